From an optimization exercise on the open Yosys and OpenROAD flow, aimed at small area and a short achievable clock period; shortcuts taken in it are not production practice.
At most, simulation tests tie the RTL to the original design; equivalence was not proved.
Runs are listed by start time; runs that overlapped did not see each other's results, and the first one shown may already differ from the original design.
Not every run is shown, and edits may drop behaviour that the tests do not exercise.
Only the layout flow was run in run 3; the RTL was not checked for function there.
Power figures rest on the tool's default switching activity, not on a simulated workload.

==> flow/design.v <==
module calc_tile_n #(
    parameter int GLB_BYTES = 64*1024,   
    parameter int BYTES_I   = 1,           
    parameter int BYTES_W   = 1,           
    parameter int BYTES_P   = 2            
)(
    input logic [1:0] layer_type,  
    input logic [7:0] out_C,  
    input  logic [1:0]  kH,           
    input  logic [1:0]  kW,       
    input  logic [7:0]  tile_D,       
    input  logic [7:0]  tile_K,      
    input  logic [7:0]  tile_D_f,     
    input  logic [7:0]  tile_K_f,    
    input   logic [7:0] M1,  
    input   logic [7:0] M2,  
    input   logic [7:0] M3,  
    output logic [31:0]  tile_n  
);
logic [31:0] n_max;
logic [31:0] tmp1, tmp2, tmp3, tmp4;
assign tmp1 = kH * kW * tile_D_f * tile_K_f * BYTES_W;  
assign tmp2 = tile_K * BYTES_P;  
assign tmp3 = M2 * M3 * tile_K * BYTES_P;
assign tmp4 = M1 * tile_D * BYTES_I + M3 * tile_K * BYTES_P;
assign n_max = (GLB_BYTES - tmp1 - tmp2 + tmp3) / tmp4;  
always_comb begin
    if (layer_type == 2'd0)
        tile_n = {n_max[31:2], 2'b0};
    else
        tile_n = n_max;  
end
endmodule
module Layer_Decoder #(
    parameter int GLB_BYTES  = 64*1024,  
    parameter int BYTES_I    = 1,  
    parameter int BYTES_W    = 1,  
    parameter int BYTES_P    = 2   
) (
    input  logic         clk,
    input  logic         rst_n,
    input logic uLD_en_i,  
    input  logic [5:0]   layer_id_i,
    input  logic [1:0]   layer_type_i,      
    input  logic [7:0]   in_R_i, in_C_i,    
    input  logic [10:0]   in_D_i, out_K_i,   
    input  logic [1:0]   stride_i,          
    input  logic [1:0]   pad_T_i, pad_B_i, pad_L_i, pad_R_i,
    input  logic [31:0]  base_ifmap_i,
    input  logic [31:0]  base_weight_i,
    input  logic [31:0]  base_bias_i,
    input  logic [31:0]  base_ofmap_i,
    input  logic [3:0]   flags_i,          
    input  logic [7:0]   quant_scale_i,    
    output logic [5:0]   layer_id_o,
    output logic [1:0]   layer_type_o,
    output logic [7:0]   padded_R_o, padded_C_o,
    output logic [10:0]   in_D_o, out_K_o,
    output logic [1:0]   stride_o,
    output logic [1:0]   pad_T_o, pad_B_o, pad_L_o, pad_R_o,
    output logic [1:0]   kH_o, kW_o,  
    output logic [31:0]  base_ifmap_o,
    output logic [31:0]  base_weight_o,
    output logic [31:0]  base_bias_o,
    output logic [31:0]  base_ofmap_o,
    output logic [3:0]   flags_o,
    output logic [5:0]   quant_scale_o,
    output logic [31:0]  tile_n_o,  
    output logic [7:0]   tile_D_o,
    output logic [7:0]   tile_K_o,
    output logic [7:0]   tile_D_f_o,  
    output logic [7:0]   tile_K_f_o,  
    output logic [7:0]   in_R_o,
    output logic [7:0]   in_C_o,
    output logic [7:0]   out_R_o,
    output logic [7:0]   out_C_o 
);
logic [7:0] padded_R, padded_C;
logic [1:0] kH, kW;
logic [7:0] out_R, out_C;
logic [7:0] tile_D, tile_K;
logic [7:0] tile_D_f, tile_K_f;
logic [31:0] tile_n;  
always_comb begin
    unique case (layer_type_i)
        2'd0: begin kH = 2'd1; kW = 2'd1; end  
        2'd1: begin kH = 2'd3; kW = 2'd3; end  
        2'd2: begin kH = 2'd1; kW = 2'd1; end  
        default: begin kH = 2'd3; kW = 2'd3; end
    endcase
end
always_comb begin
    unique case (layer_type_i)
        2'd0: begin tile_D = 11'd32; tile_K = 11'd32; end   
        2'd1: begin tile_D = 11'd10;  tile_K = 11'd10; end  
        2'd2: begin tile_D = 11'd10; tile_K = 11'd10; end   
        default: begin tile_D = 11'd32; tile_K = 11'd32; end
    endcase
end
always_comb begin
    unique case (layer_type_i)
        2'd0: begin tile_D_f = 11'd32; tile_K_f = 11'd32; end   
        2'd1: begin tile_D_f = 11'd1;  tile_K_f = 11'd10; end   
        2'd2: begin tile_D_f = 11'd10; tile_K_f = 11'd10; end   
        default: begin tile_D_f = 11'd32; tile_K_f = 11'd32; end
    endcase
end
logic [7:0] M1, M2, M3;
always_comb begin
    unique case (layer_type_i)
        2'd0: begin M1 = 8'd1; M2 = 8'd0; M3 = 8'd1; end  
        2'd1: begin M1 = in_C_i; M2 = 8'd2; M3 = out_C; end  
        2'd2: begin M1 = 8'd1; M2 = 8'd0; M3 = 8'd1; end  
        default: begin M1 = 8'd1; M2 = 8'd0; M3 = 8'd1; end  
    endcase
end
assign padded_R = in_R_i + pad_T_i + pad_B_i;  
assign padded_C = in_C_i + pad_L_i + pad_R_i;  
assign out_R = ((padded_R - kH + stride_i - 1)/stride_i ) + 1;
assign out_C =  ((padded_C - kW + stride_i - 1)/stride_i) + 1;
calc_tile_n #(
    .GLB_BYTES(GLB_BYTES),
    .BYTES_I(BYTES_I),
    .BYTES_W(BYTES_W),
    .BYTES_P(BYTES_P)
) calc_n_max_u (
    .layer_type(layer_type_i),
    .out_C(out_C),
    .kH(kH),
    .kW(kW),   
    .tile_D(tile_D), 
    .tile_K(tile_K),
    .tile_D_f(tile_D_f),
    .tile_K_f(tile_K_f),
    .M1(M1),  
    .M2(M2),  
    .M3(M3),  
    .tile_n(tile_n)
);
always_ff @(posedge clk or negedge rst_n) begin
    if (!rst_n) begin
        layer_id_o      <= 6'd0;
        layer_type_o    <= 2'd0;
        padded_R_o      <= 8'd0; 
        padded_C_o      <= 8'd0;
        kH_o           <= 2'd0;
        kW_o           <= 2'd0;
        in_D_o          <= 11'd0; 
        out_K_o         <= 11'd0;
        stride_o        <= 2'd0;
        pad_T_o         <= 2'd0; 
        pad_B_o         <= 2'd0;
        pad_L_o         <= 2'd0; 
        pad_R_o         <= 2'd0;
        base_ifmap_o    <= 32'd0;
        base_weight_o   <= 32'd0;
        base_bias_o     <= 32'd0;
        base_ofmap_o    <= 32'd0;
        flags_o         <= 4'd0;
        quant_scale_o   <= 6'd0;
        tile_n_o         <= 32'd0;
        tile_D_o        <= 8'd0;
        tile_K_o        <= 8'd0;
        tile_D_f_o      <= 8'd0;
        tile_K_f_o      <= 8'd0;
        in_R_o          <= 8'd0;
        in_C_o          <= 8'd0;
        out_R_o         <= 8'd0;
        out_C_o         <= 8'd0;
    end 
    else if(uLD_en_i) begin
        layer_id_o      <= layer_id_i;
        layer_type_o    <= layer_type_i;
        padded_R_o      <= padded_R;   
        padded_C_o      <= padded_C;   
        kH_o           <= kH;
        kW_o           <= kW;
        in_D_o          <= in_D_i;   
        out_K_o         <= out_K_i;
        stride_o        <= stride_i;
        pad_T_o         <= pad_T_i;  
        pad_B_o         <= pad_B_i;
        pad_L_o         <= pad_L_i;  
        pad_R_o         <= pad_R_i;
        base_ifmap_o    <= base_ifmap_i;
        base_weight_o   <= base_weight_i;
        base_bias_o     <= base_bias_i;
        base_ofmap_o    <= base_ofmap_i;
        flags_o         <= flags_i;
        quant_scale_o   <= quant_scale_i;
        tile_n_o         <= tile_n;
        tile_D_o        <= tile_D;
        tile_K_o        <= tile_K;
        tile_D_f_o        <= tile_D_f;
        tile_K_f_o        <= tile_K_f;
        in_R_o          <= in_R_i;
        in_C_o          <= in_C_i;
        out_R_o         <= out_R;
        out_C_o         <= out_C;
    end
end
endmodule
==> flow/run.sh <==
#!/bin/bash
# synth_recipe.tcl (not shown) runs the flow's synth.tcl, then flattens the netlist and writes it again
# the make line also repeats each setting of config.mk as NAME=value (left out here)
make -C /OpenROAD-flow-scripts/flow DESIGN_CONFIG=/design/flow/config.mk WORK_HOME=/design/flow/orfs CLKGATE_MAP_FILE= SYNTH_SCRIPT=/design/flow/synth_recipe.tcl finish
==> flow/config.mk <==
export PLATFORM = sky130hd
export DESIGN_NAME = Layer_Decoder
export DESIGN_NICKNAME = Layer_Decoder
export VERILOG_FILES = /design/flow/design.v
export SDC_FILE = /design/flow/constraint.sdc
export NUM_CORES = 4
export LEC_CHECK = 0
export CAP_MARGIN = 20
export CORE_MARGIN = 2
export CORE_UTILIZATION = 40
export SLEW_MARGIN = 20
==> flow/constraint.sdc <==
create_clock -name core_clock -period 200.0 [get_ports {clk}]
set_input_delay 40.0000 -clock core_clock [delete_from_list [all_inputs] [get_ports {clk}]]
set_output_delay 40.0000 -clock core_clock [all_outputs]
set_load 0.01 [all_outputs]
==> results of run 1 <==
synth_stat cells, types with 35 or more instances:
| cell | number | area, um^2 |
|---|---|---|
| a211oi_1 | 71 | 533 |
| a21boi_0 | 40 | 300 |
| a21o_1 | 110 | 826 |
| a21oi_1 | 737 | 3690 |
| a31oi_1 | 108 | 676 |
| and2_1 | 134 | 838 |
| and3_1 | 123 | 769 |
| and4_1 | 53 | 464 |
| buf_2 | 44 | 220 |
| buf_4 | 41 | 308 |
| clkbuf_1 | 168 | 631 |
| dfrtp_1 | 264 | 6610 |
| fa_1 | 47 | 941 |
| ha_1 | 640 | 8010 |
| inv_1 | 491 | 1840 |
| mux2_2 | 338 | 3810 |
| mux2i_1 | 102 | 1020 |
| nand2_1 | 651 | 2440 |
| nand2b_1 | 99 | 619 |
| nand3_1 | 289 | 1450 |
| nand3b_1 | 39 | 293 |
| nand4_1 | 135 | 845 |
| nor2_1 | 921 | 3460 |
| nor2b_1 | 117 | 732 |
| nor3_1 | 366 | 1830 |
| nor4_1 | 107 | 669 |
| o2111ai_1 | 35 | 307 |
| o211ai_1 | 82 | 616 |
| o21a_1 | 244 | 1830 |
| o21ai_0 | 396 | 1980 |
| o21ai_1 | 64 | 320 |
| o21bai_1 | 53 | 398 |
| o31a_1 | 46 | 403 |
| o31ai_1 | 73 | 548 |
| or2_2 | 130 | 813 |
| or3_1 | 114 | 713 |
| or4_1 | 62 | 465 |
| xnor2_1 | 407 | 3560 |
| xor2_1 | 290 | 2540 |
final cells by class:
| class | instances | area (um^2) |
|---|---|---|
| clock buffer | 39 | 845 |
| tap | 2189 | 2740 |
| clock inverter | 14 | 200 |
| multi-input combinational | 8098 | 61000 |
| inverter | 499 | 1880 |
| fill | 16400 | 81200 |
| timing repair buffer | 1256 | 10700 |
| sequential | 264 | 6610 |
state kept, by name (all words and copies together) (netlist names), 11 cells and up:
register       cells
base_ifmap_o      32
out_K_o           11
base_bias_o       32
base_ofmap_o      32
in_D_o            11
tile_n_o          32
base_weight_o     32
kinds of logic after synthesis:
kind of cell | Yosys count | synth area share
adders and majority gates | 702 | 0.136
AOI/OAI and AO/OA | 2625 | 0.268
DFF | 264 | 0.0991
and+or+nand+nor | 3578 | 0.281
other | 2 | 0.000113
buffers and inverters | 785 | 0.0473
muxes | 444 | 0.0732
xor gates and xnor gates | 708 | 0.0948
layout by cell type (no fill, tap or decap), types with 93 or more instances in the layout:
master	netlist	final
nor2b_1	117	104
clkdlybuf4s50_1	0	458
nor4_1	107	104
mux2_2	338	337
nand2_1	651	621
nor3_1	366	341
or2_2	130	116
and2_1	134	122
dfrtp_1	264	264
ha_1	640	594
a21o_1	110	110
nand2b_1	99	97
inv_1	491	477
and3_1	123	115
nor2_1	921	829
a21oi_1	737	523
or3_1	114	109
nand4_1	135	135
nand3_1	289	271
buf_4	41	771
a31oi_1	108	103
a21oi_2	9	197
o21ai_0	396	345
xnor2_1	407	392
o21a_1	244	231
xor2_1	290	285
mux2i_1	102	93
per-stage QoR:
| step | setup WS (ns) | instances | hold WS, ns | setup TNS, ns |
|---|---|---|---|---|
| 2_1_floorplan | 0.0125 | 9147 | 0.518 | 0 |
| 3_3_place_gp | -1.08 | 12100 | 0.468 | -1.08 |
| 3_5_place_dp | -2.33 | 12100 | 0.469 | -2.33 |
| 4_1_cts | 0.0393 | 12100 | 0.485 | 0 |
| 5_1_grt | -1.72 | 12400 | 0.512 | -1.72 |
| 6_report | 8.74 | 12400 | 0.480 | 0 |
repair_timing:
action,4_1_cts,5_1_grt
gates resized for setup,29,423
hold buffers,0,0
pin swaps,7,462
endpoints found under the setup margin,1,4
buffers inserted,11,235
per-layer routing:
| layer | GRT usage | share of wire |
|---|---|---|
| met1 | 0.384 | 0.47 |
| met2 | 0.430 | 0.46 |
| met3 | 0.0264 | 0.056 |
| met4 | 0.0451 | 0.018 |
| met5 | 0 | 0 |
==> results.txt, run 1 <==
Placed Area roughly 0.079 mm^2; DRC 0; Bufs and invs on worst path ~210; register area share after synthesis 0.0991; DR WL/cell slightly below 20 um; Worst Setup SP pad_R_i[1]; diode count 0; CP max FO 26; critical path type in -> reg; Hold Crit Endpoint tile_n_o[1]; Sink Count between 200 and 300; R2R setup slack 199.06 ns; CTS tree done; pin count of the biggest net entering global routing 90; initial DRC count 5348; Most common cell on crit path a21oi_2; CP arrival 191.75 ns; crit end category flop; Ports 493; Initial Util 0.404; post-route cell area about 0.084 mm^2; Final Hold Viols 0; Avg Vias per Cell 5.98; vias in the first global route 68300; Syn Std Cell Area roughly 0.067 mm^2; max-capacitance violation count 0; Layout area overhead 25.9%; crit path launch type primary input; final max-slew violation count 0; Cell variety after synth 154; Worst R2R End out_C_o[1]; I/O Buffers around 470; DR pass1 iterations 8; Tcrit/Tclk final 0.956; nets@finish 11000; total global routing track utilization 0.266; Clock H-tree levels 1; Worst EP required ~200 ns; status no timing/DRC/antenna violations; relative slew slack 0.259; worst hold path stage count 2; Cells after Synth about 9000; clock transition at the registers of the reported paths around 0.060 ns; Synth async-reset ratio 1.00; DP HPWL between 150000 and 200000 um; Avg Inst Size Synth 7.32 um^2; Slew @ Worst Pin approximately 1.1 ns; clk latency of the worst-skew pair about 0.65 ns; Reg2Reg Depth 1; critical path's largest stage delay ~0.68 ns; fin crit period about 190 ns; Die Height 412 um; layout cell share with drive strength beyond 1 0.212; Worst Setup EP tile_n_o[0]; Root Driver clkbuf_16; Routed Antenna Nets 0; vias after detailed routing around 74000; Slowest-stage cell, CP or4_4; Primary FF master, synth dfrtp_1; core area about 0.17 mm^2; reg2reg start out_C_o[1]; fmax approximately 5.2 MHz; Stages on worst setup path roughly 1100; first-pass GRT wire length about 370000 um; Post-synth EDFFs 0; overflow left after global routing 0; HP Class reg -> reg; final setup fails 0; Layout Skew 0 ns; die area about 0.17 mm^2; gpl congestion a little over 0.9; TritonCTS buffer count 30; Die X 412 um; fin util 0.508; WL final about 240000 um; row count around 150; HP Start tile_n_o[1]; FF+latch count, synth between 200 and 300; maximum root-to-sink buffer count 3; Ys Warns 2; RSZ-0062 raised after global routing yes; antenna violations before repair 7; cell family with most CP delay compound AO/OA/AOI/OAI gates
Power of run 1 is not shown: the default activity estimate is doubtful for this run.
==> run 2: changes to the inputs <==
==> flow/design.v (replaced) <==
module calc_tile_n (
    input  logic [7:0]  in_C,
    input  logic [7:0]  out_C,
    output logic [12:0] tile_n
);
logic [12:0] num;
logic [9:0]  den;
assign num = 13'd6542 + {3'd0, out_C, 2'b00};
assign den = {2'd0, in_C} + {1'b0, out_C, 1'b0};
function automatic logic [13:0] borrows(input logic [12:0] a, input logic [12:0] b);
    logic [12:0] g, t, g2, t2;
    integer j, s;
    g = ~a & b;           
    t = ~a | b;           
    for (s = 1; s < 13; s = s * 2) begin
        g2 = g; t2 = t;
        for (j = 0; j < 13; j = j + 1)
            if (j >= s) begin
                g2[j] = g[j] | (t[j] & g[j-s]);
                t2[j] = t[j] & t[j-s];
            end
        g = g2; t = t2;
    end
    borrows = {g, 1'b0};
endfunction
logic [12:0] dd;
logic [12:0] rem [0:13];
assign dd      = {3'd0, den};
assign rem[13] = num;
genvar i;
generate
    for (i = 12; i >= 0; i--) begin : g_div
        logic [12:0] a, diff;
        logic [13:0] bo;
        assign a  = rem[i+1] >> i;
        assign bo = borrows(a, dd);
        assign tile_n[i] = ~bo[13];
        assign diff = a ^ ({13{tile_n[i]}} & (dd ^ bo[12:0]));
        assign rem[i] = (diff << i) | (rem[i+1] & ((13'd1 << i) - 1));
    end
endgenerate
endmodule
module Layer_Decoder (
    input  logic         clk,
    input  logic         rst_n,
    input logic uLD_en_i,  
    input  logic [5:0]   layer_id_i,
    input  logic [1:0]   layer_type_i,      
    input  logic [7:0]   in_R_i, in_C_i,    
    input  logic [10:0]   in_D_i, out_K_i,   
    input  logic [1:0]   stride_i,          
    input  logic [1:0]   pad_T_i, pad_B_i, pad_L_i, pad_R_i,
    input  logic [31:0]  base_ifmap_i,
    input  logic [31:0]  base_weight_i,
    input  logic [31:0]  base_bias_i,
    input  logic [31:0]  base_ofmap_i,
    input  logic [3:0]   flags_i,          
    input  logic [7:0]   quant_scale_i,    
    output logic [5:0]   layer_id_o,
    output logic [1:0]   layer_type_o,
    output logic [7:0]   padded_R_o, padded_C_o,
    output logic [10:0]   in_D_o, out_K_o,
    output logic [1:0]   stride_o,
    output logic [1:0]   pad_T_o, pad_B_o, pad_L_o, pad_R_o,
    output logic [1:0]   kH_o, kW_o,  
    output logic [31:0]  base_ifmap_o,
    output logic [31:0]  base_weight_o,
    output logic [31:0]  base_bias_o,
    output logic [31:0]  base_ofmap_o,
    output logic [3:0]   flags_o,
    output logic [5:0]   quant_scale_o,
    output logic [31:0]  tile_n_o,
    output logic [7:0]   tile_D_o,
    output logic [7:0]   tile_K_o,
    output logic [7:0]   tile_D_f_o,
    output logic [7:0]   tile_K_f_o,
    output logic [7:0]   in_R_o,
    output logic [7:0]   in_C_o,
    output logic [7:0]   out_R_o,
    output logic [7:0]   out_C_o
);
function automatic logic [7:0] out_size(input logic [7:0] padded,
                                        input logic       k3,
                                        input logic [1:0] stride);
    logic [8:0] z;
    logic [8:0] z3;
    z  = {1'b0, padded} + (k3 ? 9'd0 : 9'd2);
    z3 = z + 9'd2;
    case (stride)
        2'd2:    out_size = z[8:1];
        2'd3:    out_size = (z == 9'd0) ? 8'd86 : 8'(z3 / 9'd3);
        default: out_size = 8'(z - 9'd2);
    endcase
endfunction
logic       k3_i;
logic [7:0] padded_R_i, padded_C_i;
logic [7:0] out_R_d, out_C_d;
assign k3_i       = layer_type_i[0];              
assign padded_R_i = in_R_i + pad_T_i + pad_B_i;
assign padded_C_i = in_C_i + pad_L_i + pad_R_i;
assign out_R_d    = out_size(padded_R_i, k3_i, stride_i);
assign out_C_d    = out_size(padded_C_i, k3_i, stride_i);
always_ff @(posedge clk or negedge rst_n) begin
    if (!rst_n) begin
        layer_id_o      <= 6'd0;
        layer_type_o    <= 2'd0;
        in_D_o          <= 11'd0;
        out_K_o         <= 11'd0;
        stride_o        <= 2'd0;
        pad_T_o         <= 2'd0;
        pad_B_o         <= 2'd0;
        pad_L_o         <= 2'd0;
        pad_R_o         <= 2'd0;
        base_ifmap_o    <= 32'd0;
        base_weight_o   <= 32'd0;
        base_bias_o     <= 32'd0;
        base_ofmap_o    <= 32'd0;
        flags_o         <= 4'd0;
        quant_scale_o   <= 6'd0;
        in_R_o          <= 8'd0;
        in_C_o          <= 8'd0;
        out_R_o         <= 8'd0;
        out_C_o         <= 8'd0;
    end
    else if (uLD_en_i) begin
        layer_id_o      <= layer_id_i;
        layer_type_o    <= layer_type_i;
        in_D_o          <= in_D_i;
        out_K_o         <= out_K_i;
        stride_o        <= stride_i;
        pad_T_o         <= pad_T_i;
        pad_B_o         <= pad_B_i;
        pad_L_o         <= pad_L_i;
        pad_R_o         <= pad_R_i;
        base_ifmap_o    <= base_ifmap_i;
        base_weight_o   <= base_weight_i;
        base_bias_o     <= base_bias_i;
        base_ofmap_o    <= base_ofmap_i;
        flags_o         <= flags_i;
        quant_scale_o   <= quant_scale_i[5:0];
        in_R_o          <= in_R_i;
        in_C_o          <= in_C_i;
        out_R_o         <= out_R_d;
        out_C_o         <= out_C_d;
    end
end
logic        loaded;                  
logic        pw, dw, std, lin;
logic [12:0] n_dw;
assign loaded = |stride_o;
assign pw  = loaded & (layer_type_o == 2'd0);
assign dw  = (layer_type_o == 2'd1);
assign std = (layer_type_o == 2'd2);
assign lin = (layer_type_o == 2'd3);
assign padded_R_o = in_R_o + pad_T_o + pad_B_o;
assign padded_C_o = in_C_o + pad_L_o + pad_R_o;
assign kH_o = {layer_type_o[0], loaded};
assign kW_o = kH_o;
assign tile_D_o   = {2'b00, pw | lin, 1'b0, dw | std, 1'b0, dw | std, 1'b0};
assign tile_K_o   = tile_D_o;
assign tile_K_f_o = tile_D_o;
assign tile_D_f_o = {2'b00, pw | lin, 1'b0, std, 1'b0, std, dw};
calc_tile_n calc_n_max_u (
    .in_C   (in_C_o),
    .out_C  (out_C_o),
    .tile_n (n_dw)
);
always_comb begin
    tile_n_o = 32'd0;
    if (dw)  tile_n_o[12:0] = n_dw;
    if (pw)  tile_n_o[12:0] = 13'd668;
    if (std) tile_n_o[12:0] = 13'd2180;
    if (lin) tile_n_o[12:0] = 13'd586;
end
endmodule
--- a/flow/config.mk
+++ b/flow/config.mk
@@ -7,2 +7,3 @@
 export LEC_CHECK = 0
+export ABC_AREA = 1
 export CAP_MARGIN = 20
==> results.txt, run 2 <==
# resized after CTS 0 (-100%); post-synthesis simple-gate area fraction 0.431 (+0.150); Synth area leaders dfrtp_1 (31%), nand2_1 (25%), nand3_1 (6.4%); Synth top area share 0.314 (+0.194); clk latency of the worst-skew pair 0.53 ns (-0.12 ns); Die X 208 um (-49%); fmax 18.5 MHz (+250%); Worst R2R End in_C_o[0]; vias in the first global route 17200 (-75%); Syn Std Cell Area 0.0167 mm^2 (-75%); Root Driver clkbuf_16; Worst EP required 160.00 ns (-40.49 ns); Post-synth top cells nand2_1 (1098), inv_1 (262), nand3_1 (214), dfrtp_1 (210), nor2_1 (164); Avg Vias per Cell 5.01 (-16%); Slowest-stage cell, CP inv_1; RSZ-0062 raised after global routing no; layout cell share with drive strength beyond 1 0.0619 (-0.150); Reg2Reg Depth 2 (+1); final max-slew violation count 0 (unchanged); DP HPWL 47400 um (-76%); Layout Skew 0 ns (unchanged); count leader, synth nand2_1; clock transition at the registers of the reported paths 0.06 ns (about the same); gpl congestion 0.928 (+0.61%); Avg Inst Size Synth 6.41 um^2 (-12%); Sink Count 210 (-20%); critical path type reg -> out; Slew @ Worst Pin 1.12 ns (+0.0319 ns); reg2reg start in_C_o[0]; Cells after Synth 2606 (-71%); combinational family with the most area after synthesis simple AND/OR/NAND/NOR gates; Tcrit/Tclk final 0.270 (-0.686); Hold Crit Endpoint base_ifmap_o[5]; row count 74 (-50%); cell family with most CP delay simple AND/OR/NAND/NOR gates; total global routing track utilization 0.278 (+0.0121); setup TNS 0 ns (unchanged); register area share after synthesis 0.314 (+0.215); pre-CTS setup slack 146.66 ns (+148.99 ns); Layout area overhead 33.3%; final setup fails 0 (unchanged); crit path launch type flop; CP max FO 17 (-35%); Cell variety after synth 61 (-60%); maximum root-to-sink buffer count 3 (unchanged); DR pass1 iterations 5 (-3); fin crit period 54.01 ns (-137.24 ns); CP arrival 14.01 ns (-177.74 ns); CTS tree done; worst hold path stage count 2 (unchanged); crit end category primary output; vias after detailed routing 17800 (-76%); first-pass GRT wire length 96100 um (-74%); fill count 4052 (-75%); Ports 493 (unchanged); die area 0.0434 mm^2 (-74%); Post-Synth Adder-Cell Area 0.0440 (-0.0925); Hold-fix buffers, CTS 0 (unchanged); Initial Util 0.408 (+0.00387); Primary FF master, synth dfrtp_1; critical path's largest stage delay 0.75 ns (+0.07 ns); antenna violations before repair 3 (-4); R2R setup slack 198.28 ns (-0.78 ns); compound-cell area share of the yosys netlist 0.0624 (-0.206); Bufs and invs on worst path 12 (-94%); Synth async-reset ratio 1.00 (unchanged); mux cell area share after synthesis 0.000674 (-0.0725); DRC 0 (unchanged); TritonCTS buffer count 26 (-13%); DR WL/cell 17.2 um (-12%); overflow left after global routing 0 (unchanged); commonest non-fill, non-tap cell in the layout nand2_1; Ys Warns 3 (+1); Clock H-tree levels 1 (unchanged); Die Height 208 um (-49%); xor and xnor area share after synthesis 0.0367 (-0.0581); Placed Area 0.0214 mm^2 (-73%); post-CTS setup buffer count 0 (-11); worst setup margin 145.99 ns (+137.24 ns); HP Class reg -> reg; relative slew slack 0.256 (-0.00257); max-capacitance violation count 0 (unchanged); initial DRC count 1247 (-77%); post-route cell area 0.0223 mm^2 (-73%); I/O Buffers 452 (-4.0%); nets@finish 3255 (-71%); post-synth top area cell dfrtp_1; Final Hold Viols 0 (unchanged); core area 0.0410 mm^2 (-75%); HP Start base_ifmap_o[5]; FF+latch count, synth 210 (-20%); commonest cells after routing, fill and taps aside nand2_1 (1098), clkdlybuf4s50_1 (450), inv_1 (261), nand3_1 (214), dfrtp_1 (209); WL final 61300 um (-75%); status no timing/DRC/antenna violations; Worst Setup SP out_C_o[2]; Most common cell on crit path nand2_1; Post-synth EDFFs 0 (unchanged); pin count of the biggest net entering global routing 129 (+43%); Routed Antenna Nets 0 (unchanged)
-- run 2: cell types whose count changed after synthesis, moves of 243 or more --
cell and change:
a21oi_1 -688, ha_1 -602, mux2_2 -337, nand2_1 +447, nor2_1 -757, nor3_1 -351
o21a_1 -243, o21ai_0 -326, xnor2_1 -394
-- run 2: final cells by class --
type	instances	area, um^2	share of cell area
antenna	2	5.00	0.000225
clock buffer	35	734	0.0330
clock inverter	9	135	0.00606
inverter	293	1110	0.0497
multi-input combinational	2009	9750	0.438
sequential	210	5260	0.236
tap	532	666	0.0299
timing repair buffer	465	4630	0.208
-- run 2: cells by family after synthesis --
logic type,count (synthesis)
muxes,1
AOI/OAI and AO/OA,179
xor gates and xnor gates,70
adders and majority gates,51
buffers and inverters,424
and+or+nand+nor,1670
other,1
DFF,210
-- run 2: worst max-delay path by stage --
| stage | cells after the start | slack [ns] | endpoint |
|---|---|---|---|
| finish | 87 | 145.99 | tile_n_o[0] |
| floorplan | 89 | 151.12 | tile_n_o[0] |
| global placement | 89 | 146.89 | tile_n_o[0] |
| CTS | 89 | 146.08 | tile_n_o[0] |
| detailed placement | 89 | 146.66 | tile_n_o[0] |
| global route | 87 | 144.45 | tile_n_o[0] |
-- run 2: stage by stage --
step                utilization  hold WS, ns  cells
global route              0.543        0.485   3554
finish                    0.543        0.466   3555
floorplan                     -        0.509   2643
global placement          0.522        0.453   3509
detailed placement        0.522        0.457   3509
CTS                       0.543        0.472   3553
-- run 2: metal layers --
layer / vias up / share of wire / track usage
li1: 8904 / - / -
met1: 8310 / 0.42 / 0.341
met2: 507 / 0.50 / 0.495
met3: 87 / 0.064 / 0.0568
met4: 2 / 0.022 / 0.0722
met5: - / 0.00024 / 0
-- run 2: worst min-delay path, stage by stage (launching register included) --
cell and delay [ns]:
dfrtp_1 0.34, nand2_1 0.05, nand2_1 0.04
Power of run 2 is not shown: default switching activity piles up to over one toggle a cycle in this logic, so the estimate is an artifact.
==> run 3: changes to the inputs <==
--- a/flow/design.v
+++ b/flow/design.v
@@ -9,10 +9,10 @@
 assign den = {2'd0, in_C} + {1'b0, out_C, 1'b0};
-function automatic logic [13:0] borrows(input logic [12:0] a, input logic [12:0] b);
-    logic [12:0] g, t, g2, t2;
+function automatic logic [11:0] borrows(input logic [10:0] a, input logic [10:0] b);
+    logic [10:0] g, t, g2, t2;
     integer j, s;
-    g = ~a & b;           
-    t = ~a | b;           
-    for (s = 1; s < 13; s = s * 2) begin
+    g = ~a & b;
+    t = ~a | b;
+    for (s = 1; s < 11; s = s * 2) begin
         g2 = g; t2 = t;
-        for (j = 0; j < 13; j = j + 1)
+        for (j = 0; j < 11; j = j + 1)
             if (j >= s) begin
@@ -25,6 +25,4 @@
 endfunction
-logic [12:0] dd;
-logic [12:0] rem [0:13];
-assign dd      = {3'd0, den};
-assign rem[13] = num;
+logic [12:0] r [0:13];
+assign r[13] = num;
 genvar i;
@@ -32,9 +30,22 @@
     for (i = 12; i >= 0; i--) begin : g_div
-        logic [12:0] a, diff;
-        logic [13:0] bo;
-        assign a  = rem[i+1] >> i;
-        assign bo = borrows(a, dd);
-        assign tile_n[i] = ~bo[13];
-        assign diff = a ^ ({13{tile_n[i]}} & (dd ^ bo[12:0]));
-        assign rem[i] = (diff << i) | (rem[i+1] & ((13'd1 << i) - 1));
+        localparam int W  = 13 - i;               
+        localparam int WC = (W < 11) ? W : 11;    
+        logic [10:0] a, b, nb;
+        logic [11:0] bo;
+        logic        hi_zero;
+        assign a  = 11'(r[i+1] >> i);             
+        assign b  = {1'b0, den} & ((11'd1 << WC) - 11'd1);
+        if (WC < 10) begin : g_hz
+            assign hi_zero = ~|den[9:WC];
+        end else begin : g_nhz
+            assign hi_zero = 1'b1;
+        end
+        assign bo = borrows(a & ((11'd1 << WC) - 11'd1), b);
+        assign tile_n[i] = hi_zero & ~bo[WC];
+        assign nb = (a ^ ({11{tile_n[i]}} & (b ^ bo[10:0]))) & ((11'd1 << WC) - 11'd1);
+        if (i > 0) begin : g_lo
+            assign r[i] = {13'(nb) << i} | (r[i+1] & ((13'd1 << i) - 13'd1));
+        end else begin : g_last
+            assign r[i] = 13'(nb);
+        end
     end
@@ -95,8 +106,6 @@
 logic       k3_i;
-logic [7:0] padded_R_i, padded_C_i;
-logic [7:0] out_R_d, out_C_d;
+logic [7:0] padded_C_i;
+logic [7:0] out_C_d;
 assign k3_i       = layer_type_i[0];              
-assign padded_R_i = in_R_i + pad_T_i + pad_B_i;
 assign padded_C_i = in_C_i + pad_L_i + pad_R_i;
-assign out_R_d    = out_size(padded_R_i, k3_i, stride_i);
 assign out_C_d    = out_size(padded_C_i, k3_i, stride_i);
@@ -121,3 +130,2 @@
         in_C_o          <= 8'd0;
-        out_R_o         <= 8'd0;
         out_C_o         <= 8'd0;
@@ -142,3 +150,2 @@
         in_C_o          <= in_C_i;
-        out_R_o         <= out_R_d;
         out_C_o         <= out_C_d;
@@ -156,2 +163,3 @@
 assign padded_C_o = in_C_o + pad_L_o + pad_R_o;
+assign out_R_o = out_size(padded_R_o, layer_type_o[0], stride_o);
 assign kH_o = {layer_type_o[0], loaded};
==> flow/flow/run.sh (new file) <==
#!/bin/bash
# The standard layout (standard.sh, ORFS synthesis to final), with one
# change: the buffer that global placement puts on every input and output port
# is sky130_fd_sc_hd__buf_1 instead of the cell buffer_ports picks by default.
# make's full output goes to standard.log here; ORFS keeps each step's log
# under orfs/logs.
set -euo pipefail
cd "$(dirname "$0")/.."
bash standard.sh "BUFFER_PORTS_ARGS=-buffer_cell sky130_fd_sc_hd__buf_1" finish > standard.log 2>&1
==> flow/standard.sh (new file) <==
#!/bin/bash
# synth_recipe.tcl (not shown) runs the flow's synth.tcl, then flattens the netlist and writes it again
# the make line also repeats each setting of config.mk as NAME=value (left out here)
make -C /OpenROAD-flow-scripts/flow DESIGN_CONFIG=/design/flow/config.mk WORK_HOME=/design/flow/orfs CLKGATE_MAP_FILE= SYNTH_SCRIPT=/design/flow/synth_recipe.tcl "${@:-finish}"
--- a/flow/config.mk
+++ b/flow/config.mk
@@ -10,3 +10,3 @@
 export CORE_MARGIN = 2
-export CORE_UTILIZATION = 40
+export CORE_UTILIZATION = 60
 export SLEW_MARGIN = 20
removed: flow/run.sh
==> results.txt, run 3 <==
final max-slew violation count 0 (unchanged); max-capacitance violation count 0 (unchanged); pin count of the biggest net entering global routing 109 (-16%); post-CTS setup buffer count 0 (unchanged); commonest cells after routing, fill and taps aside nand2_1 (1062), buf_1 (450), inv_1 (268), dfrtp_1 (201), nand3_1 (193); setup TNS 0 ns (unchanged); DR WL/cell 16.2 um (-6.2%); reg2reg start in_C_o[0]; Post-Synth Adder-Cell Area 0.0374 (-0.00666); Most common cell on crit path nand2_1; count leader, synth nand2_1; core area 0.0286 mm^2 (-30%); Cell variety after synth 71 (+16%); DRC 0 (unchanged); Synth top area share 0.290 (-0.0241); maximum root-to-sink buffer count 3 (unchanged); fmax 19.2 MHz (+3.8%); CTS tree done; register area share after synthesis 0.290 (-0.0241); Worst EP required 160.00 ns (about the same); critical path's largest stage delay 0.55 ns (-0.20 ns); fin util 0.688 (+0.145); Syn Std Cell Area 0.0174 mm^2 (+4.2%); FF+latch count, synth 202 (-3.8%); Layout Skew 0 ns (unchanged); Ys Warns 3 (unchanged); crit end category primary output; Primary FF master, synth dfrtp_1; Synth area leaders dfrtp_1 (29%), nand2_1 (23%), inv_1 (5.8%); Slowest-stage cell, CP dfrtp_1; total global routing track utilization 0.352 (+0.0743); RSZ-0062 raised after global routing no; gpl congestion 0.936 (+0.86%); row count 62 (-16%); commonest non-fill, non-tap cell in the layout nand2_1; Post-synth EDFFs 0 (unchanged); status no timing/DRC/antenna violations; die area 0.0304 mm^2 (-30%); first-pass GRT wire length 87400 um (-9.1%); diode count 0 (-2); Hold-fix buffers, CTS 0 (unchanged); compound-cell area share of the yosys netlist 0.0606 (-0.00172); TritonCTS buffer count 23 (-12%); post-synth top area cell dfrtp_1; vias in the first global route 16900 (-1.7%); Avg Vias per Cell 5.32 (+6.2%); hold slack 0.468 ns (+0.00265 ns); Stages on worst setup path 82 (-5.7%); # resized after CTS 0 (unchanged); Slew @ Worst Pin 1.02 ns (-0.0997 ns); mux cell area share after synthesis 0 (-0.000674); Routed Antenna Nets 0 (unchanged); post-synthesis simple-gate area fraction 0.458 (+0.0272); Post-synth top cells nand2_1 (1062), inv_1 (268), dfrtp_1 (202), nand3_1 (193), nor2_1 (130); CP arrival 12.04 ns (-1.97 ns); critical path type reg -> out; clk latency of the worst-skew pair 0.51 ns (-0.02 ns); R2R setup slack 198.39 ns (+0.11 ns); worst hold path stage count 2 (unchanged); Die Height 174 um (-16%); Reg2Reg Depth 2 (unchanged); final setup fails 0 (unchanged); relative slew slack 0.323 (+0.0665); Avg Inst Size Synth 6.70 um^2 (+4.5%); Worst R2R End in_C_o[0]; fin crit period 52.04 ns (-1.97 ns); Layout area overhead 13.1%; Tcrit/Tclk final 0.260 (-0.00986); HP Start base_ofmap_o[19]; overflow left after global routing 0 (unchanged); DR pass1 iterations 6 (+1); CP max FO 20 (+3); Synth async-reset ratio 1.00 (unchanged); Initial Util 0.608 (+0.201); cell family with most CP delay simple AND/OR/NAND/NOR gates; Cells after Synth 2598 (-0.31%); vias after detailed routing 18100 (+1.4%); antenna violations before repair 0 (-3); xor and xnor area share after synthesis 0.0251 (-0.0116); Sink Count 202 (-3.8%); Final Hold Viols 0 (unchanged); Hold Crit Endpoint base_ofmap_o[19]; layout cell share with drive strength beyond 1 0.111 (+0.0491); clock transition at the registers of the reported paths 0.07 ns (about the same); Root Driver clkbuf_16; combinational family with the most area after synthesis simple AND/OR/NAND/NOR gates; Die X 174 um (-16%); initial DRC count 1322 (+6.0%); HP Class reg -> reg; Bufs and invs on worst path 9 (-3); WL final 54900 um (-10%); Ports 493 (unchanged); DP HPWL 42500 um (-10%); crit path launch type flop; I/O Buffers 452 (unchanged); Clock H-tree levels 1 (unchanged); nets@finish 3237 (-0.55%)
-- run 3: changes by cell type after synthesis, moves of 17 or more --
cell,before,now
nand3_1,214,193
nand2_4,5,23
nand3_2,23,65
nand4_1,67,49
nand2_1,1098,1062
nor2_1,164,130
nand2_2,42,82
clkbuf_8,0,17
xor2_1,57,39
-- run 3: per-stage QoR --
step	instance area [um^2]	std cells	setup slack, ns
finish	19700	3393	147.96
floorplan	17600	2635	151.44
global route	19700	3393	146.94
detailed placement	18800	3351	148.69
CTS	19700	3393	148.11
global placement	18800	3351	148.90
-- run 3: layout make-up --
| class | count | area (um^2) |
|---|---|---|
| Inverter | 311 | 1250 |
| Clock buffer | 25 | 593 |
| Sequential cell | 202 | 5060 |
| Tap cell | 384 | 480 |
| Multi-Input combinational cell | 1993 | 10300 |
| Fill cell | 2601 | 8920 |
| Timing Repair Buffer | 461 | 1770 |
| Clock inverter | 17 | 285 |
-- run 3: how the worst max path moves through the flow --
| stage | start | to | slack [ns] |
|---|---|---|---|
| 6_report | out_C_o[0] | tile_n_o[0] | 147.96 |
| 4_1_cts | out_C_o[0] | tile_n_o[0] | 148.11 |
| 3_5_place_dp | out_C_o[0] | tile_n_o[0] | 148.69 |
| 5_1_grt | out_C_o[0] | tile_n_o[0] | 146.94 |
| 2_1_floorplan | out_C_o[0] | tile_n_o[0] | 151.44 |
| 3_3_place_gp | out_C_o[0] | tile_n_o[0] | 148.90 |
-- run 3: kinds of logic after synthesis --
group / Yosys count
buf+inv: 440
other cells: 1
compound gates: 175
simple gates: 1685
flops: 202
fa+ha+maj: 46
xor+xnor: 49
-- run 3: tightest hold or removal path, stage by stage (launching register included) --
cell and delay (ns):
dfrtp_1 0.34, nand2_1 0.05, nand2_1 0.05
-- run 3: metal layers --
metal	GRT usage	vias to the layer above	wire (um)
li1	-	8853	-
met1	0.488	8399	23800
met2	0.569	689	25200
met3	0.0545	112	4070
met4	0.109	0	1780
met5	0	-	0
Power of run 3 is left out for the same reason.
==> run 4: changes to the inputs <==
--- a/flow/design.v
+++ b/flow/design.v
@@ -1,31 +1,24 @@
-module calc_tile_n (
-    input  logic [7:0]  in_C,
-    input  logic [7:0]  out_C,
-    output logic [12:0] tile_n
-);
-logic [12:0] num;
-logic [9:0]  den;
-assign num = 13'd6542 + {3'd0, out_C, 2'b00};
-assign den = {2'd0, in_C} + {1'b0, out_C, 1'b0};
+module calc_tile_n #(
+    parameter int HI = 12,
+    parameter int LO = 0
+) (
+    input  logic [12:0]  rem_i,    
+    input  logic [9:0]   den,
+    output logic [HI:LO] quo,
+    output logic [12:0]  rem_o     
+);
 function automatic logic [11:0] borrows(input logic [10:0] a, input logic [10:0] b);
-    logic [10:0] g, t, g2, t2;
-    integer j, s;
-    g = ~a & b;
-    t = ~a | b;
-    for (s = 1; s < 11; s = s * 2) begin
-        g2 = g; t2 = t;
-        for (j = 0; j < 11; j = j + 1)
-            if (j >= s) begin
-                g2[j] = g[j] | (t[j] & g[j-s]);
-                t2[j] = t[j] & t[j-s];
-            end
-        g = g2; t = t2;
-    end
-    borrows = {g, 1'b0};
-endfunction
-logic [12:0] r [0:13];
-assign r[13] = num;
+    logic [11:0] bo;
+    integer j;
+    bo[0] = 1'b0;
+    for (j = 0; j < 11; j = j + 1)
+        bo[j+1] = (~a[j] & b[j]) | ((~a[j] | b[j]) & bo[j]);
+    borrows = bo;
+endfunction
+logic [12:0] r [LO:HI+1];
+assign r[HI+1] = rem_i;
+assign rem_o   = r[LO];
 genvar i;
 generate
-    for (i = 12; i >= 0; i--) begin : g_div
+    for (i = HI; i >= LO; i--) begin : g_row
         localparam int W  = 13 - i;               
@@ -35,3 +28,3 @@
         logic        hi_zero;
-        assign a  = 11'(r[i+1] >> i);             
+        assign a  = 11'(r[i+1] >> i) & ((11'd1 << WC) - 11'd1);
         assign b  = {1'b0, den} & ((11'd1 << WC) - 11'd1);
@@ -42,7 +35,7 @@
         end
-        assign bo = borrows(a & ((11'd1 << WC) - 11'd1), b);
-        assign tile_n[i] = hi_zero & ~bo[WC];
-        assign nb = (a ^ ({11{tile_n[i]}} & (b ^ bo[10:0]))) & ((11'd1 << WC) - 11'd1);
+        assign bo     = borrows(a, b);
+        assign quo[i] = hi_zero & ~bo[WC];
+        assign nb     = (a ^ ({11{quo[i]}} & (b ^ bo[10:0]))) & ((11'd1 << WC) - 11'd1);
         if (i > 0) begin : g_lo
-            assign r[i] = {13'(nb) << i} | (r[i+1] & ((13'd1 << i) - 13'd1));
+            assign r[i] = (13'(nb) << i) | (r[i+1] & ((13'd1 << i) - 13'd1));
         end else begin : g_last
@@ -92,2 +85,18 @@
 );
+function automatic logic [7:0] div3(input logic [8:0] x);
+    logic [1:0] r;
+    logic [8:0] q;
+    r = 2'd0;
+    for (int i = 8; i >= 0; i--) begin
+        q[i] = (r == 2'd2) | ((r == 2'd1) & x[i]);
+        case ({r, x[i]})
+            3'b001:  r = 2'd1;
+            3'b010:  r = 2'd2;
+            3'b100:  r = 2'd1;
+            3'b101:  r = 2'd2;
+            default: r = 2'd0;
+        endcase
+    end
+    div3 = q[7:0];    
+endfunction
 function automatic logic [7:0] out_size(input logic [7:0] padded,
@@ -96,8 +105,6 @@
     logic [8:0] z;
-    logic [8:0] z3;
-    z  = {1'b0, padded} + (k3 ? 9'd0 : 9'd2);
-    z3 = z + 9'd2;
+    z = {1'b0, padded} + (k3 ? 9'd0 : 9'd2);
     case (stride)
         2'd2:    out_size = z[8:1];
-        2'd3:    out_size = (z == 9'd0) ? 8'd86 : 8'(z3 / 9'd3);
+        2'd3:    out_size = (z == 9'd0) ? 8'd86 : div3(z + 9'd2);
         default: out_size = 8'(z - 9'd2);
@@ -111,2 +118,28 @@
 assign out_C_d    = out_size(padded_C_i, k3_i, stride_i);
+localparam int SPLIT = 8;
+function automatic logic [12:0] tile_n_const(input logic [1:0] t);
+    case (t)
+        2'd0: tile_n_const = 13'd668;
+        2'd2:  tile_n_const = 13'd2180;
+        2'd3:    tile_n_const = 13'd586;
+        default:    tile_n_const = 13'd0;
+    endcase
+endfunction
+logic [9:0]        den_d;
+logic [12:0]       num_d, rem_d;
+logic [12:SPLIT]   quo_hi, tile_n_hi_d;
+assign num_d = 13'd6542 + {3'd0, out_C_d, 2'b00};
+assign den_d = {2'd0, in_C_i} + {1'b0, out_C_d, 1'b0};
+calc_tile_n #(.HI(12), .LO(SPLIT)) calc_n_hi_u (
+    .rem_i (num_d),
+    .den   (den_d),
+    .quo   (quo_hi),
+    .rem_o (rem_d)
+);
+logic [12:0]       const_d;
+assign const_d     = tile_n_const(layer_type_i);
+assign tile_n_hi_d = (layer_type_i == 2'd1) ? quo_hi : const_d[12:SPLIT];
+logic [12:SPLIT]   tile_n_hi;
+logic [9:0]        den_q;
+logic [12:0]       rem_q;
 always_ff @(posedge clk or negedge rst_n) begin
@@ -131,2 +164,5 @@
         out_C_o         <= 8'd0;
+        tile_n_hi       <= '0;
+        den_q           <= 10'd0;
+        rem_q           <= 13'd0;
     end
@@ -151,2 +187,5 @@
         out_C_o         <= out_C_d;
+        tile_n_hi       <= tile_n_hi_d;
+        den_q           <= den_d;
+        rem_q           <= rem_d;
     end
@@ -155,3 +194,2 @@
 logic        pw, dw, std, lin;
-logic [12:0] n_dw;
 assign loaded = |stride_o;
@@ -170,13 +208,19 @@
 assign tile_D_f_o = {2'b00, pw | lin, 1'b0, std, 1'b0, std, dw};
-calc_tile_n calc_n_max_u (
-    .in_C   (in_C_o),
-    .out_C  (out_C_o),
-    .tile_n (n_dw)
-);
+logic [SPLIT-1:0] quo_lo;
+logic [12:0]      rem_unused;
+calc_tile_n #(.HI(SPLIT-1), .LO(0)) calc_n_lo_u (
+    .rem_i (rem_q),
+    .den   (den_q),
+    .quo   (quo_lo),
+    .rem_o (rem_unused)
+);
+logic [12:0]      const_q;
+assign const_q = tile_n_const(layer_type_o);
 always_comb begin
     tile_n_o = 32'd0;
-    if (dw)  tile_n_o[12:0] = n_dw;
-    if (pw)  tile_n_o[12:0] = 13'd668;
-    if (std) tile_n_o[12:0] = 13'd2180;
-    if (lin) tile_n_o[12:0] = 13'd586;
+    tile_n_o[12:SPLIT] = tile_n_hi;
+    if (dw)
+        tile_n_o[SPLIT-1:0] = quo_lo;
+    else if (loaded)
+        tile_n_o[SPLIT-1:0] = const_q[SPLIT-1:0];
 end
==> results.txt, run 4 <==
HP Class reg -> reg; Tcrit/Tclk final 0.254 (-0.00591); final setup fails 0 (unchanged); fmax 19.7 MHz (+2.3%); critical path's largest stage delay 0.74 ns (+0.19 ns); RSZ-0062 raised after global routing no; die area 0.0261 mm^2 (-14%); HP Start base_ofmap_o[9]; count leader, synth nand2_1; Worst R2R End den_q[3]; Die X 162 um (-7.4%); WL final 45100 um (-18%); gpl congestion 0.927 (-0.93%); crit path launch type flop; Avg Inst Size Synth 7.12 um^2 (+6.2%); Synth async-reset ratio 1.00 (unchanged); Slew @ Worst Pin 0.967 ns (-0.0490 ns); antenna violations before repair 0 (unchanged); Slowest-stage cell, CP dfrtp_1; Die Height 162 um (-7.4%); Hold Crit Endpoint base_ofmap_o[9]; post-synthesis simple-gate area fraction 0.355 (-0.103); R2R setup slack 198.52 ns (+0.13 ns); commonest non-fill, non-tap cell in the layout nand2_1; TritonCTS buffer count 26 (+13%); # resized after CTS 0 (unchanged); CP max FO 16 (-20%); worst setup margin 149.14 ns (+1.18 ns); reg2reg start den_q[3]; Routed Antenna Nets 0 (unchanged); Cell variety after synth 56 (-21%); overflow left after global routing 0 (unchanged); relative slew slack 0.356 (+0.0326); Layout area overhead 16.5%; hold slack 0.468 ns (-0.0000620 ns); vias in the first global route 13900 (-18%); I/O Buffers 452 (unchanged); core area 0.0243 mm^2 (-15%); Worst EP required 160.00 ns (about the same); DR pass1 iterations 5 (-1); Final Hold Viols 0 (unchanged); status no timing/DRC/antenna violations; clk latency of the worst-skew pair 0.53 ns (+0.02 ns); post-CTS setup buffer count 0 (unchanged); compound-cell area share of the yosys netlist 0.0594 (-0.00123); first-pass GRT wire length 72600 um (-17%); Reg2Reg Depth 2 (unchanged); Most common cell on crit path nand3_2; row count 57 (-8.1%); Post-synth top cells nand2_1 (905), dfrtp_1 (228), inv_1 (210), nand3_1 (113), o21ai_0 (92); Sink Count 228 (+13%); nets@finish 2725 (-16%); Initial Util 0.612 (+0.00388); layout cell share with drive strength beyond 1 0.0587 (-0.0523); clock transition at the registers of the reported paths 0.06 ns (about the same); mux cell area share after synthesis 0 (unchanged); diode count 0 (unchanged); critical path type reg -> out; total global routing track utilization 0.344 (-0.00829); Hold-fix buffers, CTS 0 (unchanged); Primary FF master, synth dfrtp_1; DP HPWL 34800 um (-18%); Synth top area share 0.383 (+0.0929); DRC 0 (unchanged); worst hold path stage count 2 (unchanged); CP arrival 10.86 ns (-1.18 ns); vias after detailed routing 14700 (-19%); pin count of the biggest net entering global routing 133 (+22%); Root Driver clkbuf_16; Synth area leaders dfrtp_1 (38%), nand2_1 (23%), inv_1 (5.3%); CTS tree done; xor and xnor area share after synthesis 0.0584 (+0.0333); Ports 493 (unchanged); maximum root-to-sink buffer count 3 (unchanged); post-synth top area cell dfrtp_1; Layout Skew 0 ns (unchanged); max-capacitance violation count 0 (unchanged); Avg Vias per Cell 5.20 (-2.3%); DR WL/cell 15.9 um (-1.5%); Clock H-tree levels 1 (unchanged); fin util 0.713 (+0.0251); combinational family with the most area after synthesis simple AND/OR/NAND/NOR gates; setup TNS 0 ns (unchanged); Post-synth EDFFs 0 (unchanged); crit end category primary output; final max-slew violation count 0 (unchanged); commonest cells after routing, fill and taps aside nand2_1 (905), buf_1 (450), dfrtp_1 (228), inv_1 (210), nand3_1 (113); Cells after Synth 2091 (-20%); Syn Std Cell Area 0.0149 mm^2 (-14%); register area share after synthesis 0.383 (+0.0929); Post-Synth Adder-Cell Area 0.0385 (+0.00113); fin crit period 50.86 ns (-1.18 ns); initial DRC count 1168 (-12%); Ys Warns 5 (+2); FF+latch count, synth 228 (+13%); pre-CTS setup slack 149.25 ns (+0.563 ns)
[run 4: cell types whose count changed after synthesis, sizes merged, moves of 26 or more]
cell,previous run,this run
nand2,1169,925
xor2,40,71
nand4,65,17
inv,298,220
dfrtp,202,228
nor2,150,92
nand3,267,157
a21oi,55,21
[run 4: cell type report]
type	instances	area, um^2
Multi-Input combinational cell	1550	7760
Tap cell	324	405
Fill cell	2138	6970
Timing Repair Buffer	459	1760
Inverter	222	843
Sequential cell	228	5710
Clock inverter	8	121
Clock buffer	37	763
[run 4: kinds of logic (layout without fill, tap and decap cells)]
logic type / count (synthesis) / count (layout)
AND/OR/NAND/NOR: 1224 / 1224
buffers and inverters: 350 / 726
flip-flops: 228 / 228
AO/OA/AOI/OAI: 153 / 153
XOR/XNOR: 95 / 95
adder cells (fa/ha/maj): 40 / 40
other: 1 / 38
[run 4: worst max-delay path, delay by kind of cell, from the launching register on]
kind / cells / cell delay (ns)
buffers and inverters: 6 / 0.99
xor gates and xnor gates: 4 / 0.87
DFF: 1 / 0.74
AOI/OAI and AO/OA: 2 / 0.20
and+or+nand+nor: 69 / 7.45
[run 4: per-layer routing]
metal	wire [um]	GRT usage
met1	19400	0.479
met2	20600	0.540
met3	3620	0.0747
met4	1470	0.108
met5	0	0
[run 4: worst max-delay path by stage]
stage,from,to,slack [ns],cells past startpoint
floorplan,in_C_i[1],rem_q[10],151.14,68
global placement,in_C_i[1],rem_q[8],149.59,68
detailed placement,in_C_i[1],rem_q[10],149.25,69
CTS,den_q[2],tile_n_o[0],149.28,81
global route,den_q[2],tile_n_o[0],147.96,81
finish,den_q[2],tile_n_o[0],149.14,81
[run 4: per-stage QoR]
| step | std cells | cell area [um^2] |
|---|---|---|
| after global routing | 2828 | 17400 |
| after CTS | 2828 | 17400 |
| after global placement | 2783 | 16500 |
| after detailed placement | 2783 | 16500 |
| final | 2828 | 17400 |
| after floorplan | 2128 | 15000 |
Power of run 4 is left out for the same reason.
==> run 5: changes to the inputs <==
--- a/flow/config.mk
+++ b/flow/config.mk
@@ -10,3 +10,4 @@
 export CORE_MARGIN = 2
-export CORE_UTILIZATION = 60
+export CORE_UTILIZATION = 70
+export CTS_BUF_LIST = sky130_fd_sc_hd__clkbuf_4 sky130_fd_sc_hd__clkbuf_8
 export SLEW_MARGIN = 20
==> results.txt, run 5 <==
TritonCTS buffer count 38 (+46%); final setup fails 0 (unchanged); Most common cell on crit path nand3_2; vias in the first global route 13900 (-0.59%); Slowest-stage cell, CP dfrtp_1; count leader, synth nand2_1; wire length on met3 4690 um (+30%); first-pass GRT wire length 70500 um (-2.9%); Avg Inst Size Synth 7.12 um^2 (unchanged); Sink Count 228 (unchanged); Cell variety after synth 56 (unchanged); Routed Antenna Nets 0 (unchanged); clock transition at the registers of the reported paths 0.06 ns (about the same); core area 0.0210 mm^2 (-14%); RSZ-0062 raised after global routing no; final max-slew violation count 0 (unchanged); worst hold path stage count 2 (unchanged); max-capacitance violation count 0 (unchanged); Worst EP required 160.00 ns (about the same); WL final 45700 um (+1.3%); commonest cells after routing, fill and taps aside nand2_1 (905), buf_1 (450), dfrtp_1 (228), inv_1 (210), nand3_1 (113); maximum root-to-sink buffer count 3 (unchanged); crit end category primary output; Die Height 150 um (-7.2%); Reg2Reg Depth 2 (unchanged); Synth top area share 0.383 (unchanged); critical path's largest stage delay 0.79 ns (+0.05 ns); die area 0.0225 mm^2 (-14%); Primary FF master, synth dfrtp_1; crit path launch type flop; fin crit period 51.09 ns (+0.232 ns); met2 WL 20000 um (-2.6%); Clock H-tree levels 2 (+1); FF+latch count, synth 228 (unchanged); DRC 0 (unchanged); Syn Std Cell Area 0.0149 mm^2 (unchanged); Layout Skew 0 ns (unchanged); DP HPWL 34800 um (about the same); overflow left after global routing 0 (unchanged); DR pass1 iterations 5 (unchanged); total global routing track utilization 0.400 (+0.0563); commonest non-fill, non-tap cell in the layout nand2_1; CP arrival 11.09 ns (+0.23 ns); Tcrit/Tclk final 0.255 (+0.00116); initial DRC count 1333 (+14%); Hold-fix buffers, CTS 0 (unchanged); antenna violations before repair 5 (+5); setup TNS 0 ns (unchanged); clk latency of the worst-skew pair 0.54 ns (about the same); Root Driver clkbuf_8; Ys Warns 5 (unchanged); Synth async-reset ratio 1.00 (unchanged); post-CTS setup buffer count 0 (unchanged); Ports 493 (unchanged); gpl congestion 0.932 (+0.58%); relative slew slack 0.348 (-0.00785); Synth area leaders dfrtp_1 (38%), nand2_1 (23%), inv_1 (5.3%); HP Class reg -> reg; post-synth top area cell dfrtp_1; layout cell share with drive strength beyond 1 0.0681 (+0.00944); # resized after CTS 0 (unchanged); CP max FO 16 (unchanged); DR WL/cell 16.3 um (+2.2%); Top Layer Used met5; Die X 150 um (-7.2%); Slew @ Worst Pin 0.978 ns (+0.0118 ns); Cells after Synth 2091 (unchanged); critical path type reg -> out; vias after detailed routing 15100 (+2.5%); status no timing/DRC/antenna violations; nets@finish 2736 (+0.40%); fmax 19.6 MHz (-0.46%); Post-synth top cells nand2_1 (905), dfrtp_1 (228), inv_1 (210), nand3_1 (113), o21ai_0 (92); Post-synth EDFFs 0 (unchanged); Layout area overhead 15.2%; Avg Vias per Cell 5.38 (+3.5%); I/O Buffers 452 (unchanged); Initial Util 0.711 (+0.0983); pin count of the biggest net entering global routing 124 (-6.8%); row count 53 (-7.0%); Final Hold Viols 0 (unchanged); CTS tree done; register area share after synthesis 0.383 (unchanged); M1 wire length 18300 um (-5.7%)
## run 5: cells by family after synthesis
| kind of cell | share of synthesized area |
|---|---|
| xor gates and xnor gates | 0.0584 |
| AOI/OAI and AO/OA | 0.0594 |
| adders and majority gates | 0.0385 |
| other | 0.000252 |
| buffers and inverters | 0.105 |
| and+or+nand+nor | 0.355 |
| DFF | 0.383 |
## run 5: per-layer routing
layer  vias up  GRT usage
met3       160      0.114
met2       712      0.591
met5         -          0
met1      6992      0.538
met4         2      0.209
li1       7204          -
## run 5: cell type report
type                    instances  area, um^2
well taps                     275         344
diodes                          3        7.51
repair buffers                458        1750
flip-flops and latches        228        5710
multi-input cells            1550        7760
clock inverters                10        63.8
clock buffers                  56         683
fillers                      1518        3800
inverters                     222         843
## run 5: worst max-delay path: cells and delay by family (launching register included)
kind | cells | cell delay (ns)
DFF | 1 | 0.79
xor gates and xnor gates | 3 | 0.69
buffers and inverters | 5 | 0.91
AOI/OAI and AO/OA | 2 | 0.19
and+or+nand+nor | 71 | 7.90
## run 5: worst paths after layout
check / start / endpoint / slack, ns
setup / recovery: den_q[2] / tile_n_o[0] / 148.91
hold / removal: base_ifmap_o[25] / base_ifmap_o[25] / 0.47
setup reg to reg: den_q[3] / den_q[3] / 198.48
hold reg to reg: base_ifmap_o[25] / base_ifmap_o[25] / 0.47
max in group asynchronous: rst_n / in_R_o[7] / 158.54
min in group asynchronous: rst_n / base_bias_o[29] / 39.30
## run 5: per-stage QoR
stage               hold slack (ns)  cell area (um^2)  worst slack (ns)   util  instances
floorplan                     0.464             15000            151.14      -       2128
global placement              0.452             16400            149.57  0.783       2733
detailed placement            0.456             16400            149.12  0.783       2733
CTS                           0.471             17100            149.14  0.818       2799
global route                  0.490             17200            147.94  0.819       2802
finish                        0.467             17200            148.91  0.819       2802
Power of run 5 is left out for the same reason.
==> run 6: changes to the inputs <==
--- a/flow/design.v
+++ b/flow/design.v
@@ -85,2 +85,19 @@
 );
+function automatic logic [10:0] add11(input logic [10:0] x, input logic [10:0] y);
+    logic [10:0] g, t, g2, t2, c;
+    integer j, s;
+    g = x & y;
+    t = x | y;
+    for (s = 1; s < 11; s = s * 2) begin
+        g2 = g; t2 = t;
+        for (j = 0; j < 11; j = j + 1)
+            if (j >= s) begin
+                g2[j] = g[j] | (t[j] & g[j-s]);
+                t2[j] = t[j] & t[j-s];
+            end
+        g = g2; t = t2;
+    end
+    c = {g[9:0], 1'b0};
+    add11 = x ^ (y ^ c);
+endfunction
 function automatic logic [7:0] div3(input logic [8:0] x);
@@ -116,3 +133,3 @@
 assign k3_i       = layer_type_i[0];              
-assign padded_C_i = in_C_i + pad_L_i + pad_R_i;
+assign padded_C_i = 8'(add11({3'b000, in_C_i}, {8'd0, 3'({1'b0, pad_L_i} + {1'b0, pad_R_i})}));
 assign out_C_d    = out_size(padded_C_i, k3_i, stride_i);
@@ -130,4 +147,4 @@
 logic [12:SPLIT]   quo_hi, tile_n_hi_d;
-assign num_d = 13'd6542 + {3'd0, out_C_d, 2'b00};
-assign den_d = {2'd0, in_C_i} + {1'b0, out_C_d, 1'b0};
+assign num_d = {add11({3'd0, out_C_d}, 11'd1635), 2'b10};
+assign den_d = 10'(add11({3'd0, in_C_i}, {2'b00, out_C_d, 1'b0}));
 calc_tile_n #(.HI(12), .LO(SPLIT)) calc_n_hi_u (
@@ -165,4 +182,2 @@
         tile_n_hi       <= '0;
-        den_q           <= 10'd0;
-        rem_q           <= 13'd0;
     end
@@ -188,2 +203,6 @@
         tile_n_hi       <= tile_n_hi_d;
+    end
+end
+always_ff @(posedge clk) begin
+    if (uLD_en_i) begin
         den_q           <= den_d;
==> flow/flow/run.sh (replaced) <==
#!/bin/bash
# The standard layout (standard.sh, ORFS synthesis to final), with two
# changes to how the layout is made:
#  - the buffer that global placement puts on every input and output port is
#    sky130_fd_sc_hd__buf_1 instead of the cell buffer_ports picks by default;
set -euo pipefail
cd "$(dirname "$0")/.."
bash standard.sh "BUFFER_PORTS_ARGS=-buffer_cell sky130_fd_sc_hd__buf_1" \
    "SETUP_SLACK_MARGIN=152" finish > standard.log 2>&1
--- a/flow/config.mk
+++ b/flow/config.mk
@@ -11,3 +11,2 @@
 export CORE_UTILIZATION = 70
-export CTS_BUF_LIST = sky130_fd_sc_hd__clkbuf_4 sky130_fd_sc_hd__clkbuf_8
 export SLEW_MARGIN = 20
==> results.txt, run 6 <==
row count 52 (-1.9%); Synth area leaders dfrtp_1 (35%), nand2_1 (22%), inv_1 (5.1%); Syn Std Cell Area 0.0146 mm^2 (-1.7%); worst_ep grt tile_n_o[0]; maximum root-to-sink buffer count 3 (unchanged); Primary FF master, synth dfrtp_1; Synth top area share 0.354 (-0.0294); Log Error [ERROR GRT-0232] Routing congestion too high. Check the congestion heatmap in the GUI.; DP HPWL 33500 um (-3.5%); Ys Warns 5 (unchanged); Post-synth top cells nand2_1 (873), dfrtp_1 (207), inv_1 (199), nand3_1 (111), nor2_1 (95); register area share after synthesis 0.397 (+0.0137); Cell variety after synth 57 (+1.8%); pin count of the biggest net entering global routing roughly 120; Cells after Synth 2039 (-2.5%); gpl congestion 0.920 (-1.3%); Stop stage 5_1_grt; count leader, synth nand2_1; Sink Count 228 (unchanged); Root Driver clkbuf_16; Die X 149 um (-0.81%); Avg Inst Size Synth 7.18 um^2 (+0.84%); Synth async-reset ratio 0.908 (-0.0921); FF+latch count, synth 228 (unchanged); total global routing track utilization 0.922; Die Height 149 um (-0.81%); Clock H-tree levels 1 (-1); worst_ep kind output port; Post-synth EDFFs 21 (+21); Initial Util 0.719 (+0.00844); I/O Buffers 452 (unchanged); Ports 493 (unchanged); post-synth top area cell dfrtp_1; status aborted with a tool error; overflow left after global routing ~630; TritonCTS buffer count 24 (-37%)
==> run 6: changes by cell type after synthesis, sizes merged, moves of 6 or more <==
| cell | change |
|---|---|
| nand2 | -38 |
| dfrtp | -21 |
| edfxtp | +21 |
| nand3 | -9 |
| o21ai | -9 |
| or2 | +9 |
| nor2 | +7 |
| buf | -6 |
| ha | -6 |
==> run 6: worst min-delay path by stage <==
stage / endpoint / slack (ns) / cells after the start
after detailed placement: flags_o[3] / 0.46 / 2
after floorplan: base_bias_o[0] / 0.51 / 2
after CTS: flags_o[3] / 0.47 / 2
after global placement: base_bias_o[26] / 0.45 / 2
==> run 6: timing repair <==
| item | CTS |
|---|---|
| gates cloned | 2 |
| setup buffers | 94 |
| setup endpoints to repair | 9 |
| pin swaps | 81 |
| hold buffers | 0 |
| gates resized for setup | 109 |
==> run 6: per-layer routing <==
| metal | GRT usage | GRT overflow |
|---|---|---|
| met1 | 0.875 | 23 |
| met2 | 1.07 | 366 |
| met3 | 0.795 | 32 |
| met4 | 1.01 | 208 |
| met5 | 0.525 | 5 |
==> run 6: cells by family after synthesis <==
group | synth area share
fa+ha+maj | 0.0326
flops | 0.397
xor+xnor | 0.0595
simple gates | 0.346
compound gates | 0.0614
buf+inv | 0.103
other cells | 0.000256
==> run 6: per-stage QoR <==
step | hold slack, ns | utilization | setup WS (ns) | area [um^2] | instances
after detailed placement | 0.456 | 0.799 | 150.30 | 16300 | 2686
after CTS | 0.471 | 0.895 | 151.03 | 18200 | 2822
after global placement | 0.452 | 0.799 | 150.72 | 16300 | 2686
after floorplan | 0.509 | - | 151.81 | 14900 | 2076
==> run 7: changes to the inputs <==
==> flow/flow/run.sh (replaced) <==
#!/bin/bash
# The standard layout (standard.sh, ORFS synthesis to final), with one
# change: the buffer that global placement puts on every input and output port
# is sky130_fd_sc_hd__buf_1 instead of the cell buffer_ports picks by default.
# make's full output goes to standard.log here; ORFS keeps each step's log
# under orfs/logs.
set -euo pipefail
cd "$(dirname "$0")/.."
bash standard.sh "BUFFER_PORTS_ARGS=-buffer_cell sky130_fd_sc_hd__buf_1" finish > standard.log 2>&1
--- a/flow/config.mk
+++ b/flow/config.mk
@@ -11,2 +11,5 @@
 export CORE_UTILIZATION = 70
+export CTS_BUF_LIST = sky130_fd_sc_hd__clkbuf_8 sky130_fd_sc_hd__clkbuf_16
+export CTS_CLUSTER_DIAMETER = 80
+export CTS_CLUSTER_SIZE = 24
 export SLEW_MARGIN = 20
==> results.txt, run 7 <==
clock transition at the registers of the reported paths about 0.10 ns; post-synth top area cell dfrtp_1; Slowest-stage cell, CP edfxtp_1; count leader, synth nand2_1; relative slew slack 0.353; I/O Buffers 452 (unchanged); Worst Setup SP den_q[2]; Tcrit/Tclk final 0.251; FF+latch count, synth 228 (unchanged); CTS tree done; Ys Warns 5 (unchanged); critical path's largest stage delay roughly 0.64 ns; antenna violations before repair 0; fill count ~1400; Final Hold Viols 0; commonest cells after routing, fill and taps aside nand2_1 (873), buf_1 (450), dfrtp_1 (207), inv_1 (203), nand3_1 (111); diode count 0; Register Area 0.00581 mm^2; post-CTS setup buffer count 0 (-100%); DRC 0; multi-input logic area 0.00746 mm^2; register area share after synthesis 0.397 (unchanged); Die Height 149 um (unchanged); crit path launch type flop; nets@finish between 2000 and 3000; core area about 0.020 mm^2; gpl congestion 0.962 (+4.6%); Cells after Synth 2039 (unchanged); Most common cell on crit path nand3_2; max-capacitance violation count 0; HP Class reg -> reg; Post-synth top cells nand2_1 (873), dfrtp_1 (207), inv_1 (199), nand3_1 (111), nor2_1 (95); final max-slew violation count 0; reg2reg start stride_o[1]; Die X 149 um (unchanged); Cell variety after synth 57 (unchanged); Primary FF master, synth dfrtp_1; DR pass1 iterations 6; pin count of the biggest net entering global routing ~110; clk latency of the worst-skew pair approximately 0.47 ns; Bufs and invs on worst path 6; Synth async-reset ratio 0.908 (unchanged); commonest non-fill, non-tap cell in the layout nand2_1; # resized after CTS 0 (-100%); overflow left after global routing 0; Hold-fix buffers, CTS 0 (unchanged); crit end category primary output; WL final ~42000 um; vias in the first global route 13600; Syn Std Cell Area 0.0146 mm^2 (unchanged); Avg Inst Size Synth 7.18 um^2 (unchanged); Layout area overhead 13.2%; Synth area leaders dfrtp_1 (35%), nand2_1 (22%), inv_1 (5.1%); initial DRC count roughly 1100; TritonCTS buffer count 13 (-46%); HP Start base_ofmap_o[8]; layout cell share with drive strength beyond 1 0.0472; setup TNS 0 ns; die area approximately 0.022 mm^2; Initial Util 0.719 (unchanged); maximum root-to-sink buffer count 3 (unchanged); Worst EP required between 150 and 200 ns; cell family with most CP delay simple AND/OR/NAND/NOR gates; vias after detailed routing approximately 14000; Layout Skew 0 ns; DR WL/cell around 16 um; DP HPWL 32800 um (-2.0%); Synth top area share 0.354 (unchanged); row count 52 (unchanged); Ports 493 (unchanged); fmax 19.9 MHz; CP max FO 14; total global routing track utilization 0.376; Post-synth EDFFs 21 (unchanged); first-pass GRT wire length 66500 um; RSZ-0062 raised after global routing no; final setup fails 0; Clock H-tree levels 1 (unchanged); Slew @ Worst Pin just under 1 ns; Avg Vias per Cell ~5.4; critical path type reg -> out; CP arrival approximately 10 ns; status no timing/DRC/antenna violations; Routed Antenna Nets 0; fin crit period ~50 ns; Root Driver clkbuf_16; Sink Count 228 (unchanged)
-- run 7: final timing paths --
check | cells past startpoint | end | slack [ns]
setup reg to reg | 2 | stride_o[1] | 199.03
hold / removal | 2 | base_ofmap_o[8] | 0.48
setup / recovery | 80 | tile_n_o[0] | 149.77
max in group asynchronous | 2 | base_ofmap_o[22] | 158.81
hold reg to reg | 2 | base_ofmap_o[8] | 0.48
min in group asynchronous | 1 | base_ifmap_o[23] | 39.63
-- run 7: cell type report --
| class | count | area share |
|---|---|---|
| timing repair buffer | 460 | 0.106 |
| tap | 270 | 0.0204 |
| inverter | 218 | 0.0497 |
| sequential | 228 | 0.351 |
| clock buffer | 13 | 0.0196 |
| multi-input combinational | 1510 | 0.450 |
| clock inverter | 6 | 0.00325 |
-- run 7: worst reg2reg max path, delay by kind of cell, from the launching register on --
| kind | cells | cell delay [ns] |
|---|---|---|
| buf+inv | 1 | 0.19 |
| flops | 1 | 0.53 |
| compound gates | 1 | 0.17 |
-- run 7: logic make-up (layout without fill, tap and decap cells) --
group,after synthesis,in the layout,synth area share
AOI/OAI and AO/OA,153,153,0.0614
xor gates and xnor gates,96,96,0.0595
adders and majority gates,33,33,0.0326
buffers and inverters,338,697,0.103
DFF,228,228,0.397
other,1,38,0.000256
and+or+nand+nor,1190,1190,0.346
-- run 7: through the flow --
step | worst slack, ns | cell area [um^2] | cells | hold WS [ns] | util
2_1_floorplan | 151.34 | 14800 | 2076 | 0.509 | -
3_3_place_gp | 150.20 | 16200 | 2686 | 0.451 | 0.795
3_5_place_dp | 149.75 | 16200 | 2686 | 0.457 | 0.795
4_1_cts | 149.91 | 16600 | 2705 | 0.479 | 0.814
5_1_grt | 148.67 | 16600 | 2705 | 0.496 | 0.814
6_report | 149.77 | 16600 | 2705 | 0.477 | 0.814
-- run 7: per-layer routing --
metal,track usage,part of all wire,up-vias
li1,-,-,7011
met1,0.463,0.38,6708
met2,0.641,0.49,645
met3,0.0696,0.078,120
met4,0.183,0.051,0
met5,0,0,-
Power of run 7 is not shown: the default activity estimate is doubtful for this run.
==> run 8: changes to the inputs <==
--- a/flow/config.mk
+++ b/flow/config.mk
@@ -12,4 +12,4 @@
 export CTS_BUF_LIST = sky130_fd_sc_hd__clkbuf_8 sky130_fd_sc_hd__clkbuf_16
-export CTS_CLUSTER_DIAMETER = 80
-export CTS_CLUSTER_SIZE = 24
+export CTS_CLUSTER_DIAMETER = 100
+export CTS_CLUSTER_SIZE = 30
 export SLEW_MARGIN = 20
==> results.txt, run 8 <==
Post-Synth Adder-Cell Area 0.0326 (unchanged); clock transition at the registers of the reported paths 0.10 ns (about the same); DRC 0 (unchanged); die area 0.0221 mm^2 (unchanged); Die X 149 um (unchanged); Layout area overhead 12.8%; Synth area leaders dfrtp_1 (35%), nand2_1 (22%), inv_1 (5.1%); Reg2Reg Depth 2 (unchanged); antenna violations before repair 0 (unchanged); core area 0.0204 mm^2 (unchanged); status no timing/DRC/antenna violations; Ys Warns 5 (unchanged); pin count of the biggest net entering global routing 113 (unchanged); fill count 1459 (+0.69%); Post-synth top cells nand2_1 (873), dfrtp_1 (207), inv_1 (199), nand3_1 (111), nor2_1 (95); Initial Util 0.719 (unchanged); fin crit period 50.16 ns (-0.0720 ns); cell family with most CP delay simple AND/OR/NAND/NOR gates; layout cell share with drive strength beyond 1 0.0473 (about the same); Sink Count 228 (unchanged); Hold-fix buffers, CTS 0 (unchanged); post-CTS setup buffer count 0 (unchanged); Slew @ Worst Pin 0.963 ns (-0.00719 ns); CTS tree done; commonest cells after routing, fill and taps aside nand2_1 (873), buf_1 (450), dfrtp_1 (207), inv_1 (201), nand3_1 (111); Most common cell on crit path nand3_2; Final Hold Viols 0 (unchanged); worst hold path stage count 2 (unchanged); Primary FF master, synth dfrtp_1; Ports 493 (unchanged); xor and xnor area share after synthesis 0.0595 (unchanged); row count 52 (unchanged); DR WL/cell 15.5 um (-1.2%); vias after detailed routing 14400 (-0.48%); Synth top area share 0.354 (unchanged); relative slew slack 0.358 (+0.00479); compound-cell area share of the yosys netlist 0.0614 (unchanged); post-synth top area cell dfrtp_1; Syn Std Cell Area 0.0146 mm^2 (unchanged); commonest non-fill, non-tap cell in the layout nand2_1; Tcrit/Tclk final 0.251 (-0.000360); Post-synth EDFFs 21 (unchanged); count leader, synth nand2_1; # resized after CTS 0 (unchanged); fmax 19.9 MHz (+0.14%); WL final 41800 um (-1.3%); CP max FO 14 (unchanged); vias in the first global route 13300 (-2.2%); crit path launch type flop; critical path's largest stage delay 0.64 ns (about the same); TritonCTS buffer count 11 (-2); post-synthesis simple-gate area fraction 0.346 (unchanged); final max-slew violation count 0 (unchanged); register area share after synthesis 0.397 (unchanged); DP HPWL 32800 um (unchanged); crit end category primary output; Slowest-stage cell, CP edfxtp_1; multi-input logic area 0.00746 mm^2 (unchanged); HP Class reg -> reg; setup TNS 0 ns (unchanged); clk latency of the worst-skew pair 0.47 ns (about the same); maximum root-to-sink buffer count 3 (unchanged); critical path type reg -> out; RSZ-0062 raised after global routing no; Root Driver clkbuf_16; Routed Antenna Nets 0 (unchanged); nets@finish 2660 (-0.075%); Clock H-tree levels 1 (unchanged); total global routing track utilization 0.367 (-0.00859); I/O Buffers 452 (unchanged); Cells after Synth 2039 (unchanged); Register Area 0.00581 mm^2 (unchanged); Layout Skew 0 ns (unchanged); Worst R2R End stride_o[1]; max-capacitance violation count 0 (unchanged); CP arrival 10.16 ns (-0.07 ns); Die Height 149 um (unchanged); Hold Crit Endpoint out_K_o[6]; overflow left after global routing 0 (unchanged); FF+latch count, synth 228 (unchanged); final setup fails 0 (unchanged); initial DRC count 980 (-11%); mux cell area share after synthesis 0 (unchanged); first-pass GRT wire length 65100 um (-2.2%); combinational family with the most area after synthesis simple AND/OR/NAND/NOR gates; Avg Vias per Cell 5.33 (-0.44%); Avg Inst Size Synth 7.18 um^2 (unchanged); reg2reg start stride_o[1]; R2R setup slack 199.02 ns (about the same); Worst EP required 160.00 ns (about the same); Bufs and invs on worst path 6 (unchanged); Synth async-reset ratio 0.908 (unchanged); Cell variety after synth 57 (unchanged); DR pass1 iterations 6 (unchanged); HP Start out_K_o[6]; gpl congestion 0.962 (unchanged)
[run 8: cell counts after synthesis]
No cell type changed its count.
[run 8: worst max-delay path by stage]
stage               start           to  cells after the start
2_1_floorplan  pad_L_i[0]     rem_q[9]                     62
3_3_place_gp   pad_L_i[0]     rem_q[9]                     63
3_5_place_dp   pad_L_i[0]     rem_q[9]                     63
4_1_cts          den_q[2]  tile_n_o[0]                     79
5_1_grt          den_q[2]  tile_n_o[0]                     82
6_report         den_q[2]  tile_n_o[0]                     80
[run 8: logic make-up (layout without fill, tap and decap cells)]
family | after synthesis | in the layout
and+or+nand+nor | 1190 | 1190
buffers and inverters | 338 | 695
other | 1 | 39
DFF | 228 | 228
xor gates and xnor gates | 96 | 96
AOI/OAI and AO/OA | 153 | 153
adders and majority gates | 33 | 33
[run 8: cell type report]
class / count / area share
well taps: 270 / 0.0204
repair buffers: 460 / 0.107
flip-flops and latches: 228 / 0.352
multi-input cells: 1510 / 0.452
diodes: 1 / 0.000151
clock buffers: 13 / 0.0183
clock inverters: 4 / 0.00114
inverters: 218 / 0.0498
[run 8: routing by layer]
layer | routed length, um | global-route usage | up-vias
met5 | 0 | 0 | -
met1 | 16100 | 0.454 | 6689
met4 | 2010 | 0.166 | 0
li1 | - | - | 7006
met2 | 20500 | 0.633 | 612
met3 | 3170 | 0.0653 | 108
[run 8: worst reg2reg max path, stage by stage, from the launching register on]
cell and delay [ns]:
dfrtp_1 0.53, inv_1 0.20, o21ai_0 0.17
[run 8: stage by stage]
step           instance area, um^2  hold WS [ns]  setup slack, ns   util  cells
3_5_place_dp                 16200         0.457           149.75  0.795   2686
3_3_place_gp                 16200         0.451           150.20  0.795   2686
6_report                     16500         0.480           149.84  0.811   2704
5_1_grt                      16500         0.501           148.71  0.811   2703
4_1_cts                      16500         0.483           150.00  0.811   2703
2_1_floorplan                14800         0.509           151.34      -   2076
Power of run 8 is not shown: the default activity estimate is doubtful for this run.
==> run 9: changes to the inputs <==
--- a/flow/config.mk
+++ b/flow/config.mk
@@ -10,6 +10,6 @@
 export CORE_MARGIN = 2
-export CORE_UTILIZATION = 70
+export CORE_UTILIZATION = 75
 export CTS_BUF_LIST = sky130_fd_sc_hd__clkbuf_8 sky130_fd_sc_hd__clkbuf_16
-export CTS_CLUSTER_DIAMETER = 100
-export CTS_CLUSTER_SIZE = 30
+export CTS_CLUSTER_DIAMETER = 80
+export CTS_CLUSTER_SIZE = 24
 export SLEW_MARGIN = 20
==> results.txt, run 9 <==
DR WL/cell 16.5 um (+6.7%); antenna violations before repair 0 (unchanged); DRC 0 (unchanged); HP Start in_D_o[1]; Hold Crit Endpoint in_D_o[1]; Ys Warns 5 (unchanged); CP max FO 14 (unchanged); Sink Count 228 (unchanged); Hold-fix buffers, CTS 0 (unchanged); Die Height 144 um (-3.3%); layout cell share with drive strength beyond 1 0.0464 (-0.000822); CTS tree done; total global routing track utilization 0.418 (+0.0504); setup TNS 0 ns (unchanged); Worst EP required 160.00 ns (about the same); worst hold path stage count 2 (unchanged); Cells after Synth 2039 (unchanged); diode count 0 (-1); commonest cells after routing, fill and taps aside nand2_1 (873), buf_1 (450), dfrtp_1 (207), inv_1 (203), nand3_1 (111); I/O Buffers 452 (unchanged); Clock H-tree levels 1 (unchanged); vias in the first global route 13900 (+4.3%); Reg2Reg Depth 2 (unchanged); DR pass1 iterations 6 (unchanged); die area 0.0207 mm^2 (-6.5%); post-synth top area cell dfrtp_1; row count 51 (-1.9%); Placed Area 0.0162 mm^2 (-0.13%); gpl congestion 0.944 (-1.9%); CP arrival 10.59 ns (+0.43 ns); Primary FF master, synth dfrtp_1; Avg Inst Size Synth 7.18 um^2 (unchanged); Most common cell on crit path nand3_2; nets@finish 2660 (unchanged); HP Class reg -> reg; Root Driver clkbuf_16; Tcrit/Tclk final 0.253 (+0.00213); Synth async-reset ratio 0.908 (unchanged); relative slew slack 0.262 (-0.0958); Layout Skew 0 ns (unchanged); crit end category primary output; Avg Vias per Cell 5.55 (+4.2%); final max-slew violation count 0 (unchanged); Syn Std Cell Area 0.0146 mm^2 (unchanged); first-pass GRT wire length 67600 um (+3.8%); post-CTS setup buffer count 0 (unchanged); FF+latch count, synth 228 (unchanged); crit path launch type flop; max-capacitance violation count 0 (unchanged); pin count of the biggest net entering global routing 114 (+0.88%); clk latency of the worst-skew pair 0.48 ns (about the same); maximum root-to-sink buffer count 3 (unchanged); core area 0.0193 mm^2 (-5.1%); fin crit period 50.59 ns (+0.427 ns); post-route cell area 0.0165 mm^2 (about the same); Initial Util 0.757 (+0.0383); Ports 493 (unchanged); Post-synth top cells nand2_1 (873), dfrtp_1 (207), inv_1 (199), nand3_1 (111), nor2_1 (95); Final Hold Viols 0 (unchanged); vias after detailed routing 15000 (+4.0%); count leader, synth nand2_1; Synth top area share 0.354 (unchanged); critical path's largest stage delay 0.64 ns (about the same); final setup fails 0 (unchanged); Routed Antenna Nets 0 (unchanged); TritonCTS buffer count 13 (+2); Slowest-stage cell, CP edfxtp_1; initial DRC count 1292 (+32%); Die X 144 um (-3.3%); status no timing/DRC/antenna violations; WL final 44500 um (+6.4%); Cell variety after synth 57 (unchanged); overflow left after global routing 0 (unchanged); R2R setup slack 199.05 ns (+0.03 ns); hold slack 0.477 ns (-0.00255 ns); register area share after synthesis 0.397 (unchanged); # resized after CTS 0 (unchanged); critical path type reg -> out; Layout area overhead 12.9% (about the same); reg2reg start in_C_o[6]; Post-synth EDFFs 21 (unchanged); commonest non-fill, non-tap cell in the layout nand2_1; Worst R2R End in_C_o[6]; DP HPWL 34200 um (+4.1%); clock transition at the registers of the reported paths 0.10 ns (about the same); fmax 19.8 MHz (-0.84%); Synth area leaders dfrtp_1 (35%), nand2_1 (22%), inv_1 (5.1%); Slew @ Worst Pin 1.11 ns (+0.144 ns); RSZ-0062 raised after global routing no
-- run 9: cell counts after synthesis --
Identical to the previous run, type by type.
-- run 9: worst max path at each step --
stage | from | end
floorplan | pad_L_i[0] | rem_q[9]
global placement | pad_R_i[0] | rem_q[9]
detailed placement | pad_R_i[0] | rem_q[9]
CTS | den_q[2] | tile_n_o[0]
global route | den_q[1] | tile_n_o[0]
finish | den_q[2] | tile_n_o[0]
-- run 9: metrics by stage --
stage | std cells | setup slack [ns] | utilization
after floorplan | 2076 | 151.34 | -
after global placement | 2679 | 150.16 | 0.837
after global routing | 2698 | 148.39 | 0.855
final | 2698 | 149.41 | 0.855
after detailed placement | 2679 | 149.75 | 0.837
after CTS | 2698 | 149.59 | 0.855
-- run 9: cells by family after synthesis --
family | Yosys count | synth area share
buffers and inverters | 338 | 0.103
other | 1 | 0.000256
AO/OA/AOI/OAI | 153 | 0.0614
AND/OR/NAND/NOR | 1190 | 0.346
XOR/XNOR | 96 | 0.0595
flip-flops | 228 | 0.397
adder cells (fa/ha/maj) | 33 | 0.0326
-- run 9: layout make-up --
| class | count | area, um^2 |
|---|---|---|
| fillers | 1234 | 2800 |
| clock buffers | 13 | 325 |
| flip-flops and latches | 228 | 5810 |
| well taps | 265 | 332 |
| inverters | 218 | 823 |
| multi-input cells | 1510 | 7460 |
| clock inverters | 6 | 31.3 |
| repair buffers | 458 | 1750 |
-- run 9: critical path: cells and delay by family, from the launching register on --
kind,cells,cell delay (ns)
AO/OA/AOI/OAI,1,0.31
AND/OR/NAND/NOR,72,7.47
flip-flops,1,0.64
buffers and inverters,6,1.03
XOR/XNOR,3,0.62
-- run 9: metal layers --
layer  global-route usage  part of all wire
met5                    0                 0
met4                0.268             0.074
met3                0.103             0.096
met2                0.700              0.48
met1                0.479              0.35
Power of run 9 is not shown: the default activity estimate is doubtful for this run.
==> run 10: changes to the inputs <==
--- a/flow/config.mk
+++ b/flow/config.mk
@@ -10,6 +10,7 @@
 export CORE_MARGIN = 2
-export CORE_UTILIZATION = 75
-export CTS_BUF_LIST = sky130_fd_sc_hd__clkbuf_8 sky130_fd_sc_hd__clkbuf_16
+export CORE_UTILIZATION = 70
+export CTS_BUF_LIST = sky130_fd_sc_hd__clkbuf_16
 export CTS_CLUSTER_DIAMETER = 80
 export CTS_CLUSTER_SIZE = 24
+export PLACE_DENSITY = 0.8
 export SLEW_MARGIN = 20
==> results.txt, run 10 <==
first-pass GRT wire length 66500 um (-1.6%); initial DRC count 1096 (-15%); Worst Setup SP den_q[2]; count leader, synth nand2_1; Ys Warns 5 (unchanged); final max-slew violation count 0 (unchanged); nets@finish 2662 (+0.075%); Worst EP required 160.00 ns (about the same); HP Class reg -> reg; CTS tree done; total global routing track utilization 0.376 (-0.0418); Final Hold Viols 0 (unchanged); Cell variety after synth 57 (unchanged); gpl congestion 0.962 (+1.9%); Slowest-stage cell, CP edfxtp_1; vias after detailed routing 14500 (-3.4%); fin crit period 50.24 ns (-0.355 ns); Routed Antenna Nets 0 (unchanged); antenna violations before repair 0 (unchanged); Post-synth top cells nand2_1 (873), dfrtp_1 (207), inv_1 (199), nand3_1 (111), nor2_1 (95); post-CTS setup buffer count 0 (unchanged); cell count after placement 2686 (+0.26%); setup TNS 0 ns (unchanged); Layout Skew 0 ns (unchanged); Hold-fix buffers, CTS 0 (unchanged); DP HPWL 32800 um (-4.0%); commonest cells after routing, fill and taps aside nand2_1 (873), buf_1 (450), dfrtp_1 (207), inv_1 (203), nand3_1 (111); Primary FF master, synth dfrtp_1; commonest non-fill, non-tap cell in the layout nand2_1; final setup fails 0 (unchanged); crit end category primary output; core area 0.0204 mm^2 (+5.3%); critical path type reg -> out; Clock H-tree levels 1 (unchanged); worst setup margin 149.77 ns (+0.355 ns); Synth async-reset ratio 0.908 (unchanged); Synth top area share 0.354 (unchanged); I/O Buffers 452 (unchanged); register area share after synthesis 0.397 (unchanged); vias in the first global route 13600 (-2.0%); FF+latch count, synth 228 (unchanged); crit path launch type flop; Root Driver clkbuf_16; Layout area overhead 13.2%; WL final 42400 um (-4.8%); pin count of the biggest net entering global routing 113 (-0.88%); Register Area 0.00581 mm^2 (unchanged); TritonCTS buffer count 13 (unchanged); post-route cell area 0.0166 mm^2 (+0.24%); die area 0.0221 mm^2 (+6.9%); Ports 493 (unchanged); Avg Vias per Cell 5.35 (-3.6%); layout cell share with drive strength beyond 1 0.0472 (+0.000783); RSZ-0062 raised after global routing no; Die Height 149 um (+3.4%); HP Start base_ofmap_o[8]; maximum root-to-sink buffer count 3 (unchanged); reg2reg start stride_o[1]; post-synth top area cell dfrtp_1; fmax 19.9 MHz (+0.71%); row count 52 (+2.0%); DR WL/cell 15.7 um (-5.1%); Slew @ Worst Pin 0.970 ns (-0.137 ns); CP arrival 10.23 ns (-0.36 ns); # resized after CTS 0 (unchanged); CP max FO 14 (unchanged); DR pass1 iterations 6 (unchanged); Sink Count 228 (unchanged); critical path's largest stage delay 0.64 ns (about the same); fill count 1449 (+17%); overflow left after global routing 0 (unchanged); status no timing/DRC/antenna violations; relative slew slack 0.353 (+0.0910); Syn Std Cell Area 0.0146 mm^2 (unchanged); Synth area leaders dfrtp_1 (35%), nand2_1 (22%), inv_1 (5.1%); Non-Filler Instances 2705 (+0.26%); Die X 149 um (+3.4%); pre-CTS setup slack 149.75 ns (-0.00200 ns); Placed Area 0.0162 mm^2 (+0.13%); clk latency of the worst-skew pair 0.47 ns (about the same); Initial Util 0.719 (-0.0383); Post-synth EDFFs 21 (unchanged); clock transition at the registers of the reported paths 0.10 ns (about the same); DRC 0 (unchanged); Cells after Synth 2039 (unchanged); multi-input logic area 0.00746 mm^2 (unchanged); Tcrit/Tclk final 0.251 (-0.00177); max-capacitance violation count 0 (unchanged); diode count 0 (unchanged); Avg Inst Size Synth 7.18 um^2 (unchanged); Most common cell on crit path nand3_2
[run 10: per-layer routing]
metal / vias to the layer above / GRT usage / routed length [um]
li1: 7011 / - / -
met1: 6708 / 0.463 / 16300
met2: 645 / 0.641 / 20700
met3: 120 / 0.0696 / 3290
met4: 0 / 0.183 / 2160
met5: - / 0 / 0
[run 10: path summary, 6_finish.rpt]
kind | end | slack [ns] | depth (start not counted)
max | tile_n_o[0] | 149.77 | 80
min | base_ofmap_o[8] | 0.48 | 2
max reg2reg | stride_o[1] | 199.03 | 2
min reg2reg | base_ofmap_o[8] | 0.48 | 2
max in group asynchronous | base_ofmap_o[22] | 158.81 | 2
min in group asynchronous | base_ifmap_o[23] | 39.63 | 1
[run 10: per-stage QoR]
step | util | hold WS, ns
5_1_grt | 0.814 | 0.496
3_3_place_gp | 0.795 | 0.451
2_1_floorplan | - | 0.509
4_1_cts | 0.814 | 0.479
6_report | 0.814 | 0.477
3_5_place_dp | 0.795 | 0.457
[run 10: final cells by class]
class,count,area share
Clock inverter,6,0.00325
Clock buffer,13,0.0196
Timing Repair Buffer,460,0.106
Multi-Input combinational cell,1510,0.450
Sequential cell,228,0.351
Inverter,218,0.0497
Tap cell,270,0.0204
[run 10: logic make-up after synthesis]
family	synth area share
adder cells (fa/ha/maj)	0.0326
AO/OA/AOI/OAI	0.0614
XOR/XNOR	0.0595
other	0.000256
flip-flops	0.397
AND/OR/NAND/NOR	0.346
buffers and inverters	0.103
[run 10: critical path: cells and delay by family (launching register included)]
family / cells / cell delay [ns]
AND/OR/NAND/NOR: 69 / 7.14
flip-flops: 1 / 0.64
AO/OA/AOI/OAI: 1 / 0.12
buffers and inverters: 6 / 1.01
XOR/XNOR: 4 / 0.78
Power of run 10 is not shown: the default activity estimate is doubtful for this run.
==> run 11: changes to the inputs <==
--- a/flow/design.v
+++ b/flow/design.v
@@ -129,2 +129,14 @@
 endfunction
+function automatic logic [7:0] out_size_fast(input logic [7:0] padded,
+                                             input logic       k3,
+                                             input logic [1:0] stride);
+    logic [10:0] p11;
+    p11 = {3'b000, padded};
+    case (stride)
+        2'd2:    out_size_fast = 8'(add11(p11, k3 ? 11'd0 : 11'd2) >> 1);
+        2'd3:    out_size_fast = (k3 && padded == 8'd0) ? 8'd86
+                                 : div3(9'(add11(p11, k3 ? 11'd2 : 11'd4)));
+        default: out_size_fast = 8'(add11(p11, k3 ? 11'h7fe : 11'd0));
+    endcase
+endfunction
 logic       k3_i;
@@ -134,3 +146,3 @@
 assign padded_C_i = 8'(add11({3'b000, in_C_i}, {8'd0, 3'({1'b0, pad_L_i} + {1'b0, pad_R_i})}));
-assign out_C_d    = out_size(padded_C_i, k3_i, stride_i);
+assign out_C_d    = out_size_fast(padded_C_i, k3_i, stride_i);
 localparam int SPLIT = 8;
--- a/flow/config.mk
+++ b/flow/config.mk
@@ -11,6 +11,5 @@
 export CORE_UTILIZATION = 70
-export CTS_BUF_LIST = sky130_fd_sc_hd__clkbuf_16
+export CTS_BUF_LIST = sky130_fd_sc_hd__clkbuf_8 sky130_fd_sc_hd__clkbuf_16
 export CTS_CLUSTER_DIAMETER = 80
 export CTS_CLUSTER_SIZE = 24
-export PLACE_DENSITY = 0.8
 export SLEW_MARGIN = 20
==> results.txt, run 11 <==
status no timing/DRC/antenna violations; Worst EP required 160.00 ns (about the same); Synth top area share 0.354 (about the same); maximum root-to-sink buffer count 3 (unchanged); power per cell area 17.5 mW/mm^2; combinational fraction of design power 0.697; core area 0.0204 mm^2 (unchanged); Ports 493 (unchanged); Clock H-tree levels 1 (unchanged); Switching Power about 0.16 mW; commonest non-fill, non-tap cell in the layout nand2_1; met2 usage 0.692 (+0.0514); Layout Skew 0 ns (unchanged); Initial Util 0.719 (about the same); nets@finish 2682 (+0.75%); Root Driver clkbuf_16; reg2reg start stride_o[1]; Sink Count 228 (unchanged); total global routing track utilization 0.421 (+0.0452); Avg Vias per Cell 5.58 (+4.2%); register area share after synthesis 0.397 (about the same); Tcrit/Tclk final 0.253 (+0.00192); Ys Warns 5 (unchanged); cell count after placement 2704 (+0.67%); setup TNS 0 ns (unchanged); final max-slew violation count 0 (unchanged); critical path type reg -> out; post-synth top area cell dfrtp_1; FF+latch count, synth 228 (unchanged); post-CTS setup buffer count 0 (unchanged); vias in the first global route 14400 (+6.1%); fill count 1398 (-3.5%); GR Util met3 0.0730 (+0.00337); TritonCTS buffer count 14 (+1); Worst Setup SP den_q[1]; first-pass GRT wire length 73500 um (+10%); RSZ-0062 raised after global routing no; multi-input logic area 0.00744 mm^2 (-0.25%); DRC 0 (unchanged); Die Height 149 um (about the same); Slowest-stage cell, CP edfxtp_1; Primary FF master, synth dfrtp_1; critical path's largest stage delay 0.56 ns (-0.08 ns); Reg2Reg Depth 2 (unchanged); fin util 0.817 (+0.00326); CP max FO 14 (unchanged); Synth area leaders dfrtp_1 (35%), nand2_1 (23%), inv_1 (5.3%); Non-Filler Instances 2726 (+0.78%); crit path launch type flop; fmax 19.8 MHz (-0.76%); vias after detailed routing 15200 (+5.0%); DP HPWL 34900 um (+6.3%); Avg Inst Size Synth 7.13 um^2 (-0.76%); I/O Buffers 452 (unchanged); Final Hold Viols 0 (unchanged); Reg power frac 0.197; WL final 47200 um (+11%); P_leak a little under 9 nW; overflow left after global routing 0 (unchanged); crit end category primary output; final setup fails 0 (unchanged); DR pass1 iterations 8 (+2); Syn Std Cell Area 0.0146 mm^2 (about the same); initial DRC count 1358 (+24%); # resized after CTS 0 (unchanged); Most common cell on crit path nand3_2; Hold-fix buffers, CTS 0 (unchanged); Worst Setup EP tile_n_o[0]; Cell variety after synth 57 (unchanged); Cells after Synth 2055 (+0.78%); row count 52 (unchanged); Slew @ Worst Pin 1.05 ns (+0.0753 ns); Synth async-reset ratio 0.908 (unchanged); HP Class reg -> reg; Clock power frac 0.105; VDD IR max ~0.025 mV; GR Util met1 0.531 (+0.0684); antenna violations before repair 1 (+1); Tot Pwr just under 0.3 mW; die area 0.0221 mm^2 (about the same); Worst R2R End stride_o[1]; fin crit period 50.62 ns (+0.385 ns); Die X 149 um (about the same); count leader, synth nand2_1; clk latency of the worst-skew pair 0.49 ns (+0.02 ns); clock transition at the registers of the reported paths 0.10 ns (about the same); Post-synth EDFFs 21 (unchanged); Routed Antenna Nets 0 (unchanged); Register Area 0.00581 mm^2 (unchanged); Layout area overhead 13.6%; CP arrival 10.62 ns (+0.39 ns); pin count of the biggest net entering global routing 105 (-7.1%); switching share of total power 0.536; max-capacitance violation count 0 (unchanged); commonest cells after routing, fill and taps aside nand2_1 (882), buf_1 (450), inv_1 (209), dfrtp_1 (207), nand3_1 (125); relative slew slack 0.303 (-0.0502); Post-synth top cells nand2_1 (882), dfrtp_1 (207), inv_1 (207), nand3_1 (125), nor2_1 (96); internal power around 0.14 mW; R2R setup slack 199.02 ns (about the same); most used routing layer met2; CTS tree done; hold slack 0.475 ns (-0.00260 ns); DR WL/cell 17.3 um (+10%); gpl congestion 0.985 (+2.4%); layout cell share with drive strength beyond 1 0.0432 (-0.00405)
## run 11: critical path, delay by kind of cell (launching register included)
family          cells  cell delay [ns]
compound gates      2             0.32
flops               1             0.56
simple gates       62             6.68
xor+xnor            5             1.27
buf+inv             8             1.33
## run 11: cell type report
class                      count  area share
inverter                     223      0.0507
sequential                   228       0.349
clock inverter                 6     0.00301
clock buffer                  15      0.0226
tap                          270      0.0203
antenna                        1    0.000150
timing repair buffer         462       0.107
multi-input combinational   1521       0.447
## run 11: worst min-delay path by stage
stage / from / end / slack [ns] / cells past startpoint
CTS: base_ifmap_o[5] / base_ifmap_o[5] / 0.48 / 2
finish: out_K_o[2] / out_K_o[2] / 0.47 / 2
global placement: quant_scale_o[0] / quant_scale_o[0] / 0.45 / 2
global route: base_weight_o[0] / base_weight_o[0] / 0.49 / 2
detailed placement: base_weight_o[6] / base_weight_o[6] / 0.46 / 2
floorplan: base_bias_o[0] / base_bias_o[0] / 0.51 / 2
## run 11: metrics by stage
stage	instance area (um^2)	setup WS (ns)
CTS	16600	149.65
global route	16600	148.37
finish	16600	149.38
detailed placement	16200	150.10
floorplan	14800	151.89
global placement	16200	150.61
## run 11: power groups by stage
| stage | clock network [mW] | logic, mW | registers [mW] |
|---|---|---|---|
| final | 0.0307 | 0.203 | 0.0574 |
| after global routing | 0.0323 | 0.227 | 0.0579 |
| after CTS | 0.0306 | 0.199 | 0.0572 |
| after detailed placement | 0 | 0.197 | 0.0578 |
| after global placement | 0 | 0.190 | 0.0576 |
| after floorplan | 0 | 0.160 | 0.0583 |
## run 11: cell families after synthesis
| family | synth area share |
|---|---|
| simple gates | 0.347 |
| buf+inv | 0.104 |
| flops | 0.397 |
| compound gates | 0.0586 |
| xor+xnor | 0.0590 |
| fa+ha+maj | 0.0335 |
| other cells | 0.000256 |
## run 11: per-layer routing
layer  vias to the layer above  share of wire
li1                       7066              -
met1                      6984           0.36
met2                       954           0.47
met3                       209          0.097
met4                         0          0.068
met5                         -              0
==> run 12: changes to the inputs <==
--- a/flow/design.v
+++ b/flow/design.v
@@ -147,3 +147,3 @@
 assign out_C_d    = out_size_fast(padded_C_i, k3_i, stride_i);
-localparam int SPLIT = 8;
+localparam int SPLIT = 7;
 function automatic logic [12:0] tile_n_const(input logic [1:0] t);
==> results.txt, run 12 <==
reg2reg start stride_o[1]; HP Class reg -> reg; Avg Vias per Cell 5.40 (-3.3%); first-pass GRT wire length 67300 um (-8.4%); CP max FO 6 (-8); clk latency of the worst-skew pair 0.49 ns (about the same); Synth async-reset ratio 0.908 (about the same); Worst R2R End stride_o[1]; core area 0.0210 mm^2 (+2.9%); DRC 0 (unchanged); gpl congestion 0.977 (-0.84%); crit path launch type primary input; DP HPWL 33700 um (-3.5%); Slew @ Worst Pin 1.11 ns (+0.0620 ns); commonest cells after routing, fill and taps aside nand2_1 (877), buf_1 (450), dfrtp_1 (208), inv_1 (202), nand3_1 (92); Ys Warns 5 (unchanged); # resized after CTS 0 (unchanged); multi-input logic area 0.00763 mm^2 (+2.5%); Root Driver clkbuf_16; Syn Std Cell Area 0.0149 mm^2 (+1.9%); Die X 150 um (+0.90%); Worst EP required 200.23 ns (+40.23 ns); Cell variety after synth 65 (+14%); post-CTS setup buffer count 0 (unchanged); final max-slew violation count 0 (unchanged); R2R setup slack 199.04 ns (+0.02 ns); Post-synth EDFFs 21 (unchanged); Slowest-stage cell, CP fa_1; relative slew slack 0.250 (-0.0530); antenna violations before repair 0 (-1); Worst Setup EP rem_q[8]; Avg Inst Size Synth 7.33 um^2 (+2.8%); Most common cell on crit path nand2_1; Worst Setup SP pad_L_i[0]; status no timing/DRC/antenna violations; Post-synth top cells nand2_1 (877), dfrtp_1 (208), inv_1 (199), nand3_1 (92), xor2_1 (91); vias in the first global route 13400 (-7.3%); Layout Skew 0 ns (unchanged); Reg2Reg Depth 2 (unchanged); Die Height 150 um (+0.90%); critical path type in -> reg; I/O Buffers 452 (unchanged); commonest non-fill, non-tap cell in the layout nand2_1; Routed Antenna Nets 0 (unchanged); diode count 0 (-1); Register Area 0.00584 mm^2 (+0.43%); Stages on worst setup path 76 (-1.3%); Ports 493 (unchanged); die area 0.0225 mm^2 (+1.8%); RSZ-0062 raised after global routing no; initial DRC count 1159 (-15%); DR pass1 iterations 5 (-3); Layout area overhead 12.8%; max-capacitance violation count 0 (unchanged); Tcrit/Tclk final 0.250 (-0.00349); Primary FF master, synth dfrtp_1; critical path's largest stage delay 0.53 ns (-0.03 ns); fill count 1557 (+11%); nets@finish 2664 (-0.67%); fin crit period 49.92 ns (-0.698 ns); Bufs and invs on worst path 11 (+3); TritonCTS buffer count 14 (unchanged); layout cell share with drive strength beyond 1 0.0583 (+0.0151); final setup fails 0 (unchanged); Cells after Synth 2036 (-0.92%); Clock H-tree levels 1 (unchanged); overflow left after global routing 0 (unchanged); row count 53 (+1.9%); Initial Util 0.712 (-0.00725); pin count of the biggest net entering global routing 161 (+53%); clock transition at the registers of the reported paths 0.09 ns (about the same); Hold-fix buffers, CTS 0 (unchanged); DR WL/cell 16.0 um (-7.4%); cell family with most CP delay simple AND/OR/NAND/NOR gates; Synth area leaders dfrtp_1 (35%), nand2_1 (22%), xor2_1 (5.3%); post-synth top area cell dfrtp_1; Final Hold Viols 0 (unchanged); Synth top area share 0.349 (-0.00479); Sink Count 229 (+0.44%); WL final 43400 um (-8.0%); CTS tree done; total global routing track utilization 0.376 (-0.0449); count leader, synth nand2_1; fmax 20.0 MHz (+1.4%); crit end category flop; maximum root-to-sink buffer count 3 (unchanged); setup TNS 0 ns (unchanged); CP arrival 50.15 ns (+39.53 ns); vias after detailed routing 14600 (-3.9%); register area share after synthesis 0.391 (-0.00558); FF+latch count, synth 229 (+0.44%)
## run 12: cell families after synthesis
group           after synthesis  synth area share
simple gates               1181             0.340
buf+inv                     333             0.107
flops                       229             0.391
compound gates              148            0.0614
xor+xnor                    107            0.0646
fa+ha+maj                    37            0.0355
other cells                   1          0.000251
## run 12: worst reg2reg max path, cell delays in order, from the launching register on
cell     delay, ns
dfrtp_1       0.54
inv_1         0.17
o21ai_0       0.17
## run 12: final cells by class
cell class | instances | share of cell area
Tap cell | 275 | 0.0204
Clock inverter | 7 | 0.00468
Inverter | 216 | 0.0488
Sequential cell | 229 | 0.347
Clock buffer | 15 | 0.0223
Timing Repair Buffer | 457 | 0.104
Multi-Input combinational cell | 1511 | 0.453
## run 12: per-layer routing
layer,global-route usage,up-vias,wire [um]
met5,0,-,0
met4,0.147,0,1600
met3,0.0692,120,3620
li1,-,7018,-
met2,0.627,700,21200
met1,0.489,6784,16900
## run 12: worst min-delay path by stage
stage          slack [ns]               end  cells past startpoint             start
2_1_floorplan        0.51    base_bias_o[0]                      2    base_bias_o[0]
3_3_place_gp         0.45  quant_scale_o[4]                      2  quant_scale_o[4]
3_5_place_dp         0.46  base_weight_o[2]                      2  base_weight_o[2]
4_1_cts              0.48  quant_scale_o[4]                      2  quant_scale_o[4]
5_1_grt              0.50  base_ifmap_o[26]                      2  base_ifmap_o[26]
6_report             0.48     layer_id_o[3]                      2     layer_id_o[3]
## run 12: metrics by stage
step | cell area [um^2] | hold slack, ns | setup slack, ns | util | cells
final | 16800 | 0.477 | 150.08 | 0.803 | 2710
after detailed placement | 16400 | 0.456 | 149.79 | 0.782 | 2688
after CTS | 16800 | 0.479 | 150.25 | 0.803 | 2710
after global placement | 16400 | 0.452 | 150.05 | 0.782 | 2688
after floorplan | 15100 | 0.509 | 151.35 | - | 2073
after global routing | 16800 | 0.501 | 149.04 | 0.803 | 2710
Power of run 12 is not shown: the default activity estimate is doubtful for this run.

-- static timing again, ports no longer ideal --
The results above use ideal ports. As a check the final layouts listed here were re-extracted and re-timed, cells and wires unchanged.
Step 1, drivers: a clkbuf_16 drives clk and a buf_2 each remaining input, both assumed.
Step 2 adds t to the input delays and takes it off the output delays; t is the mean of the earliest and latest rising clock arrival at the registers after step 1. Input paths then give back, and output paths get back, about the clock's delay inside the block.
Three values: ideal, step 1, step 2; two values: the first two.
| run | t (ns) | slack for setup (ns) | cell pins on the clock port's net |
|---|---|---|---|
| run 1 | 0.702 | 8.741 / 8.769 / 8.067 | 1 |
| run 2 | 0.597 | 145.986 / 145.927 / 146.524 | 1 |
| run 3 | 0.562 | 147.958 / 147.917 / 148.480 | 1 |
| run 4 | 0.575 | 149.139 / 149.093 / 148.948 | 1 |
| run 5 | 0.575 | 148.907 / 148.865 / 148.843 | 1 |
| run 7 | 0.533 | 149.765 / 149.716 / 149.467 | 1 |
| run 8 | 0.528 | 149.837 / 149.786 / 149.501 | 1 |
| run 9 | 0.530 | 149.410 / 149.358 / 149.494 | 1 |
| run 10 | 0.533 | 149.765 / 149.716 / 149.467 | 1 |
| run 11 | 0.530 | 149.380 / 149.331 / 149.860 | 1 |
| run 12 | 0.528 | 150.078 / 150.076 / 149.548 | 1 |
After both steps every run listed still meets setup and hold. For run 1, which loses most, drivers alone change the setup slack by +0.028 ns; drivers and shift together by -0.674 ns.
